This is an optimization exercise on Yosys and OpenROAD, whose aim is small area, not a production implementation. Function was checked by simulation only, so behaviour that the tests miss may differ from the original. Order is by start time. A run may have started before the one above it ended, and the first run may already hold edits. The series may have gaps, and a smaller design here may also do less where the tests do not look. Power and IR drop assume default switching activity.

==> flow/design.v <==
module ALU(a,b,ALUop,zero,c);
input [31:0] a;
input [31:0] b;
input [10:0]ALUop;
output reg [31:0] c;
output  reg zero;
always @(* ) begin begin
if ((ALUop[6:0]==7'b0110111)|(ALUop[6:0]==7'b0010111))  
    begin c=a+b ; end
  else if ((ALUop[6:0]==7'b1101111)|(ALUop[6:0]==7'b1100111)|(ALUop[6:0]==7'b0000011)|(ALUop[6:0]==7'b0100011))  
   c<= a+b;
  else begin
   case (ALUop[10:7])
4'b0000: begin c<= a+b ; end  
4'b1000: begin c<= a-b ; end   
4'b0001: begin c=a<<b ; end          
4'b0010:           
c<= ($signed(a)< $signed(b))?1:0;
4'b0011: begin c<=(a>=b)?1:0;  end        
4'b0100: begin c[31:0] <= a[31:0] ^ b[31:0] ;  end     
4'b0101: begin c<=a>>b;  end                
4'b1101: begin  c <= a>>>b ; end      
4'b0110: begin c <= a |b ;  end        
4'b0111: begin c <= a &b ;  end        
default begin c <=0 ; end
endcase end
case (ALUop[9:0])
10'b0001100011: zero <= (a==b)?1:0;  
10'b0011100011: zero <= (a==b)?0:1;  
10'b1001100011: zero <= ($signed(a)< $signed(b))?1:0;  
10'b1011100011: zero <= ($signed(a)> $signed(b))?1:0;  
10'b1101100011: zero <= (a<b)?1:0;  
10'b1111100011: zero <= (a>b)?1:0;  
default: zero <=1;
endcase 
end end
endmodule
module BHT (clk, rst, br_inst_detect,
           ID_EX_br_inst_detect,
            pc,
            ID_EX_pc,
            ID_EX_new_bht,
            bht_out
);
    input               clk, rst;
    input               br_inst_detect;
    input               ID_EX_br_inst_detect;
    input [31:0]        ID_EX_pc,pc;
    input [1:0]         ID_EX_new_bht;
    output [1:0]        bht_out;
    reg [1:0] bht_mem [31:0];
    wire[4:0]          bht_wr_addr;
    wire[4:0]          bht_rd_addr;
    assign bht_wr_addr = ID_EX_pc[5:1];
    assign bht_rd_addr = pc[5:1];
    integer i;
    assign bht_out = br_inst_detect ? bht_mem[bht_rd_addr] : 2'b00;
    always @(posedge clk) begin
        if (rst) begin
            for (i = 0; i < 32; i = i + 1) bht_mem[i] <= 2'b00;
        end else if (ID_EX_br_inst_detect) begin
            bht_mem[bht_wr_addr] <= ID_EX_new_bht;
        end
    end
endmodule
module BTB ( clk, rst, br_inst_detect, ID_EX_br_inst_detect,pc,ID_EX_pc, ID_EX_new_pred_pc_val,
             tag_val,pred_pc_val
);
        input           clk, rst;
        input           br_inst_detect,ID_EX_br_inst_detect;
        input [31:0]    pc, ID_EX_pc;
        input [31:0]    ID_EX_new_pred_pc_val;
        output [25:0]   tag_val;
        output [31:0]   pred_pc_val;
        wire [3:0]      tag_predpc_wr_addr;
        wire [3:0]      tag_predpc_rd_addr;
        reg [25:0]      tag_table [15:0];
        reg [31:0]      pred_pc_table [15:0];
        assign tag_predpc_wr_addr = ID_EX_pc[5:2];
        assign tag_predpc_rd_addr = pc[5:2];
        integer i;
        assign tag_val     = br_inst_detect ? tag_table[tag_predpc_rd_addr] : 26'd0;
        assign pred_pc_val = br_inst_detect ? pred_pc_table[tag_predpc_rd_addr] : 32'd0;
        always @(posedge clk) begin
            if (rst) begin
                for (i = 0; i < 16; i = i + 1) begin
                    tag_table[i] <= 26'd0;
                    pred_pc_table[i] <= 32'd0;
                end
            end else if (ID_EX_br_inst_detect) begin
                tag_table[tag_predpc_wr_addr] <= ID_EX_pc[31:6];
                pred_pc_table[tag_predpc_wr_addr] <= ID_EX_new_pred_pc_val;
            end
        end
endmodule
module controlunit(in, Regwrite, ALUsrc, Memtoreg, Memread,Memwrite, Branch );
  input [6:0]in;
  output reg Regwrite, ALUsrc, Memtoreg, Memread,Memwrite, Branch; 
always @(*)
if((in==7'b0110111)|(in==7'b0010111)|(in==7'b1100111)|(in==7'b1101111)|(in==7'b1100011)|(in==7'b0000011)|(in==7'b0100011)|(in==7'b0010011)|(in==7'b0110011))
begin 
 Branch = (in[6]) & (in[5]) & (~in[4]) & ((~in[3])&(~in[2]) | (in[3])&(in[2]) | (~in[3])&(in[2]))|(in==7'b0010111);   
 Memwrite = (~in[6]) & (in[5]) & (~in[4]);
 Memread = (~in[6]) & (~in[5]) & (~in[4]);
 Memtoreg =(~in[6]) & (~in[5]) & (~in[4])?1'd1:1'd0;
 ALUsrc = (~in[6]) & ((~in[5]) | (~in[4]) | ((in[4]) & (~in[3]) & (in[2])))|(in==7'b1100111)|(in==7'b1101111);
 Regwrite = (~in[6]) & ((~in[5]) | (in[4])) | (((~in[6]) & (in[4]) & (~in[3]) | (in[6]) & (in[5]) & (~in[4])) & (in[2]));
end
else  
begin 
 Branch = 0;
 Memwrite =0;
 Memread = 0;
 Memtoreg = 0;
 ALUsrc = 0;
 Regwrite=0;
end 
endmodule
module data_mem(Nb, mem_wr , mem_rd , wr_data , mem_rdata, mem_we, mem_wdata, rd_data);
input [2:0] Nb;
input mem_wr , mem_rd ;
input [31:0] wr_data, mem_rdata;
output mem_we;
output reg [31:0] mem_wdata;
output reg [31:0] rd_data ;
wire [31:0] b;
assign b = mem_rdata;
assign mem_we = mem_wr && (Nb == 3'b000 || Nb == 3'b001 || Nb == 3'b010);
always @(*) begin
  case (Nb)
    3'b000 :   mem_wdata = { 24'd0,wr_data[7:0]};   
    3'b001 :   mem_wdata = { 16'd0,wr_data[15:0]};  
    default:   mem_wdata = wr_data;                 
  endcase
end
always @(*) begin
  case (Nb)
       3'b010 :   rd_data = b;    
       3'b000 :   rd_data = {24'd0,b[7:0]};    
       3'b001 :   rd_data = {16'd0,b[15:0]};    
       3'b100 :   rd_data = {{24{b[7]}},b[7:0]};    
       3'b101 :   rd_data = {{16{b[15]}},b[15:0]};    
       default:   rd_data = 32'd0;
  endcase
end
endmodule
module decoder ( a , b );
input [31:0] a; 
output [31:0] b ; 
wire [31:0]a ; 
reg [31:0]b ; 
always @(*) 
begin
b = 32'd0;
if ( a[1:0] == 2'b11 ) 
     b = a ; 
 else    if ( a[1:0]==2'b00)
        case (a[15:13]) 
            3'b000 : b[31:0]= {4'd0,a[3:2],a[12],a[6:4],2'd0 ,5'b00010 ,3'b010,a[11:7], 7'b0000011}       ;  
            3'b001 : b[31:0]= {4'd0,a[8:7],a[12],a[6:2],5'b00010 ,3'b010,a[11:9],2'd0, 7'b0100011}  ;  
            3'b010 : b[31:0]= {4'd0,a[10:7],a[12:11],a[5],a[6],2'b0,5'b00010 ,3'b000,2'b0,a[4:2], 7'b0010011}   ;  
            3'b011 : b[31:0]= {6'd0,a[12],a[6:2],a[11:7],3'b001,a[11:7], 7'b0010011}   ;  
            3'b100 : b[31:0]= {7'd0,a[12],a[6:2]      ,a[11:7] ,3'b101,a[11:7], 7'b0010011}       ; 
            endcase
 else if( a[1:0]==2'b10) 
        case (a[15:13])
            3'b000 : b[31:0]= {5'd0,a[5],a[12:10],a[6],2'd0   ,2'b00,a[9:7],3'b010,2'b00,a[4:2], 7'b0000011}       ;  
            3'b001 : b[31:0]= {5'd0,a[5],a[12]        ,2'd0,a[4:2],2'd0,a[9:7],3'b010,a[11:10],a[6],2'b0,7'b0100011}  ;  
            3'b010 : begin 
                     if (a[6:5]==2'b00)
                     b[31:0]= {9'd0,a[12:10],2'd0,a[9:7],3'b000,2'b0,a[4:2], 7'b0010011}   ;  
                     else if (a[6:5]==2'b01)
                     b[31:0]= {9'd0,a[12:10],2'd0,a[9:7],3'b111,2'b0,a[4:2], 7'b0010011}   ;  
                     else if (a[6:5]==2'b10)
                     b[31:0]= {9'd0,a[12:10],2'd0,a[9:7],3'b110,2'b0,a[4:2], 7'b0010011}   ;  
                     else if (a[6:5]==2'b01)
                     b[31:0]= {9'd0,a[12:10],2'd0,a[9:7],3'b100,2'b0,a[4:2], 7'b0010011}   ;  
                    end 
            3'b011:  begin
                     if (a[6:5]==2'b00)
                     b[31:0]= {7'd0      ,2'd0,a[4:2],2'd0,a[9:7],3'b000,2'b0,a[12:10], 7'b0110011}   ;  
                     else if (a[6:5]==2'b01)
                     b[31:0]= {7'b0100000,2'd0,a[4:2],2'd0,a[9:7],3'b000,2'b0,a[12:10], 7'b0110011}   ;  
                     else if (a[6:5]==2'b10)
                     b[31:0]= {7'd0      ,2'd0,a[4:2],2'd0,a[9:7],3'b111,2'b0,a[12:10], 7'b0110011}   ;  
                     else if (a[6:5]==2'b11)
                     b[31:0]= {7'd0      ,2'd0,a[4:2],2'd0,a[9:7],3'b110,2'b0,a[12:10], 7'b0110011}   ;  
                    end  
            3'b100 : b[31:0]= {2'b01,5'd0,a[12],a[6:2],a[11:7] ,3'b101,a[11:7], 7'b0010011}       ;  
            3'b101 : begin
            if({a[15:10],a[6:5]}==8'b10100000)         b[31:0]= {7'd0      ,2'd0,a[4:2],2'd0,a[9:7],3'b100,2'd0,a[9:7], 7'b0110011}  ;  
            else  if({a[15:10],a[6:5]}==8'b10100001)   b[31:0]= {7'd0      ,2'd0,a[4:2],2'd0,a[9:7],3'b001,2'd0,a[9:7], 7'b0110011}  ;  
            else  if({a[15:10],a[6:5]}==8'b10100010)   b[31:0]= {2'b01,5'd0,2'd0,a[4:2],2'd0,a[9:7],3'b101,2'd0,a[9:7], 7'b0110011}  ;  
            else  if({a[15:10],a[6:5]}==8'b10100011)   b[31:0]= {7'd0      ,2'd0,a[4:2],2'd0,a[9:7],3'b101,2'd0,a[9:7], 7'b0110011}  ;  
            else  if({a[15:10],a[6:5]}==8'b10100100)   b[31:0]= {7'd0      ,2'd0,a[4:2],2'd0,a[9:7],3'b010,2'd0,a[9:7], 7'b0110011}  ;  
            else  if({a[15:10],a[6:5]}==8'b10100101)   b[31:0]= {7'd0      ,2'd0,a[4:2],2'd0,a[9:7],3'b011,2'd0,a[9:7], 7'b0110011}  ;  
            else  if({a[15:10],a[6:5]}==8'b10100110)   b[31:0]= {7'd0      ,2'd0,a[4:2],2'd0,a[9:7],3'b001,2'd0,a[4:2], 7'b0110011}  ;  
            else  if({a[15:10],a[6:5]}==8'b10100111)   b[31:0]= {7'd0      ,2'd0,a[4:2],2'd0,a[9:7],3'b101,2'd0,a[4:2], 7'b0110011}  ;  
            else  if({a[15:10],a[6:5]}==8'b10101000)   b[31:0]= {7'd0      ,2'd0,a[4:2],2'd0,a[9:7],3'b010,2'd0,a[4:2], 7'b0110011}  ;  
            else  if({a[15:10],a[6:5]}==8'b10101001)   b[31:0]= {7'd0      ,2'd0,a[4:2],2'd0,a[9:7],3'b011,2'd0,a[4:2], 7'b0110011}  ;  
                     end 
            3'b110 : if(a[12]==1'b0 && a[11:7]!=5'b0 && a[6:2]!=5'h0)
                     b[31:0]={7'b0,a[6:2],5'h0,3'b000,a[11:7],7'b0110011};
                    else if(a[12]==1'b1 && a[11:7]!=5'b0 && a[6:2]!=5'h0) 
                     b[31:0]={7'b0,a[6:2],a[11:7],3'b000,a[11:7],7'b0110011};
            endcase 
 else if( a[1:0]==2'b01)
        case (a[15:13]) 
            3'b000 : if (a[12:2]==11'b0)
                     b[31:0]={25'b0,7'b0010011};             
                     else
                     b[31:0]= {3'd0,a[8:7],a[2],a[6:3],a[12],8'd0 ,5'b00000, 7'b1101111}       ;  
            3'b001 : b[31:0]= {3'd0,a[8:7],a[2],a[6:3],a[12],8'd0 ,5'b00001, 7'b1101111}       ;  
            3'b010 : b[31:0]= {3'd0,a[12:10],a[2]  ,5'd0 ,2'b00,a[9:7] ,3'b000,a[6:3],1'b0, 7'b1100011}       ;  
            3'b011 : b[31:0]= {3'd0,a[12:10],a[2]  ,5'd0 ,2'b00,a[9:7] ,3'b001,a[6:3],1'b0, 7'b1100011}       ;  
            3'b100 : b[31:0]= {{6{a[12]}},a[12],a[6:2] ,5'd0 ,3'b000,a[11:7], 7'b0010011}       ;  
            3'b101 : b[31:0]= {{14{a[12]}},a[12],a[6:0],12'd0, a[11:7], 7'b0110111}       ;  
            3'b110 : b[31:0]= {{6{a[12]}},a[12],a[6:2] ,a[11:7],3'b000,a[11:7], 7'b0010011}       ;  
            3'b111 : if ( a[11:7]!=5'd0)
                     b[31:0]= {    {6'd0},a[12],a[6:2] ,a[11:7],3'b000,a[11:7], 7'b0010011}       ;  
                     else
                     b[31:0]= {{2{a[12]}},a[12],a[4:2],a[5],a[6],a[11:7],3'b000,a[11:7],7'b0010011}       ;  
            endcase     
end
endmodule
module FF_PC(clk , en , rst , pc , pc_out );
input clk , rst , en;
input [31:0] pc ; 
output reg[31:0] pc_out ; 
always @(posedge clk )
begin 
  if(rst ==0 )
     begin
     if (en==1)  pc_out<=pc;
     end
  else 
begin
pc_out <= 0;
 end
end
endmodule 
module FP_PC_IF ( clk, en, rst, pc   , a    ,a_32, bht  
                              , pc_out, a_out ,a_32_out, bht_out);
input clk , rst, en;
input [31:0]a,a_32,pc;
input [1:0] bht;
output reg[1:0] bht_out;
output reg[31:0]a_out ,a_32_out, pc_out ;
always @(posedge clk )
if(rst ==0) begin
   if (en==1) begin 
   pc_out <= pc; bht_out <= bht;  
a_32_out<=a_32;a_out<= a ;   
   end end
else begin pc_out <=0; a_out<=0;  bht_out <= 0;a_32_out<=0;   
end
endmodule
module FP_ID_EX( clk ,en ,rst, a,a_32,pc,rs1,rs2,rd, imm,ALUsrc,Regwrite,Memtoreg, Memread, Memwrite,Branch,ALUop, Nb,rs1_a,rs2_a,bht,
a_out,a_32_out,pc_out,rs1_out,rs2_out,rd_out,imm_out,ALUsrc_out,Regwrite_out, Memtoreg_out, Memread_out, Memwrite_out,Branch_out,ALUop_out,Nb_out,rs1_addr,rs2_addr, bht_out);
input clk ,en , rst;
input [31:0]pc,imm,rs1,rs2 ,a,a_32;
input ALUsrc,Regwrite, Memtoreg, Memread, Memwrite,Branch;
input [10:0]ALUop; 
input [4:0]rd,rs1_a,rs2_a;
input [2:0] Nb;
input [1:0] bht;
output reg [2:0] Nb_out;
output reg [ 4:0] rs1_addr , rs2_addr,rd_out;
output reg[31:0] imm_out,rs1_out,rs2_out,pc_out,a_out,a_32_out;
output reg[1:0] bht_out;
output reg ALUsrc_out,Regwrite_out, Memtoreg_out, Memread_out, Memwrite_out,Branch_out;
output reg[10:0]ALUop_out ;
always @(posedge clk )
if(rst ==0 )
begin if (en==1) begin 
rs1_addr<=rs1_a; 
rs2_addr<=rs2_a;
pc_out <= pc;  imm_out<=imm;a_32_out<=a_32;
Regwrite_out<=Regwrite;
 Memtoreg_out<=Memtoreg; Memread_out<=Memread;a_out<=a;
Memwrite_out<=Memwrite;
Branch_out<=Branch; ALUop_out<=ALUop;ALUsrc_out<=ALUsrc;
rs1_out <= rs1; rs2_out<=rs2;  rd_out<=rd; Nb_out<=Nb; bht_out<=bht ;  
end end
else begin
rs1_addr<=0;
rs2_addr<=0;
pc_out <= 0;ALUsrc_out<=0;imm_out<=0;a_32_out<=0; 
Regwrite_out<=0;  Memtoreg_out<=0;a_out <=0;
 Memread_out<=0;   Memwrite_out<=0;
Branch_out<=0; ALUop_out<=0;
rs1_out <= 0; rs2_out<=0;Nb_out<=0; bht_out<=0 ; 
rd_out<=0;  end
endmodule 
module FP_EX_MEM( clk ,en,rst, pc ,ALU_result,zero,rs2,rd,Regwrite, Memtoreg, Memread, Memwrite,Branch,Nb,
pc_out,ALU_result_out,zero_out,rs2_out,rd_out,Regwrite_out, Memtoreg_out, Memread_out, Memwrite_out,Branch_out,Nb_out  );
input clk,en,rst,zero ;
input [31:0]pc,ALU_result,rs2;
input Regwrite, Memtoreg, Memread, Memwrite,Branch;
input [4:0]rd;
input [2:0]Nb;
output reg[2:0] Nb_out;
output reg[4:0] rd_out;
output reg[31:0] rs2_out,ALU_result_out,pc_out;
output reg Regwrite_out, Memtoreg_out, Memread_out, Memwrite_out,Branch_out;
output reg zero_out;
always @(posedge clk )
if(rst ==0 )
begin
if (en==1)
begin 
pc_out <= pc;
Regwrite_out<=Regwrite; Memtoreg_out<=Memtoreg;
 Memread_out<=Memread; Memwrite_out<=Memwrite;
Branch_out<=Branch; rs2_out<=rs2;
rd_out<=rd; zero_out<=zero;
ALU_result_out<=ALU_result;
Nb_out<= Nb;
end end
else begin
pc_out <= 0;
Regwrite_out<=0;
 Memtoreg_out<=0; Memread_out<=0;
 Memwrite_out<=0; Branch_out<=0;
zero_out <= 0; rs2_out<=0;
rd_out<=0;
ALU_result_out<=0;
Nb_out<=0;
 end
endmodule 
module FP_MEM_WB ( clk ,en,rst,pc,rd,ALU_result,Regwrite, Memtoreg,rd_data,PCsrc,delay1,
pc_out,rd_out,ALU_result_out,Regwrite_out ,Memtoreg_out,rd_data_out  ,PCsrc_out,delay2 );
input clk,en,rst ;
input [31:0]pc,ALU_result,rd_data;
input Regwrite, Memtoreg, PCsrc,delay1;
input [4:0]rd;
output reg[31:0]pc_out,ALU_result_out,rd_data_out;
output reg[4:0]rd_out;
output reg Regwrite_out,Memtoreg_out,PCsrc_out,delay2;
always @(posedge clk )
if(rst ==0 )
begin
if (en==1)
begin 
delay2<=delay1;
PCsrc_out<=PCsrc;
rd_data_out<=rd_data;
pc_out<=pc;rd_out<=rd;
ALU_result_out<=ALU_result;
Regwrite_out<=Regwrite;
 Memtoreg_out<=Memtoreg;
end end
else  begin
PCsrc_out<=0; delay2<=0;
pc_out<=0; rd_data_out<=0;
ALU_result_out<=0; Regwrite_out<=0;
 Memtoreg_out<=0; rd_out<=0;
 end
endmodule
module forwarding(EX_MEM_RegWrite, MEM_WB_RegWrite,Regwrite3 ,     
	EX_MEM_rd, MEM_WB_rd,                       
	ID_EX_rs1, ID_EX_rs2,signal_cache,
         Aforward_sel, Bforward_sel,AAforward_sel, BBforward_sel,
	EX_MEM_WREN,  
	enable_PC,enable_IF_ID,enable_ID_EX,enable_EX_MEM,enable_MEM_WB,
	reset_EX_MEM,reset_MEM_WB,
        delay);
       input [4:0] EX_MEM_rd,MEM_WB_rd;
       input [4:0] ID_EX_rs1,ID_EX_rs2;
       input EX_MEM_RegWrite,MEM_WB_RegWrite,EX_MEM_WREN,Regwrite3,signal_cache;
       output reg [1:0] Aforward_sel,Bforward_sel;
       output reg AAforward_sel, BBforward_sel;
       output reg enable_PC,enable_IF_ID, enable_ID_EX, enable_EX_MEM, enable_MEM_WB;
       output reg reset_EX_MEM,reset_MEM_WB;
       output reg delay;
       always@(*) 
			begin
               Aforward_sel = 2'b00;
				if((EX_MEM_RegWrite == 1'b1) && (EX_MEM_rd != 5'b0) && (EX_MEM_rd == ID_EX_rs1)) 
                    begin
						Aforward_sel = 2'b01;
                    end
				else if((MEM_WB_RegWrite == 1'b1) && (MEM_WB_rd != 5'b0) && (MEM_WB_rd == ID_EX_rs1))
                    begin
						Aforward_sel = 2'b10;
					end
            end
       always@(*)
			begin
               Bforward_sel = 2'b00;
				if((EX_MEM_RegWrite == 1'b1) && (EX_MEM_rd != 5'b0) && (EX_MEM_rd == ID_EX_rs2)) 
					begin
						Bforward_sel = 2'b01;
					end
				else if((MEM_WB_RegWrite == 1'b1)&& (MEM_WB_rd != 5'b0) && (MEM_WB_rd == ID_EX_rs2))
					begin
						Bforward_sel = 2'b10;
                    end
            end
     always@(*) 
		begin
            enable_IF_ID = 1'b1;
            enable_ID_EX = 1'b1;
            enable_EX_MEM= 1'b1;
            enable_MEM_WB= 1'b1;
             enable_PC =1'b1;
              delay =1'b0;AAforward_sel = 1'b0; BBforward_sel=1'b0;
			reset_EX_MEM = 1'b0;
			reset_MEM_WB = 1'b0;
               if((EX_MEM_RegWrite == 1'b1)&& (EX_MEM_rd != 5'b0)&& (EX_MEM_WREN  == 1'b1)&& ((EX_MEM_rd == ID_EX_rs1)|| (EX_MEM_rd == ID_EX_rs2)))
	                begin
                       if ((signal_cache ==1 )   && (EX_MEM_rd == ID_EX_rs1)) AAforward_sel = 1'b1;
                        else if ((signal_cache ==1 )&& (EX_MEM_rd == ID_EX_rs2)) BBforward_sel = 1'b1;
                        else
                        begin   
                        enable_EX_MEM= 1'b0; enable_IF_ID = 1'b0;
                    enable_ID_EX = 1'b0;enable_PC =1'b0;
                       reset_EX_MEM = 1'b1; delay =1'b1;reset_MEM_WB = 1'b1;
                    end
end
                end
endmodule
module imm(in,out);
  input [31:0]in;
  output reg [31:0]out;
  reg[31:0]out1;
always@(*) begin
out1=32'b0;
case (in[6:0])
  55: out={in[31:12],12'b0};  
  23: out={in[31:12],12'b0};  
  111: begin out1={in[31],in[19:12],in[20],in[30:21],12'b0}; out=out1>>>11; end  
  103: begin out={20'b0,in[31:20]};  end  
  99: begin out1={in[31],in[7],in[30:25],in[11:8],20'b0}; out=out1>>>19; end  
  3: begin out1={in[31:20],20'b0}; out=out1>>>20; end  
  35: begin out1={in[31:25],in[11:7],20'b0}; out=out1>>>20; end  
  19: begin out1={in[31:20],20'b0}; out=out1>>>20; end  
  default: out=32'b0;
endcase
end
endmodule
module MUX(a , b ,c , s);
input [31:0]a;
input [31:0]b;
input s;
output [31:0]c ;
assign c= (s==0)?a:b;
endmodule
module MUX3(a,b,c,s,out);
input [31:0]a,b,c;
input [1:0]s;
output reg[31:0]out; 
always @(*)
case (s)
2'b00: out<=a;
2'b01: out<=b;
2'b10: out<=c;
default out<=a;
endcase 
endmodule
module Regfile(clk, rst, we, ra1, ra2, wa, wd, rd1, rd2);
input clk, rst, we;
input [4:0] ra1, ra2, wa;
input [31:0] wd;
output [31:0] rd1, rd2;
reg [31:0] rf [31:1];
integer i;
always @(posedge clk) begin
  if (rst) begin
    for (i = 1; i < 32; i = i + 1) rf[i] <= 32'd0;
  end else if (we && wa != 5'd0) begin
    rf[wa] <= wd;
  end
end
assign rd1 = (ra1 == 5'd0) ? 32'd0 : (we && wa == ra1) ? wd : rf[ra1];
assign rd2 = (ra2 == 5'd0) ? 32'd0 : (we && wa == ra2) ? wd : rf[ra2];
endmodule
module br_inst_detect(opcode,br_inst_detect);
        input [6:0] opcode;
        output reg br_inst_detect;
        always @(*) begin
           if((opcode == 7'b1101111)||(opcode == 7'b1100111)||(opcode == 7'b1100011)||(opcode == 7'b0010111)) begin  
               br_inst_detect = 1'b1;
           end else begin
               br_inst_detect = 1'b0;
           end
        end
endmodule
module cachemem(clk,rst,Nb,mem_wr , mem_rd , addr ,wr_data , rd_data_out,signal);
input [31:0]addr;
input [2:0] Nb;
input mem_wr , mem_rd,clk,rst ;
input [31:0] wr_data;
output [31:0]rd_data_out ;
output signal;
reg        cache_v   [15:0];
reg [27:0] cache_tag [15:0];
reg [31:0] cache_dat [15:0];
reg [31:0] data_w;
reg [31:0] rd_data;
wire [31:0] data_m;
wire hit;
integer i;
always @(*) begin
  case (Nb)
    3'b000 : data_w = {24'd0,wr_data[7:0]};    
    3'b001 : data_w = {16'd0,wr_data[15:0]};   
    default: data_w = wr_data;                 
  endcase
end
always @(posedge clk) begin
  if (rst) begin
    for (i = 0; i < 16; i = i + 1) begin
      cache_v[i] <= 1'b0; cache_tag[i] <= 28'd0; cache_dat[i] <= 32'd0;
    end
  end else if (mem_wr == 1 && (Nb == 3'b000 || Nb == 3'b001 || Nb == 3'b010)) begin
    cache_v[addr[3:0]]   <= 1'b1;
    cache_tag[addr[3:0]] <= addr[31:4];
    cache_dat[addr[3:0]] <= data_w;
  end
end
assign data_m = cache_dat[addr[3:0]];
always @(*) begin
  case (Nb)
    3'b010 :   rd_data = data_m;                           
    3'b000 :   rd_data = {24'd0,data_m[7:0]};              
    3'b001 :   rd_data = {16'd0,data_m[15:0]};             
    3'b100 :   rd_data = {{24{data_m[7]}},data_m[7:0]};    
    3'b101 :   rd_data = {{16{data_m[15]}},data_m[15:0]};  
    default:   rd_data = 32'd0;
  endcase
end
assign hit = cache_v[addr[3:0]] && (addr[31:4] == cache_tag[addr[3:0]]);
assign rd_data_out = hit ? rd_data : 32'd0;
assign signal = hit && (mem_rd == 1);
endmodule
module compare (en, pred_bit_ex, PCsrc,
                miss);
        input en ;
        input pred_bit_ex;
        input PCsrc;
        output reg miss;
        always @(*) begin
           if(en == 1'b0)  begin
               miss <= 1'b0;
           end else begin
               if(pred_bit_ex == PCsrc) begin
                   miss <= 1'b0;
               end else begin
                   miss <= 1'b1;
               end
           end
        end
endmodule
module fsm( br_addr, br_inst_detect_ex, old_bht_ex, miss,
             nex_bht_ex, new_pred_ex);
        input[31:0]       br_addr;
        input             br_inst_detect_ex;
        input[1:0]        old_bht_ex;
        input             miss;
        output reg [1:0]  nex_bht_ex;
        output reg [31:0] new_pred_ex;
        parameter ST = 2'b11;  
        parameter WT = 2'b10;  
        parameter WNT= 2'b01;  
        parameter SNT= 2'b00;  
        always @(*) begin
            if(br_inst_detect_ex==0) begin   
               nex_bht_ex  = 2'b00;
               new_pred_ex = 32'b00; 
            end else begin                      
                case(old_bht_ex) 
                    ST: begin
                        if(miss == 1'b0) begin  
                        nex_bht_ex  = ST;
                        new_pred_ex = br_addr;
                        end else begin          
                        nex_bht_ex  = WT;
                        new_pred_ex = br_addr;
                        end
                    end
                    WT: begin
                        if(miss == 1'b0) begin  
                        nex_bht_ex  = ST;
                        new_pred_ex = br_addr;
                        end else begin          
                        nex_bht_ex  = SNT;
                        new_pred_ex = br_addr; 
                        end
                    end
                    WNT:begin
                        if(miss == 1'b0) begin  
                        nex_bht_ex  = SNT;
                        new_pred_ex = br_addr;
                        end else begin          
                        nex_bht_ex  = WT;
                        new_pred_ex = br_addr;
                        end
                    end
                    SNT:begin
                        if(miss == 1'b0) begin  
                        nex_bht_ex  = SNT;
                        new_pred_ex = br_addr;
                        end else begin          
                        nex_bht_ex  = WNT;
                        new_pred_ex = br_addr; 
                        end
                    end
                endcase
            end
        end
endmodule
module cpu_pipeline(clk, rst,
            imem_addr, imem_rdata,
            dmem_addr, dmem_wdata, dmem_we, dmem_re, dmem_rdata,
            wb_we, wb_rd, wb_data);
input clk, rst;
output [31:0] imem_addr;
input  [31:0] imem_rdata;
output [31:0] dmem_addr, dmem_wdata;
output dmem_we, dmem_re;
input  [31:0] dmem_rdata;
output wb_we;
output [4:0] wb_rd;
output [31:0] wb_data;
wire        PCsrc;
reg         rst_if, rst_ex;
wire        en_pc, en_if, en_ex, rst_mem;
wire        en_pc1, en_if1,en_id1, en_ex1, en_mem1, rst_pc1,rst_id1, en_wb1;
wire [31:0] pc_imm, pc_pc_next;
wire [31:0] rs1_data_ex, rs2_data_ex;
wire [31:0] pc_next,pc_pc_next1,pc_next_1,pred_pc_pc, pc_pc, pc_if, pc_ex, pc_mem, pc_wb;
wire [31:0] a, a_32_if, a_32_ex, a_32_out, a_if, a_ex, imm, imm_ex, data_a_if, data_b_if, data_b_ex, data_a_ex;
wire [31:0] ALU_result_ex_imm, ALU_result_ex, ALU_result_ex1, ALU_result_ex2, ALU_result_mem, ALU_result_wb;
wire [31:0] wr_data, rd_data_mem, rd_data_wb, rs2_data_mem;
wire        Regwrite, ALUsrc, Memtoreg, Memread, Memwrite, Branch, signal_1, signal_2, signal_3, br_inst_detect_pc;
wire        Regwrite_ex, ALUsrc_ex, Memtoreg_ex, Memread_ex, Memwrite_ex, Branch_ex, zero_ex, br_inst_detect_ex, miss_ex;
wire        Regwrite_mem, Memtoreg_mem, Memread_mem, Memwrite_mem, Branch_mem, zero_mem;
wire        Regwrite_wb, Memtoreg_wb, PCsrc2, delay1, delay2;
wire [2:0]  Nb, Nb_ex, Nb_mem;
wire [1:0]  Aforward_sel, Bforward_sel, bht_old_ex, bht_new_ex, bht_pc, bht_if;
wire [10:0] ALUop, ALUop_ex;
wire [4:0]  rs1_ex, rd_ex, rs2_ex, rd_wb, rd_mem;
wire [25:0] tag_val;
wire [31:0] pred_new_pc_ex;
FF_PC    FF_PC           (clk, en_pc, rst, pc_pc_next,
                                           pc_pc);
assign imem_addr = pc_pc;
assign a_32_out = imem_rdata;
decoder a3(a_32_out,a);
assign pc_next = (a_32_out[1:0]==2'b11)?pc_pc+4:pc_pc+2;
br_inst_detect a7(a[6:0],br_inst_detect_pc);
BHT a321(clk, rst, br_inst_detect_pc, br_inst_detect_ex, pc_pc, pc_ex, bht_new_ex,
     bht_pc);
BTB btt2(clk, rst, br_inst_detect_pc, br_inst_detect_ex, pc_pc, pc_ex, pc_imm,
      tag_val, pred_pc_pc);
    assign signal_1 = (pc_pc[31:6] == tag_val) ? 1'b1 : 1'b0;
    assign signal_2 = bht_pc[1];
    and(signal_3,signal_1,signal_2);
    assign pc_next_1 = signal_3 ? pred_pc_pc : pc_next;
    assign pc_pc_next1 = ((PCsrc&miss_ex)==1) ? pc_imm : pc_next_1;
    assign pc_pc_next = ((bht_old_ex[1]==1)&(miss_ex==1))?((a_32_ex[1:0]==2'b11)?pc_ex+4:pc_ex+2):pc_pc_next1;
FP_PC_IF ipcif ( clk, en_if, rst_if | rst, pc_pc, a  ,a_32_out, bht_pc,
                                     pc_if , a_if ,a_32_if, bht_if );
Regfile iregfile( clk, rst, Regwrite_wb, a_if[19:15], a_if[24:20], rd_wb, wr_data,
                               data_a_if, data_b_if);
assign ALUop = {a_if[30],a_if[14:12],a_if[6:0]};
imm a393(a_if ,imm);
assign Nb = a_if[14:12];
controlunit u144(a_if[6:0],Regwrite, ALUsrc, Memtoreg, Memread, Memwrite, Branch);
FP_ID_EX  I1 (clk, en_ex, rst_ex | rst,
              a_if,a_32_if,pc_if, data_a_if, data_b_if, a_if[11:7],imm,    ALUsrc, Regwrite,       Memtoreg,    Memread,    Memwrite,    Branch,    ALUop,    Nb,    a_if[19:15], a_if[24:20], bht_if,
              a_ex,a_32_ex,pc_ex, data_a_ex, data_b_ex, rd_ex, imm_ex,ALUsrc_ex, Regwrite_ex, Memtoreg_ex, Memread_ex, Memwrite_ex, Branch_ex, ALUop_ex, Nb_ex, rs1_ex, rs2_ex, bht_old_ex);
wire [31:0] rd_data_cache;
wire signal_cache;
wire [31:0] rs1_data_ex_cache, rs2_data_ex_cache;
wire AAforward_sel, BBforward_sel;
MUX3 a20(data_a_ex, ALU_result_mem, wr_data,Aforward_sel,rs1_data_ex);
MUX3 a21(data_b_ex, ALU_result_mem, wr_data,Bforward_sel,rs2_data_ex);
assign rs1_data_ex_cache = (AAforward_sel == 1 )?rd_data_cache:rs1_data_ex;
assign rs2_data_ex_cache = (BBforward_sel == 1 )?rd_data_cache:rs2_data_ex;
wire [31:0]data_b_imm_ex, data_a_pc_ex ;
wire [31:0]pc_imm_ex ;
assign pc_imm_ex = pc_ex + imm_ex;
assign data_a_pc_ex = ((a_ex[6:0]==7'b0010111)|(a_ex[6:0]==7'b1101111))?pc_ex : rs1_data_ex_cache ;  
assign data_b_imm_ex = (ALUsrc_ex)? imm_ex : rs2_data_ex_cache ;  
ALU a9(data_a_pc_ex,data_b_imm_ex,ALUop_ex,zero_ex,ALU_result_ex);
assign ALU_result_ex1 = (a_ex[6:0]==7'b1100011)? pc_imm_ex: ALU_result_ex;
assign ALU_result_ex_imm = (a_ex[6:0]==7'b0110111)?imm_ex : ALU_result_ex1 ;  
assign ALU_result_ex2 = ((a_ex[6:0]==7'b1100111)|(a_ex==32'd111))? pc_ex +32'd4 : ALU_result_ex_imm; 
assign pc_imm=ALU_result_ex1;
assign PCsrc= Branch_ex & zero_ex;
always @(*)
 begin
if((PCsrc&miss_ex )==1)begin
rst_ex=1;
rst_if=1;
end else begin
rst_ex=0;
 rst_if=0;
end end
br_inst_detect br_inst_detect2(a_ex[6:0],br_inst_detect_ex);
compare compare2(br_inst_detect_ex, bht_old_ex[1], PCsrc,
                miss_ex);
fsm fsm2( ALU_result_ex, br_inst_detect_ex, bht_old_ex, miss_ex,
             bht_new_ex, pred_new_pc_ex);
FP_EX_MEM b1( clk ,1'b1,rst_mem | rst,
             pc_ex,  ALU_result_ex2, 1'b0,     rs2_data_ex_cache,   rd_ex, Regwrite_ex,  Memtoreg_ex, Memread_ex, Memwrite_ex,Branch_ex, Nb_ex,
             pc_mem, ALU_result_mem, zero_mem, rs2_data_mem,rd_mem,Regwrite_mem, Memtoreg_mem, Memread_mem, Memwrite_mem, Branch_mem, Nb_mem  );
cachemem cache1 (clk,rst,Nb_mem,Memwrite_mem , Memread_mem , ALU_result_mem ,rs2_data_mem ,
             rd_data_cache,signal_cache);
forwarding a122(Regwrite_mem, Regwrite_wb,Regwrite_ex, rd_mem,rd_wb, rs1_ex,rs2_ex,signal_cache,
  Aforward_sel, Bforward_sel,AAforward_sel, BBforward_sel,Memread_mem, en_id1, en_if1, en_ex1, en_mem1,en_wb1,rst_pc1,rst_id1,delay1);
assign en_if=en_if1; assign en_ex=en_ex1;
assign en_pc=en_mem1; assign rst_mem=rst_id1;
data_mem   a10  (Nb_mem, Memwrite_mem , Memread_mem , rs2_data_mem , dmem_rdata,
             dmem_we, dmem_wdata, rd_data_mem);
assign dmem_addr = ALU_result_mem;
assign dmem_re = Memread_mem;
FP_MEM_WB a95( clk ,1'b1,rst,pc_mem,rd_mem,ALU_result_mem,Regwrite_mem, Memtoreg_mem,rd_data_mem,1'b0,delay1 ,
                                  pc_wb ,rd_wb,ALU_result_wb,Regwrite_wb ,Memtoreg_wb ,rd_data_wb,PCsrc2  ,delay2);
MUX u1(ALU_result_wb,rd_data_wb,wr_data,Memtoreg_wb);
assign wb_we = Regwrite_wb;
assign wb_rd = rd_wb;
assign wb_data = wr_data;
endmodule
==> flow/run.sh <==
#!/bin/bash
# synth_recipe.tcl (not shown) runs the flow's synth.tcl, then flattens the netlist and writes it again
# the make line also repeats each setting of config.mk as NAME=value (left out here)
make -C /OpenROAD-flow-scripts/flow DESIGN_CONFIG=/design/flow/config.mk WORK_HOME=/design/flow/orfs CLKGATE_MAP_FILE= SYNTH_SCRIPT=/design/flow/synth_recipe.tcl finish
==> flow/config.mk <==
export PLATFORM = sky130hd
export DESIGN_NAME = cpu_pipeline
export DESIGN_NICKNAME = cpu_pipeline
export VERILOG_FILES = /design/flow/design.v
export SDC_FILE = /design/flow/constraint.sdc
export NUM_CORES = 4
export LEC_CHECK = 0
export CAP_MARGIN = 20
export CORE_MARGIN = 2
export CORE_UTILIZATION = 40
export PLACE_DENSITY = 0.6
export SLEW_MARGIN = 20
==> flow/constraint.sdc <==
create_clock -name core_clock -period 15.0 [get_ports {clk}]
set_input_delay 3.0000 -clock core_clock [delete_from_list [all_inputs] [get_ports {clk}]]
set_output_delay 3.0000 -clock core_clock [all_outputs]
set_load 0.01 [all_outputs]
==> results.ini, run 1 <==
[timing]
fin_setup_tns_ns=0
slew_headroom=0.0738
setup_viol=0
finalWorstSetupSlack_ns=2.59
fin_worst_skew_ns=0.127
tightestPinTransition_ns=1.38
drv_slew=0
post-route-min-period_ns=12.41
hold_viol=0
fin_crit_sh=0.827
fmax_ghz=0.0806
rsz0062_at_grt=no

[yosys]
ys_async_sr_fraction=0
netlist_instances=13773
synth_area_per_cell_sq_um=12.6
ys_seq_area_frac=0.567
synth_ff_type=edfxtp_1
synth-seq-cells=3422
synth_cell_types=116
syn_area_sq_um=173000
yosysWarnings=20
synth_edf_count=2976

[routing]
wl_per_cell_um=34.2
routed_wl_um=671000
drc=0
drtIter0Drc=18403
antenna_left=0
vias_per_cell=6.29
drtPass1Iterations=6
vias=123300

[cells_and_area]
mostFrequentLayoutCell=edfxtp_1
syn2layout_area_growth_pct=12.2
layout-drive-gt1-share=0.185
nFillCells=38490
final_cell_mix=edfxtp_1 (2976), nor2_1 (2579), mux4_2 (1183)
layout.nets=13757

[run]
maxCapViolCount=0

[clock_tree]
cts_root_buffer=clkbuf_16
clk_pin_slew_ns=0.06
cts_resized=0
cts_tree=built
clk_latency_ns=1.05
clockBufferDepth=4
numCtsBuffers=368
cts_setup_buffers=0
clock_sinks=3422
h-tree-depth=5
holdBufCountCts=0

[die]
dieArea_sq_um=439000
row_count=241
start_util=0.402
core-area_sq_um=431000
fp.dieH_um=662
die_w_um=662
ios=202

[power_and_ir_drop]
power_density_nw_per_um2=121
leakage_nw=65.9
ir_drop_mv=0.0998

[critical_path]
arrival_ns=13.33
cp_common_cell=a21oi_1
critical_path.max_stage_delay_ns=0.90
endpoint_kind=register
worstSetupStartpointType=register
crit_type=reg2reg
crit_path_top_delay_cell=or3_1
crit_required_ns=15.92
crit_path_max_fanout=137

[place]
gp_congestion=1.03
io_buffers=201
place_hpwl_um=423000
place_ws_ns=2.94

[grt]
grt_overflow_total=0
grt_max_degree=175
grt_pass1_wl_um=934000
grt_antenna_before_repair=60
grt_pass1_vias=118122
grt_usage=0.300

[worst_hold_path]
hp-class=reg2reg

[run_status]
status=finished clean

## where the power goes
group	switching, mW	internal, mW	total [mW]
Sequential	0.215	10.6	10.9
Combinational	2.20	1.19	3.39
Clock	4.00	5.21	9.20
Total	6.41	17.0	23.5
## critical path, delay by kind of cell, from the launching register on
kind	cells	cell delay, ns
AOI/OAI and AO/OA	15	5.41
DFF	1	0.84
adders and majority gates	1	0.52
muxes	2	0.45
and+or+nand+nor	6	3.34
buffers and inverters	4	1.51
## worst paths after layout
| kind | startpoint | endpoint | slack (ns) | cells past startpoint |
|---|---|---|---|---|
| worst min register to register | ipcif.pc_out[25] | I1.pc_out[25] | 0.44 | 2 |
| worst min-delay path | ipcif.pc_out[25] | I1.pc_out[25] | 0.44 | 2 |
| worst max-delay path | b1.ALU_result_out[3] | I1.rs1_out[18] | 2.59 | 28 |
| worst max register to register | b1.ALU_result_out[3] | I1.rs1_out[18] | 2.59 | 28 |
## stage by stage
stage,hold WS [ns],power (mW),utilization,cells,area (sq um)
floorplan,0.421,13.0,-,13804,173000
global placement,0.429,14.4,0.422,18878,182000
detailed placement,0.436,14.4,0.423,18883,182000
CTS,0.433,23.4,0.451,19560,194000
global route,0.451,24.0,0.451,19570,194000
finish,0.443,23.5,0.451,19595,194000
## registers in the layout (all words and copies together) (netlist names), 32 cells and up, named ones only
signal,flops
FF_PC.pc_out,32
I1.a_out,32
I1.imm_out,32
I1.pc_out,32
I1.rs1_out,32
I1.rs2_out,32
a321.bht_mem,64
a95.ALU_result_out,32
a95.rd_data_out,32
b1.ALU_result_out,32
b1.rs2_out,32
btt2.pred_pc_table,512
btt2.tag_table,416
cache1.cache_dat,512
cache1.cache_tag,448
ipcif.a_out,32
ipcif.pc_out,32
iregfile.rf,1024
## synth_stat cells, types with 129 or more instances
master / count / area, sq um
a21oi_1: 475 / 2380
and2_1: 822 / 5140
buf_1: 129 / 484
clkbuf_1: 1024 / 3840
dfxtp_1: 446 / 8930
edfxtp_1: 2976 / 89400
ha_1: 144 / 1800
inv_1: 197 / 739
mux2i_1: 328 / 3280
mux4_2: 1183 / 26600
nand2_1: 1066 / 4000
nand3_1: 152 / 761
nor2_1: 2593 / 9730
nor3_1: 129 / 646
o21ai_0: 328 / 1640
xnor2_1: 154 / 1350
## final cells by class
type                    instances  area (sq um)  share of cell area
flip-flops and latches       3422         98400               0.506
well taps                    5710          7140              0.0367
clock buffers                 496         10100              0.0522
multi-input cells            8870         70300               0.362
inverters                     210           798             0.00411
diodes                         34          85.1            0.000438
repair buffers                672          5700              0.0293
clock inverters               181          1900             0.00976
## cells by family (layout without fill, tap and decap cells)
| family | count (synthesis) | count (layout) | synth area share |
|---|---|---|---|
| AOI/OAI and AO/OA | 1678 | 1678 | 0.0638 |
| xor gates and xnor gates | 234 | 234 | 0.0118 |
| adders and majority gates | 147 | 147 | 0.0107 |
| buffers and inverters | 1512 | 1559 | 0.0350 |
| DFF | 3422 | 3422 | 0.567 |
| muxes | 1575 | 1575 | 0.177 |
| other | 1 | 66 | 0.0000216 |
| and+or+nand+nor | 5204 | 5204 | 0.134 |
## routing by layer
layer | vias up | part of all wire | GRT usage
met3 | 1557 | 0.12 | 0.0649
met4 | 32 | 0.061 | 0.153
met5 | - | 0.00033 | 0
met2 | 8479 | 0.44 | 0.451
met1 | 62812 | 0.38 | 0.411
li1 | 50420 | - | -
==> run 2: changes to the inputs <==
==> flow/design.v (replaced) <==
module decoder ( a , b );
input [31:0] a; 
output [31:0] b ; 
wire [31:0]a ; 
reg [31:0]b ; 
always @(*) 
begin
b = 32'd0;
if ( a[1:0] == 2'b11 ) 
     b = a ; 
 else    if ( a[1:0]==2'b00)
        case (a[15:13]) 
            3'b000 : b[31:0]= {4'd0,a[3:2],a[12],a[6:4],2'd0 ,5'b00010 ,3'b010,a[11:7], 7'b0000011}       ;  
            3'b001 : b[31:0]= {4'd0,a[8:7],a[12],a[6:2],5'b00010 ,3'b010,a[11:9],2'd0, 7'b0100011}  ;  
            3'b010 : b[31:0]= {4'd0,a[10:7],a[12:11],a[5],a[6],2'b0,5'b00010 ,3'b000,2'b0,a[4:2], 7'b0010011}   ;  
            3'b011 : b[31:0]= {6'd0,a[12],a[6:2],a[11:7],3'b001,a[11:7], 7'b0010011}   ;  
            3'b100 : b[31:0]= {7'd0,a[12],a[6:2]      ,a[11:7] ,3'b101,a[11:7], 7'b0010011}       ; 
            endcase
 else if( a[1:0]==2'b10) 
        case (a[15:13])
            3'b000 : b[31:0]= {5'd0,a[5],a[12:10],a[6],2'd0   ,2'b00,a[9:7],3'b010,2'b00,a[4:2], 7'b0000011}       ;  
            3'b001 : b[31:0]= {5'd0,a[5],a[12]        ,2'd0,a[4:2],2'd0,a[9:7],3'b010,a[11:10],a[6],2'b0,7'b0100011}  ;  
            3'b010 : begin 
                     if (a[6:5]==2'b00)
                     b[31:0]= {9'd0,a[12:10],2'd0,a[9:7],3'b000,2'b0,a[4:2], 7'b0010011}   ;  
                     else if (a[6:5]==2'b01)
                     b[31:0]= {9'd0,a[12:10],2'd0,a[9:7],3'b111,2'b0,a[4:2], 7'b0010011}   ;  
                     else if (a[6:5]==2'b10)
                     b[31:0]= {9'd0,a[12:10],2'd0,a[9:7],3'b110,2'b0,a[4:2], 7'b0010011}   ;  
                     else if (a[6:5]==2'b01)
                     b[31:0]= {9'd0,a[12:10],2'd0,a[9:7],3'b100,2'b0,a[4:2], 7'b0010011}   ;  
                    end 
            3'b011:  begin
                     if (a[6:5]==2'b00)
                     b[31:0]= {7'd0      ,2'd0,a[4:2],2'd0,a[9:7],3'b000,2'b0,a[12:10], 7'b0110011}   ;  
                     else if (a[6:5]==2'b01)
                     b[31:0]= {7'b0100000,2'd0,a[4:2],2'd0,a[9:7],3'b000,2'b0,a[12:10], 7'b0110011}   ;  
                     else if (a[6:5]==2'b10)
                     b[31:0]= {7'd0      ,2'd0,a[4:2],2'd0,a[9:7],3'b111,2'b0,a[12:10], 7'b0110011}   ;  
                     else if (a[6:5]==2'b11)
                     b[31:0]= {7'd0      ,2'd0,a[4:2],2'd0,a[9:7],3'b110,2'b0,a[12:10], 7'b0110011}   ;  
                    end  
            3'b100 : b[31:0]= {2'b01,5'd0,a[12],a[6:2],a[11:7] ,3'b101,a[11:7], 7'b0010011}       ;  
            3'b101 : begin
            if({a[15:10],a[6:5]}==8'b10100000)         b[31:0]= {7'd0      ,2'd0,a[4:2],2'd0,a[9:7],3'b100,2'd0,a[9:7], 7'b0110011}  ;  
            else  if({a[15:10],a[6:5]}==8'b10100001)   b[31:0]= {7'd0      ,2'd0,a[4:2],2'd0,a[9:7],3'b001,2'd0,a[9:7], 7'b0110011}  ;  
            else  if({a[15:10],a[6:5]}==8'b10100010)   b[31:0]= {2'b01,5'd0,2'd0,a[4:2],2'd0,a[9:7],3'b101,2'd0,a[9:7], 7'b0110011}  ;  
            else  if({a[15:10],a[6:5]}==8'b10100011)   b[31:0]= {7'd0      ,2'd0,a[4:2],2'd0,a[9:7],3'b101,2'd0,a[9:7], 7'b0110011}  ;  
            else  if({a[15:10],a[6:5]}==8'b10100100)   b[31:0]= {7'd0      ,2'd0,a[4:2],2'd0,a[9:7],3'b010,2'd0,a[9:7], 7'b0110011}  ;  
            else  if({a[15:10],a[6:5]}==8'b10100101)   b[31:0]= {7'd0      ,2'd0,a[4:2],2'd0,a[9:7],3'b011,2'd0,a[9:7], 7'b0110011}  ;  
            else  if({a[15:10],a[6:5]}==8'b10100110)   b[31:0]= {7'd0      ,2'd0,a[4:2],2'd0,a[9:7],3'b001,2'd0,a[4:2], 7'b0110011}  ;  
            else  if({a[15:10],a[6:5]}==8'b10100111)   b[31:0]= {7'd0      ,2'd0,a[4:2],2'd0,a[9:7],3'b101,2'd0,a[4:2], 7'b0110011}  ;  
            else  if({a[15:10],a[6:5]}==8'b10101000)   b[31:0]= {7'd0      ,2'd0,a[4:2],2'd0,a[9:7],3'b010,2'd0,a[4:2], 7'b0110011}  ;  
            else  if({a[15:10],a[6:5]}==8'b10101001)   b[31:0]= {7'd0      ,2'd0,a[4:2],2'd0,a[9:7],3'b011,2'd0,a[4:2], 7'b0110011}  ;  
                     end 
            3'b110 : if(a[12]==1'b0 && a[11:7]!=5'b0 && a[6:2]!=5'h0)
                     b[31:0]={7'b0,a[6:2],5'h0,3'b000,a[11:7],7'b0110011};
                    else if(a[12]==1'b1 && a[11:7]!=5'b0 && a[6:2]!=5'h0) 
                     b[31:0]={7'b0,a[6:2],a[11:7],3'b000,a[11:7],7'b0110011};
            endcase 
 else if( a[1:0]==2'b01)
        case (a[15:13]) 
            3'b000 : if (a[12:2]==11'b0)
                     b[31:0]={25'b0,7'b0010011};             
                     else
                     b[31:0]= {3'd0,a[8:7],a[2],a[6:3],a[12],8'd0 ,5'b00000, 7'b1101111}       ;  
            3'b001 : b[31:0]= {3'd0,a[8:7],a[2],a[6:3],a[12],8'd0 ,5'b00001, 7'b1101111}       ;  
            3'b010 : b[31:0]= {3'd0,a[12:10],a[2]  ,5'd0 ,2'b00,a[9:7] ,3'b000,a[6:3],1'b0, 7'b1100011}       ;  
            3'b011 : b[31:0]= {3'd0,a[12:10],a[2]  ,5'd0 ,2'b00,a[9:7] ,3'b001,a[6:3],1'b0, 7'b1100011}       ;  
            3'b100 : b[31:0]= {{6{a[12]}},a[12],a[6:2] ,5'd0 ,3'b000,a[11:7], 7'b0010011}       ;  
            3'b101 : b[31:0]= {{14{a[12]}},a[12],a[6:0],12'd0, a[11:7], 7'b0110111}       ;  
            3'b110 : b[31:0]= {{6{a[12]}},a[12],a[6:2] ,a[11:7],3'b000,a[11:7], 7'b0010011}       ;  
            3'b111 : if ( a[11:7]!=5'd0)
                     b[31:0]= {    {6'd0},a[12],a[6:2] ,a[11:7],3'b000,a[11:7], 7'b0010011}       ;  
                     else
                     b[31:0]= {{2{a[12]}},a[12],a[4:2],a[5],a[6],a[11:7],3'b000,a[11:7],7'b0010011}       ;  
            endcase     
end
endmodule
module imm(in,out);
  input [31:0]in;
  output reg [31:0]out;
  reg[31:0]out1;
always@(*) begin
out1=32'b0;
case (in[6:0])
  55: out={in[31:12],12'b0};  
  23: out={in[31:12],12'b0};  
  111: begin out1={in[31],in[19:12],in[20],in[30:21],12'b0}; out=out1>>>11; end  
  103: begin out={20'b0,in[31:20]};  end  
  99: begin out1={in[31],in[7],in[30:25],in[11:8],20'b0}; out=out1>>>19; end  
  3: begin out1={in[31:20],20'b0}; out=out1>>>20; end  
  35: begin out1={in[31:25],in[11:7],20'b0}; out=out1>>>20; end  
  19: begin out1={in[31:20],20'b0}; out=out1>>>20; end  
  default: out=32'b0;
endcase
end
endmodule
module cpu_pipeline(clk, rst,
            imem_addr, imem_rdata,
            dmem_addr, dmem_wdata, dmem_we, dmem_re, dmem_rdata,
            wb_we, wb_rd, wb_data);
input clk, rst;
output [31:0] imem_addr;
input  [31:0] imem_rdata;
output [31:0] dmem_addr, dmem_wdata;
output dmem_we, dmem_re;
input  [31:0] dmem_rdata;
output wb_we;
output [4:0] wb_rd;
output [31:0] wb_data;
integer i;
reg  [31:0] pc;
reg  [15:0] poh;         
reg  [31:0] pc_d;
reg  [31:2] a_d;
reg         v_d;         
reg         c32_d;
reg  [1:0]  bht_d;
reg  [31:0] pc_e;
reg  [31:2] a_e;
reg         v_e;
reg         c32_e;
reg  [1:0]  bht_e;
reg  [31:0] ra_e, rb_e;
reg  [31:0] res_m, st_m;
reg  [4:0]  rd_m;
reg  [2:0]  f3_m;
reg         rw_m, ld_m, sw_m;
reg  [15:0] coh_m;       
reg  [31:0] wd_w;
reg  [4:0]  rd_w;
reg         rw_w;
reg  [31:0] rf   [1:31];
reg  [1:0]  bht  [0:31];
reg  [25:0] btag [0:15];
reg  [31:0] btgt [0:15];
reg  [15:0] cv;
reg  [27:0] ct   [0:15];
wire stall, flush, recover;
wire [31:0] tgt_e, pcseq_e;
wire [31:0] a;
decoder dec (imem_rdata, a);
wire c32   = imem_rdata[1:0] == 2'b11;
wire br_f  = (a[6:0] == 7'b1101111) | (a[6:0] == 7'b1100111) |
             (a[6:0] == 7'b1100011) | (a[6:0] == 7'b0010111);
wire [1:0] bht_f = bht[pc[5:1]];
reg [25:0] btag_f;
reg [31:0] btgt_f;
always @(*) begin
  btag_f = 26'd0; btgt_f = 32'd0;
  for (i = 0; i < 16; i = i + 1) begin
    btag_f = btag_f | (btag[i] & {26{poh[i]}});
    btgt_f = btgt_f | (btgt[i] & {32{poh[i]}});
  end
end
wire pred  = br_f & bht_f[1] & (btag_f == pc[31:6]);
wire [31:0] pcseq;
rca #(32) incf (pc, {29'd0, c32, ~c32, 1'b0}, 1'b0, pcseq, );
wire [31:0] npc = recover ? pcseq_e :
                  flush   ? tgt_e :
                  pred    ? btgt_f : pcseq;
assign imem_addr = pc;
always @(posedge clk) begin
  if (rst) pc <= 32'd0;
  else if (!stall) pc <= npc;
  for (i = 0; i < 16; i = i + 1)
    if (rst) poh[i] <= (i == 0);
    else if (!stall) poh[i] <= (npc[5:2] == i);
  if (rst | flush) v_d <= 1'b0;
  else if (!stall) v_d <= a[0];
  if (!stall) begin
    pc_d <= pc; a_d <= a[31:2]; c32_d <= c32; bht_d <= bht_f;
  end
end
wire [31:0] r1 = (a_d[19:15] == 5'd0) ? 32'd0 : rf[a_d[19:15]];
wire [31:0] r2 = (a_d[24:20] == 5'd0) ? 32'd0 : rf[a_d[24:20]];
always @(posedge clk) begin
  if (rst | flush) v_e <= 1'b0;
  else if (!stall) v_e <= v_d;
  if (!stall) begin
    pc_e <= pc_d; a_e <= a_d; c32_e <= c32_d; bht_e <= bht_d;
    ra_e <= r1; rb_e <= r2;
  end
end
wire [4:0] opc = a_e[6:2];
wire isLUI   = v_e & (opc == 5'b01101);
wire isAUIPC = v_e & (opc == 5'b00101);
wire isJAL   = v_e & (opc == 5'b11011);
wire isJALR  = v_e & (opc == 5'b11001);
wire isBR    = v_e & (opc == 5'b11000);
wire isLOAD  = v_e & (opc == 5'b00000);
wire isSTORE = v_e & (opc == 5'b01000);
wire isOPI   = v_e & (opc == 5'b00100);
wire isOP    = v_e & (opc == 5'b01100);
wire br_e    = isJAL | isJALR | isBR | isAUIPC;
wire rw_e    = isLUI | isAUIPC | isJAL | isJALR | isLOAD | isOPI | isOP;
wire [2:0] f3 = a_e[14:12];
wire a30 = a_e[30];
wire [4:0] rs1_e = v_e ? a_e[19:15] : 5'd0;
wire [4:0] rs2_e = v_e ? a_e[24:20] : 5'd0;
wire [31:0] imm_e;
imm immgen ({a_e[31:2], v_e, v_e}, imm_e);
wire fa_m = rw_m & (rd_m != 5'd0) & (rd_m == rs1_e);
wire fb_m = rw_m & (rd_m != 5'd0) & (rd_m == rs2_e);
wire fa_w = rw_w & (rd_w != 5'd0) & (rd_w == rs1_e);
wire fb_w = rw_w & (rd_w != 5'd0) & (rd_w == rs2_e);
wire hit;
wire sc = hit & ld_m;
assign stall = ld_m & (fa_m | fb_m) & ~hit;
wire [31:0] ldv;
wire [31:0] ma = sc ? ldv : res_m;
wire [31:0] mb = (sc & ~fa_m) ? ldv : res_m;
wire [31:0] A = fa_m ? ma : fa_w ? wd_w : ra_e;
wire [31:0] B = fb_m ? mb : fb_w ? wd_w : rb_e;
wire alusrc = isOPI | isLOAD | isSTORE | isJALR;
wire [31:0] opB = alusrc ? imm_e : B;
wire addm = isLOAD | isSTORE | isJALR | ((isOP | isOPI) & (f3 == 3'b000) & ~a30);
wire sub = ~addm;
wire [32:0] S = {1'b0, A} + {1'b0, opB ^ {32{sub}}} + {32'd0, sub};
wire cout = S[32];                        
wire eq   = (S[31:0] == 32'd0);
wire lts  = (A[31] ^ opB[31]) ? A[31] : S[31];
wire shl = ~f3[2];
wire [31:0] shin, shout, shrev;
genvar g;
generate for (g = 0; g < 32; g = g + 1) begin : rv
  assign shin[g]  = shl ? A[31-g] : A[g];
  assign shrev[g] = shout[31-g];
end endgenerate
assign shout = shin >> opB[4:0];
wire big = |opB[31:5];
wire [31:0] shres = big ? 32'd0 : (shl ? shrev : shout);
reg [31:0] alu;
always @(*) begin
  case (f3)
    3'b000: alu = S[31:0];
    3'b001: alu = a30 ? 32'd0 : shres;
    3'b010: alu = a30 ? 32'd0 : {31'd0, lts};
    3'b011: alu = a30 ? 32'd0 : {31'd0, cout};
    3'b100: alu = a30 ? 32'd0 : A ^ opB;
    3'b101: alu = shres;
    3'b110: alu = a30 ? 32'd0 : A | opB;
    default: alu = a30 ? 32'd0 : A & opB;
  endcase
end
reg cond;
always @(*) begin
  case (f3)
    3'b000: cond = eq;
    3'b001: cond = ~eq;
    3'b100: cond = lts;
    3'b101: cond = ~lts & ~eq;
    3'b110: cond = ~cout;
    3'b111: cond = cout & ~eq;
    default: cond = 1'b1;
  endcase
end
assign tgt_e   = isJALR ? S[31:0] : pc_e + imm_e;
rca #(32) ince (pc_e, {29'd0, c32_e, ~c32_e, 1'b0}, 1'b0, pcseq_e, );
wire pcsrc = br_e & (~isBR | cond);
wire miss  = br_e & (bht_e[1] ^ pcsrc);
assign flush   = pcsrc & miss;
assign recover = bht_e[1] & miss;
wire [31:0] res_e = isLUI ? imm_e :
                    (isAUIPC | isJAL) ? tgt_e :
                    isJALR ? pcseq_e :
                    (isLOAD | isSTORE) ? S[31:0] : alu;
reg [1:0] bht_n;
always @(*) begin
  case (bht_e)
    2'b11: bht_n = miss ? 2'b10 : 2'b11;
    2'b10: bht_n = miss ? 2'b00 : 2'b11;
    2'b01: bht_n = miss ? 2'b10 : 2'b00;
    default: bht_n = miss ? 2'b01 : 2'b00;
  endcase
end
always @(posedge clk) begin
  for (i = 0; i < 32; i = i + 1)
    if (rst | (br_e & (pc_e[5:1] == i))) bht[i] <= bht_n & {2{~rst}};
  if (br_e) begin
    btag[pc_e[5:2]] <= pc_e[31:6];
    btgt[pc_e[5:2]] <= tgt_e;
  end
end
always @(posedge clk) begin
  if (rst | stall) begin
    rw_m <= 1'b0; ld_m <= 1'b0; sw_m <= 1'b0;
  end else begin
    rw_m <= rw_e; ld_m <= isLOAD; sw_m <= isSTORE & ~f3[2] & ~(f3[1] & f3[0]);
  end
  res_m <= res_e; st_m <= B; rd_m <= a_e[11:7]; f3_m <= f3;
  for (i = 0; i < 16; i = i + 1) coh_m[i] <= (res_e[3:0] == i);
end
assign dmem_addr = res_m;
assign dmem_we   = sw_m;
assign dmem_re   = ld_m;
assign dmem_wdata = (f3_m[1:0] == 2'b00) ? {24'd0, st_m[7:0]} :
                    (f3_m[1:0] == 2'b01) ? {16'd0, st_m[15:0]} : st_m;
reg [31:0] ldf;
always @(*) begin
  case (f3_m)
    3'b010:  ldf = dmem_rdata;
    3'b000:  ldf = {24'd0, dmem_rdata[7:0]};
    3'b001:  ldf = {16'd0, dmem_rdata[15:0]};
    3'b100:  ldf = {{24{dmem_rdata[7]}}, dmem_rdata[7:0]};
    3'b101:  ldf = {{16{dmem_rdata[15]}}, dmem_rdata[15:0]};
    default: ldf = 32'd0;
  endcase
end
assign ldv = ldf;
reg [27:0] ct_m;
always @(*) begin
  ct_m = 28'd0;
  for (i = 0; i < 16; i = i + 1) ct_m = ct_m | (ct[i] & {28{coh_m[i]}});
end
assign hit = |(cv & coh_m) & (ct_m == res_m[31:4]);
always @(posedge clk) begin
  for (i = 0; i < 16; i = i + 1) begin
    if (rst | (sw_m & coh_m[i])) cv[i] <= ~rst;
    if (sw_m & coh_m[i]) ct[i] <= res_m[31:4];
  end
end
wire [31:0] wd_m = ld_m ? ldv : res_m;
always @(posedge clk) begin
  rw_w <= rw_m & ~rst;
  wd_w <= wd_m;
  rd_w <= rd_m;
end
assign wb_we   = rw_w;
assign wb_rd   = rd_w;
assign wb_data = wd_w;
always @(posedge clk)
  for (i = 1; i < 32; i = i + 1)
    if (rst | (rw_m & (rd_m == i))) rf[i] <= wd_m & {32{~rst}};
endmodule
module rca #(parameter W = 32) (a, b, ci, s, co);
input  [W-1:0] a, b;
input  ci;
output [W-1:0] s;
output co;
wire [W:0] c;
assign c[0] = ci;
genvar k;
generate for (k = 0; k < W; k = k + 1) begin : bitk
  assign s[k]   = a[k] ^ b[k] ^ c[k];
  assign c[k+1] = (a[k] & b[k]) | (c[k] & (a[k] ^ b[k]));
end endgenerate
assign co = c[W];
endmodule
==> flow/flow/run.sh (new file) <==
#!/bin/bash
# Own layout flow: the standard synthesis and layout, with a leaner clock
# tree (no dummy loads, small clock buffers) and minimum-size port buffers.
# Every tool's full output goes to a log file in the work folder.
set -euo pipefail
cd "$(dirname "$0")/.."
export CTS_ARGS="-sink_clustering_enable -repair_clock_nets -dont_use_dummy_load -buf_list {sky130_fd_sc_hd__clkbuf_8} -sink_clustering_size 12 -sink_clustering_max_diameter 50"
export BUFFER_PORTS_ARGS="-buffer_cell sky130_fd_sc_hd__buf_1"
bash standard.sh synth > log_synth.txt 2>&1
bash standard.sh floorplan > log_floorplan.txt 2>&1
bash standard.sh place > log_place.txt 2>&1
bash standard.sh cts > log_cts.txt 2>&1
bash standard.sh route > log_route.txt 2>&1
bash standard.sh finish > log_finish.txt 2>&1
==> flow/standard.sh (new file) <==
#!/bin/bash
# synth_recipe.tcl (not shown) runs the flow's synth.tcl, then flattens the netlist and writes it again
# the make line also repeats each setting of config.mk as NAME=value (left out here)
make -C /OpenROAD-flow-scripts/flow DESIGN_CONFIG=/design/flow/config.mk WORK_HOME=/design/flow/orfs CLKGATE_MAP_FILE= SYNTH_SCRIPT=/design/flow/synth_recipe.tcl "${@:-finish}"
--- a/flow/config.mk
+++ b/flow/config.mk
@@ -8,5 +8,5 @@
 export CAP_MARGIN = 20
 export CORE_MARGIN = 2
-export CORE_UTILIZATION = 40
+export CORE_UTILIZATION = 50
 export PLACE_DENSITY = 0.6
 export SLEW_MARGIN = 20
removed: flow/run.sh
==> run 2 against run 1 <==
Utilization is 9.5 points higher. Register-to-register slack worse by 0.63 ns. Still clean on timing, DRC and antenna. Global-route usage rose by 9.5 points. Worst hold slack got worse by 0.068 ns. Combinational power is 67% higher. Clock power fell by about 50%.
==> results.ini, run 2 <==
[timing]
fmax_ghz=0.0767  ; was 0.0806 GHz
hold_viol=0  ; unchanged
finalWorstSetupSlack_ns=1.96  ; was 2.59 ns
slew_headroom=0.0885  ; was 0.0738
rsz0062_at_grt=no  ; unchanged
tightestPinTransition_ns=1.36  ; was 1.38 ns
whs_ns=0.375  ; was 0.443 ns
fin_crit_sh=0.869  ; was 0.827
setup_viol=0  ; unchanged
fin_worst_skew_ns=0.184  ; was 0.127 ns
fin_setup_tns_ns=0  ; unchanged
post-route-min-period_ns=13.04  ; was 12.41 ns
drv_slew=0  ; unchanged

[clock_tree]
holdBufCountCts=0  ; unchanged
clk_pin_slew_ns=0.08  ; was 0.06 ns
clk_latency_ns=1.23  ; was 1.05 ns
clockBufferDepth=4  ; unchanged
cts_setup_buffers=0  ; unchanged
h-tree-depth=5  ; unchanged
cts_resized=0  ; unchanged
cts_tree=built  ; unchanged
cts_root_buffer=clkbuf_8  ; was clkbuf_16
clock_sinks=2821  ; was 3422
numCtsBuffers=332  ; was 368

[cells_and_area]
post-route-util=0.545  ; was 0.451
regMostFlops=rf  ; was iregfile.rf
finalInstanceArea_sq_um=132000  ; was 194000 sq um
layout-drive-gt1-share=0.113  ; was 0.185
finalNonFillerCells=12150  ; was 19595
final_cell_mix=edfxtp_1 (2642), a22oi_1 (548), a221oi_1 (535)  ; was edfxtp_1 (2976), nor2_1 (2579), mux4_2 (1183)
largest_reg_flops=992  ; was 1024
layout.nets=9196  ; was 13757
mostFrequentLayoutCell=edfxtp_1  ; unchanged
syn2layout_area_growth_pct=8.59  ; was 12.2%

[yosys]
synth-seq-cells=2821  ; was 3422
ys_seq_area_frac=0.680  ; was 0.567
synth_area_leader_cell=edfxtp_1  ; unchanged
synth_ff_type=edfxtp_1  ; unchanged
yosys-top-cells-area=edfxtp_1 (65%), a221oi_1 (3.8%), a22o_1 (3.7%), a22oi_1 (3.4%), dfxtp_1 (2.9%)  ; was edfxtp_1 (52%), mux4_2 (15%), nor2_1 (5.6%), dfxtp_1 (5.2%), and2_1 (3.0%)
ys_async_sr_fraction=0  ; unchanged
synth_top_area_frac=0.651  ; was 0.516
synth_area_per_cell_sq_um=14.1  ; was 12.6 sq um
synth_cell_types=96  ; was 116
netlist_instances=8677  ; was 13773
synth_edf_count=2642  ; was 2976
yosys.cell_count.top_type=edfxtp_1  ; unchanged
yosysWarnings=38  ; was 20
yosys-top-cells-count=edfxtp_1 (2642), a22oi_1 (548), a221oi_1 (535)  ; was edfxtp_1 (2976), nor2_1 (2593), mux4_2 (1183)
syn_area_sq_um=122000  ; was 173000 sq um

[place]
dpl_cell_area_sq_um=128000  ; was 182000 sq um
gp_congestion=1.01  ; was 1.03
place_hpwl_um=299000  ; was 423000 um
io_buffers=201  ; unchanged
place_inst=11801  ; was 18883
place_ws_ns=2.34  ; was 2.94 ns

[grt]
grt_pass1_vias=85363  ; was 118122
grt_antenna_before_repair=37  ; was 60
grt_max_degree=94  ; was 175
grt_usage=0.395  ; was 0.300
grt_overflow_total=0  ; unchanged
grt_pass1_wl_um=686000  ; was 934000 um

[worst_hold_path]
hp-class=reg2reg  ; unchanged
holdCritStartpoint=pc_d[5]  ; was ipcif.pc_out[25]
hold_path_depth=0  ; was 2
hold-path-endpoint=pc_e[5]  ; was I1.pc_out[25]

[critical_path]
regToRegStartpoint=coh_m[1]  ; was b1.ALU_result_out[3]
ff2ff_setup_slack_ns=1.96  ; was 2.59 ns
crit_required_ns=15.99  ; was 15.92 ns
reg2regPathDepth=33  ; was 28
crit_type=reg2reg  ; unchanged
arrival_ns=14.03  ; was 13.33 ns
worstSetupStartpointType=register  ; unchanged
critical_path.max_stage_delay_ns=1.08  ; was 0.90 ns
worst_r2r_endpoint=pc[0]  ; was I1.rs1_out[18]
crit_path_max_fanout=28  ; was 137
crit_path_top_delay_cell=dfxtp_1  ; was or3_1
cp_common_cell=buf_4  ; was a21oi_1
endpoint_kind=register  ; unchanged

[power_and_ir_drop]
leakage_nw=45.1  ; was 65.9 nW
totalPowerFinal_mw=20.6  ; was 23.5 mW
ir_drop_mv=0.0872  ; was 0.0998 mV
power_density_nw_per_um2=156  ; was 121 nW/um^2

[routing]
wl_per_cell_um=41.7  ; was 34.2 um
vias_per_cell=7.58  ; was 6.29
drtPass1Iterations=11  ; was 6
routed_wl_um=506000  ; was 671000 um
drtIter0Drc=18249  ; was 18403
antenna_left=0  ; unchanged
vias=92075  ; was 123300
drc=0  ; unchanged

[die]
row_count=181  ; was 241
dieArea_sq_um=248000  ; was 439000 sq um
fp.dieH_um=498  ; was 662 um
die_w_um=498  ; was 662 um
core-area_sq_um=243000  ; was 431000 sq um
ios=202  ; unchanged
start_util=0.502  ; was 0.402

[run_status]
status=finished clean  ; unchanged

[run]
maxCapViolCount=0  ; unchanged

-- run 2: per-layer routing --
metal	routed length, um	GRT usage
met5	643	0.00695
met4	30700	0.185
met3	79000	0.144
met2	210000	0.560
met1	186000	0.540
-- run 2: area by class of cell --
| class | instances | area (sq um) |
|---|---|---|
| antenna | 13 | 32.5 |
| clock buffer | 332 | 4570 |
| fill | 19877 | 110000 |
| inverter | 141 | 536 |
| multi-input combinational | 5097 | 36900 |
| sequential | 2821 | 83000 |
| tap | 3202 | 4010 |
| timing repair buffer | 544 | 3360 |
-- run 2: cells by family (layout without fill, tap and decap cells) --
group                    Yosys count  count (layout)  share of synthesized area
other                              0              13                          0
multiplexers                     248             248                     0.0242
AND/OR/NAND/NOR                 1800            1800                     0.0724
flip-flops                      2821            2821                      0.680
AO/OA/AOI/OAI                   2717            2717                      0.168
buffers and inverters            759            1017                     0.0254
adder cells (fa/ha/maj)          193             193                     0.0200
XOR/XNOR                         139             139                    0.00998
-- run 2: worst max path at each step --
stage                 end  cells past startpoint  slack [ns]           from
5_1_grt             pc[0]                     33        1.31       coh_m[1]
4_1_cts         bht[0][0]                     32        2.24      coh_m[15]
6_report            pc[0]                     33        1.96       coh_m[1]
3_5_place_dp   bht[15][0]                     31        2.34       coh_m[1]
3_3_place_gp        pc[0]                     34        2.57      coh_m[15]
2_1_floorplan      pc[30]                     39        5.13  imem_rdata[0]
-- run 2: critical path: cells and delay by family, from the launching register on --
| family | cells | cell delay [ns] |
|---|---|---|
| AO/OA/AOI/OAI | 13 | 4.23 |
| XOR/XNOR | 3 | 0.76 |
| adder cells (fa/ha/maj) | 1 | 0.33 |
| buffers and inverters | 4 | 1.82 |
| flip-flops | 1 | 1.08 |
| multiplexers | 2 | 0.43 |
| AND/OR/NAND/NOR | 10 | 4.24 |
-- run 2: where the power goes --
group          leakage, nW  internal (mW)  switching, mW  total [mW]
Sequential            27.4           9.72          0.659        10.4
Clock                 2.39           1.96           2.61        4.57
Combinational         15.3           1.69           3.96        5.65
Total                 45.1           13.4           7.23        20.6
==> run 3: changes to the inputs <==
--- a/flow/flow/run.sh
+++ b/flow/flow/run.sh
@@ -5,5 +5,5 @@
 set -euo pipefail
 cd "$(dirname "$0")/.."
-export CTS_ARGS="-sink_clustering_enable -repair_clock_nets -dont_use_dummy_load -buf_list {sky130_fd_sc_hd__clkbuf_8} -sink_clustering_size 12 -sink_clustering_max_diameter 50"
+export CTS_ARGS="-sink_clustering_enable -repair_clock_nets -dont_use_dummy_load -buf_list {sky130_fd_sc_hd__clkbuf_8} -sink_clustering_size 15 -sink_clustering_max_diameter 50"
 export BUFFER_PORTS_ARGS="-buffer_cell sky130_fd_sc_hd__buf_1"
 bash standard.sh synth > log_synth.txt 2>&1
==> run 3 against run 2 <==
Clock skew fell by 0.021 ns. Clock power fell by 4%. Synthesized cell count did not move. Utilization fell by 0.13 points. Die area did not move. Critical path type unchanged. Critical endpoint unchanged. Largest power group unchanged.
==> results.ini, run 3 <==
[critical_path]
regToRegStartpoint=coh_m[1]  ; unchanged
ff2ff_setup_slack_ns=2.01  ; was 1.96 ns
crit_required_ns=15.97  ; was 15.99 ns
cp_common_cell=buf_4  ; unchanged
crit_type=reg2reg  ; unchanged
reg2regPathDepth=33  ; unchanged
crit_path_top_delay_cell=dfxtp_1  ; unchanged
critical_path.max_stage_delay_ns=1.09  ; was 1.08 ns
worst_r2r_endpoint=pc[0]  ; unchanged
worstSetupStartpointType=register  ; unchanged
endpoint_kind=register  ; unchanged
crit_path_max_fanout=30  ; was 28
arrival_ns=13.96  ; was 14.03 ns

[clock_tree]
cts_root_buffer=clkbuf_8  ; unchanged
clk_pin_slew_ns=0.09  ; was 0.08 ns
cts_setup_buffers=0  ; unchanged
holdBufCountCts=0  ; unchanged
clock_sinks=2821  ; unchanged
clk_latency_ns=1.19  ; was 1.23 ns
clockBufferDepth=4  ; unchanged
cts_tree=built  ; unchanged
h-tree-depth=5  ; unchanged
cts_resized=0  ; unchanged
numCtsBuffers=308  ; was 332

[yosys]
ys_async_sr_fraction=0  ; unchanged
synth_cell_types=96  ; unchanged
yosys-top-cells-count=edfxtp_1 (2642), a22oi_1 (548), a221oi_1 (535)  ; unchanged
syn_area_sq_um=122000  ; unchanged
netlist_instances=8677  ; unchanged
synth_area_leader_cell=edfxtp_1  ; unchanged
synth_ff_type=edfxtp_1  ; unchanged
synth_edf_count=2642  ; unchanged
synth_area_per_cell_sq_um=14.1  ; unchanged
synth_top_area_frac=0.651  ; unchanged
yosys-top-cells-area=edfxtp_1 (65%), a221oi_1 (3.8%), a22o_1 (3.7%), a22oi_1 (3.4%), dfxtp_1 (2.9%)  ; unchanged
yosysWarnings=38  ; unchanged
ys_seq_area_frac=0.680  ; unchanged
synth-seq-cells=2821  ; unchanged
yosys.cell_count.top_type=edfxtp_1  ; unchanged

[worst_hold_path]
hp-class=reg2reg  ; unchanged
hold-path-endpoint=a_e[12]  ; was pc_e[5]
hold_path_depth=0  ; unchanged
holdCritStartpoint=a_d[12]  ; was pc_d[5]

[routing]
antenna_left=0  ; unchanged
vias=91874  ; was 92075
wl_per_cell_um=41.6  ; was 41.7 um
routed_wl_um=505000  ; was 506000 um
vias_per_cell=7.57  ; was 7.58
drtIter0Drc=17827  ; was 18249
drc=0  ; unchanged
drtPass1Iterations=12  ; was 11

[die]
row_count=181  ; unchanged
dieArea_sq_um=248000  ; unchanged
die_w_um=498  ; unchanged
ios=202  ; unchanged
core-area_sq_um=243000  ; unchanged
start_util=0.502  ; unchanged
fp.dieH_um=498  ; unchanged

[timing]
rsz0062_at_grt=no  ; unchanged
setup_viol=0  ; unchanged
hold_viol=0  ; unchanged
slew_headroom=0.0955  ; was 0.0885
post-route-min-period_ns=12.99  ; was 13.04 ns
fin_worst_skew_ns=0.164  ; was 0.184 ns
fmax_ghz=0.0770  ; was 0.0767 GHz
drv_slew=0  ; unchanged
tightestPinTransition_ns=1.35  ; was 1.36 ns
fin_crit_sh=0.866  ; was 0.869
fin_setup_tns_ns=0  ; unchanged

[grt]
grt_antenna_before_repair=39  ; was 37
grt_pass1_wl_um=685000  ; was 686000 um
grt_max_degree=94  ; unchanged
grt_overflow_total=0  ; unchanged
grt_pass1_vias=85123  ; was 85363
grt_usage=0.395  ; about the same

[power_and_ir_drop]
ir_drop_mv=0.0987  ; was 0.0872 mV
power_density_nw_per_um2=155  ; was 156 nW/um^2
leakage_nw=44.9  ; was 45.1 nW

[place]
io_buffers=201  ; unchanged
place_inst=11801  ; unchanged
gp_congestion=1.01  ; unchanged
place_hpwl_um=299000  ; unchanged

[cells_and_area]
mostFrequentLayoutCell=edfxtp_1  ; unchanged
finalNonFillerCells=12137  ; was 12150
layout.nets=9170  ; was 9196
final_cell_mix=edfxtp_1 (2642), a22oi_1 (548), a221oi_1 (535)  ; unchanged
layout-drive-gt1-share=0.111  ; was 0.113
regMostFlops=rf  ; unchanged
largest_reg_flops=992  ; unchanged
syn2layout_area_growth_pct=8.33  ; was 8.59%

[run]
maxCapViolCount=0  ; unchanged

[run_status]
status=finished clean  ; unchanged

## run 3: how the worst max path moves through the flow
stage,from,to,cells past startpoint
after detailed placement,coh_m[1],bht[15][0],31
after global routing,coh_m[1],pc[0],33
after floorplan,imem_rdata[0],pc[30],39
final,coh_m[1],pc[0],33
after global placement,coh_m[15],pc[0],34
after CTS,coh_m[1],bht[6][0],31
## run 3: cell type report
type / count / area [sq um]
Sequential cell: 2821 / 83000
Clock buffer: 308 / 4240
Timing Repair Buffer: 542 / 3350
Antenna cell: 26 / 65.1
Inverter: 141 / 536
Fill cell: 19904 / 111000
Tap cell: 3202 / 4010
Multi-Input combinational cell: 5097 / 36900
## run 3: stage by stage
stage	area [sq um]	util	hold slack (ns)	total power [mW]	setup WS, ns
floorplan	122000	-	0.329	13.3	5.13
global placement	128000	0.526	0.401	15.9	2.57
detailed placement	128000	0.526	0.405	15.9	2.34
CTS	132000	0.543	0.362	20.1	2.23
global route	132000	0.544	0.377	20.9	1.27
finish	132000	0.544	0.362	20.4	2.01
## run 3: cells by family (layout without fill, tap and decap cells)
logic type,after synthesis,count (layout),share of synthesized area
xor gates and xnor gates,139,139,0.00998
DFF,2821,2821,0.680
adders and majority gates,193,193,0.0200
and+or+nand+nor,1800,1800,0.0724
muxes,248,248,0.0242
other,0,26,0
buffers and inverters,759,991,0.0254
AOI/OAI and AO/OA,2717,2717,0.168
## run 3: where the power goes
group,switching (mW),total [mW],internal (mW)
logic,3.97,5.66,1.69
clock network,2.57,4.39,1.83
registers,0.656,10.4,9.72
## run 3: per-layer routing
layer | wire length [um] | up-vias | global-route usage
li1 | - | 35560 | -
met1 | 185000 | 45670 | 0.538
met2 | 210000 | 8694 | 0.561
met3 | 79100 | 1922 | 0.148
met4 | 29800 | 28 | 0.179
met5 | 487 | - | 0.00752
## run 3: worst max-delay path: cells and delay by family (launching register included)
kind            cells  cell delay [ns]
fa+ha+maj           1             0.38
flops               1             1.09
simple gates       10             3.70
buf+inv             5             2.17
xor+xnor            2             0.62
mux                 2             0.41
compound gates     13             4.35

-- port drivers added, routing unchanged --
In the flow no input, the clock included, has a driving cell. The finished layouts below were timed again as built, in two steps. Step 1 assumes that a clkbuf_16 drives the clock port and a buf_2 every other input. Step 2 moves the port delays by t, midway between the first and last clock arrival at a register: inputs arrive t later, outputs are due t later. That takes back most of the time a late clock gives input paths. a / b / c = ideal / step 1 / step 2; a / b = the first two.
run	t (ns)	setup WS [ns]	cell pins on the clock port's net
run 1	1.103	2.593 / 2.593 / 2.593	1
run 2	1.245	1.959 / 1.959 / 1.959	1
run 3	1.218	2.007 / 2.007 / 2.007	1
After both steps every run listed still meets setup and hold.
